Background: an optimization exercise with open tools, aiming at small area. Do not read the settings as production practice. RTL that was checked went through simulation tests only; none was proved equivalent to the original. Runs are listed by start time; runs that overlapped did not see each other's results, and the first one shown may already differ from the original design. The series may have gaps, and a smaller design here may also do less where the tests do not look. Only the layout flow was run in run 2; the RTL was not checked for function there. No activity file was given, so power comes from the tool's default toggle rates.

==> flow/design.v <==
module pipelined_alu_3stage(
input clk,
input reset,
input [15:0] A,
input [15:0] B,
input [3:0] opcode,
output reg [15:0] result,
output reg zero,
output reg carry,
output reg sign,
output reg overflow
);
reg [15:0] A_reg,B_reg;
reg [3:0] opcode_reg;
reg [16:0] temp_reg;
reg [15:0] result_stage2;
reg carry_stage2;
reg overflow_stage2;
always @(posedge clk or posedge reset) begin
if(reset) begin
A_reg<=0;
B_reg<=0;
opcode_reg<=0;
end else begin
A_reg<=A;
B_reg<=B;
opcode_reg<=opcode;
end
end
always @(posedge clk or posedge reset) begin
if(reset) begin
result_stage2<=0;
carry_stage2<=0;
overflow_stage2<=0;
temp_reg<=0;
end else begin
case(opcode_reg)
4'b0000: begin
temp_reg=A_reg+B_reg;
result_stage2<=temp_reg[15:0];
carry_stage2<=temp_reg[16];
overflow_stage2<=temp_reg[15]^temp_reg[16];
end
4'b0001: begin
temp_reg=A_reg-B_reg;
result_stage2<=temp_reg[15:0];
carry_stage2<=temp_reg[16];
overflow_stage2<=temp_reg[15]^temp_reg[16];
end
4'b0010: result_stage2<=A_reg&B_reg;
4'b0011: result_stage2<=A_reg|B_reg;
4'b0100: result_stage2<=A_reg^B_reg;
default: result_stage2<=0;
endcase
end
end
always @(posedge clk or posedge reset) begin
if(reset) begin
result<=0;
zero<=0;
carry<=0;
sign<=0;
overflow<=0;
end else begin
result<=result_stage2;
carry<=carry_stage2;
overflow<=overflow_stage2;
zero<=(result_stage2==0);
sign<=result_stage2[15];
end
end
endmodule
==> flow/run.sh <==
#!/bin/bash
# synth_recipe.tcl (not shown) runs the flow's synth.tcl, then flattens the netlist and writes it again
# the make line also repeats each setting of config.mk as NAME=value (left out here)
make -C /OpenROAD-flow-scripts/flow DESIGN_CONFIG=/design/flow/config.mk WORK_HOME=/design/flow/orfs CLKGATE_MAP_FILE= SYNTH_SCRIPT=/design/flow/synth_recipe.tcl finish
==> flow/config.mk <==
export PLATFORM = sky130hd
export DESIGN_NAME = pipelined_alu_3stage
export DESIGN_NICKNAME = pipelined_alu_3stage
export VERILOG_FILES = /design/flow/design.v
export SDC_FILE = /design/flow/constraint.sdc
export NUM_CORES = 4
export LEC_CHECK = 0
export CAP_MARGIN = 20
export CORE_MARGIN = 2
export CORE_UTILIZATION = 40
export SLEW_MARGIN = 20
==> flow/constraint.sdc <==
create_clock -name core_clock -period 4.0 [get_ports {clk}]
set_input_delay 0.8000 -clock core_clock [delete_from_list [all_inputs] [get_ports {clk}]]
set_output_delay 0.8000 -clock core_clock [all_outputs]
set_load 0.01 [all_outputs]
==> reports/metrics.yaml, run 1 <==
status:
  status: "finished clean"
worst_setup_path:
  path_buf_inv: 1
  crit_end: "overflow_stage2$_DFFE_PP0P_"
  reg2reg_to: "overflow_stage2$_DFFE_PP0P_"
  startpoint_type: "register"
  ff2ff_path_depth: 11
  regToRegStartpoint: "A_reg[1]$_DFF_PP0_"
  cp.required_ps: 4230
  cp-startpoint: "A_reg[1]$_DFF_PP0_"
  worst_setup_path_end_kind: "register"
  reg2reg_slack_ps: 870
  cp_slowest_stage_delay_ps: 470
  critPathKind: "reg -> reg"
  crit_arrival_ps: 3360
  critical_path.top_delay_family: "compound AO/OA/AOI/OAI gates"
  path_cells: "inv_1 -> ha_1 -> a211oi_1 -> o21ai_0 -> a21o_1 -> o31ai_1 -> o21ai_1 -> a31oi_1 -> o32ai_1 -> or4b_1 -> o311ai_0"
  path_max_fanout: 4
  critical-path-slowest-cell: "or4b_1"
  cp.depth: 11
synthesis:
  synth_seq_area_share: 0.4399
  synth_top_area_frac: 0.4399
  synth_area_um2: 4153
  synthTopCellsByArea: "dfrtp_1 (44%), ha_1 (15%), inv_1 (4.5%), a21oi_1 (4.0%), o21ai_0 (3.1%)"
  netlist_instances: 422
  synth_warnings: 1
  yosysUniqueCellTypes: 57
  synth_edf_count: 0
  netlist_top_cells_count: "dfrtp_1 (73), ha_1 (51), inv_1 (50)"
  synth_largest_area_cell: "dfrtp_1"
  synth_most_common_cell: "dfrtp_1"
  ys_ff_latch: 73
  synth_ff_type: "dfrtp_1"
  synthArstFlopShare: 1.000
  synth_area_per_cell_um2: 9.841
  synth_fp_nets: 513
final_layout:
  layout-drive-gt1-share: 0.05405
  fin_area_um2: 5045
  area_delta_synth_final_pct: 21.48
  fin_util: 0.4953
  antenna_cells: 0
  nNetsFinal: 568
grt:
  grt_max_degree: 48
  antenna_found_initial: 0
  grt_pass1_vias: 3177
  grt_pass1_wl_um: 15610
  grt-ovfl-total: 0
  grt_usage: 0.1776
timing:
  maxSlewViolCount: 0
  max_freq_ghz: 0.3194
  clock_skew_ps: 13.55
  finalSetupViolCount: 0
  tns_ps: 0
  tightest_slew_ps: 1048
  post-route-period-util: 0.7827
  hold_viol_final: 0
  rsz0062_at_grt: "false"
  slew_headroom: 0.2983
  layout_min_cycle_time_ps: 3131
clock_tree:
  post_cts_buffers: 0
  cts_max_level: 3
  cts_root_buffer: "clkbuf_8"
  clkTransAtPathRegs_ps: 80
  clock_path_buffers: 2
  ctsHoldBuffers: 0
  numCtsBuffers: 9
  cts_resized: 0
  cts_tree: "done"
  clock-sinks: 73
  insertion_delay_ps: 350
power:
  power_density_nw_per_um2: 347.4
  switching_share: 0.2966
  power_frac_seq: 0.470
  clkPwrFrac: 0.306
  p_int_mw: 1.233
  power_leakage_nw: 2.391
  comb_power_share: 0.224
  ir_drop_uv: 143.9
  p_switching_mw: 0.5198
floorplan:
  ios: 58
  start_util: 0.4077
  die_height_um: 105.9
  num_rows: 37
  core_um2: 10180
  die_area_um2: 11210
  die_w_um: 105.9
detailed_routing:
  drt_first_pass_iters: 6
  drc_errors: 0
  vias: 3268
  ant_nets: 0
  vias_per_cell: 5.297
  finalWirelength_um: 9204
  post_drt_wl_per_cell_um: 14.92
  drtIter0Drc: 261
placed_design:
  gp_congestion: 0.9575
  hpwl_um: 6669
  port_buffers: 57
  placed_cell_area_um2: 4866
hold_path:
  hp-class: "reg -> reg"
  hp-start: "overflow_stage2$_DFFE_PP0P_"
flow_run:
  max-cap-violations: 0
-- metrics by stage --
step | hold slack (ps) | setup WS, ps | power (mW) | instances
final | 365.9 | 869.0 | 1.753 | 617
after global routing | 381.1 | 556.8 | 1.858 | 617
after CTS | 371.7 | 913.9 | 1.769 | 617
after detailed placement | 362.3 | 960.2 | 1.227 | 602
after global placement | 360.5 | 1041 | 1.222 | 602
after floorplan | 353.5 | 1244 | 1.078 | 422
-- worst min path at each step --
stage	end	slack, ps	cells after the start
6_report	overflow$_DFF_PP0_	370	0
5_1_grt	overflow$_DFF_PP0_	380	0
4_1_cts	overflow$_DFF_PP0_	370	0
3_5_place_dp	result[10]$_DFF_PP0_	360	0
3_3_place_gp	result[10]$_DFF_PP0_	360	0
2_1_floorplan	overflow$_DFF_PP0_	350	0
-- area by class of cell --
| class | instances | area (um^2) |
|---|---|---|
| fill | 932 | 5140 |
| multi-input combinational | 282 | 2081 |
| tap | 136 | 170.2 |
| clock inverter | 4 | 27.53 |
| inverter | 50 | 187.7 |
| clock buffer | 11 | 151.4 |
| sequential | 73 | 1827 |
| timing repair buffer | 61 | 600.6 |
-- layer usage --
| layer | vias to the layer above | GRT usage | routed length (um) |
|---|---|---|---|
| met2 | 113 | 0.2765 | 4231 |
| li1 | 1579 | - | - |
| met4 | 0 | 0.06109 | 123 |
| met5 | - | 0 | 0 |
| met3 | 14 | 0.04231 | 533 |
| met1 | 1562 | 0.2437 | 4317 |
-- power groups by stage --
stage | sequential [mW] | combinational, mW | clock [mW]
global route | 0.833 | 0.434 | 0.590
detailed placement | 0.839 | 0.388 | 0
finish | 0.823 | 0.393 | 0.536
global placement | 0.837 | 0.385 | 0
floorplan | 0.844 | 0.234 | 0
CTS | 0.824 | 0.390 | 0.554
-- logic make-up (layout without fill, tap and decap cells) --
logic type / after synthesis / count (layout) / share of synthesized area
DFF: 73 / 73 / 0.4399
muxes: 4 / 4 / 0.009642
AOI/OAI and AO/OA: 118 / 118 / 0.1913
and+or+nand+nor: 99 / 99 / 0.1163
xor gates and xnor gates: 8 / 8 / 0.01687
adders and majority gates: 53 / 53 / 0.1633
buffers and inverters: 67 / 126 / 0.06267
-- placed cells by master (no fill, tap or decap), types with 3 or more instances in the layout --
cell	count
a31oi_1	5
o311ai_0	5
o31ai_1	4
buf_4	4
and3_1	3
nand2b_1	7
o211ai_1	5
o2111ai_1	3
a21oi_1	33
inv_1	49
a211oi_1	4
nor4_1	6
nand2_1	23
clkdlybuf4s50_1	57
mux2i_1	4
xnor2_1	7
or3_1	5
nand3_1	4
ha_1	51
nor2_1	30
a21o_1	4
nor3_1	11
o21ai_0	26
dfrtp_1	73
a221oi_1	5
clkbuf_8	11
==> inputs of run 2 (changes only) <==
==> flow/design.v (replaced) <==
module pipelined_alu_3stage(
input clk,
input reset,
input [15:0] A,
input [15:0] B,
input [3:0] opcode,
output reg [15:0] result,
output reg zero,
output reg carry,
output sign,
output reg overflow
);
wire arith = (opcode[3:1] == 3'b000);
wire [16:0] T = opcode[0] ? ({1'b0, A} - {1'b0, B}) : ({1'b0, A} + {1'b0, B});
reg [15:0] res_c;
always @(*) begin
  case (opcode)
    4'd0, 4'd1: res_c = T[15:0];
    4'd2: res_c = A & B;
    4'd3: res_c = A | B;
    4'd4: res_c = A ^ B;
    default: res_c = 16'd0;
  endcase
end
reg [15:0] res1, res2;
reg c1, v1, c2, v2;
always @(posedge clk or posedge reset) begin
  if (reset) begin
    res1 <= 0; c1 <= 0; v1 <= 0;
    res2 <= 0; c2 <= 0; v2 <= 0;
    result <= 0; zero <= 0; carry <= 0; overflow <= 0;
  end else begin
    res1 <= res_c;
    if (arith) begin
      c1 <= T[16];
      v1 <= T[15] ^ T[16];
    end
    res2 <= res1; c2 <= c1; v2 <= v1;
    result <= res2;
    zero <= (res2 == 16'd0);
    carry <= c2;
    overflow <= v2;
  end
end
assign sign = result[15];
endmodule
==> run 2 against run 1 <==
Net effect: still clean; synthesized cell count decreased by 18%; register-to-register slack improved by 2100 ps; clock skew decreased by 4.2 ps; total power decreased by 20%; first-iteration DRC count decreased by 68%; routed wire length decreased by 18%; global-route usage decreased by 1.4 points; area after synthesis decreased by 17%; non-clock buffer count increased by 17; design area decreased by 13%; via count decreased by 17%; combinational power increased by 19%; largest power group unchanged.
==> reports/metrics.yaml, run 2 <==
timing:
  hold_viol_final: 0
  post-route-period-util: 0.9244
  max_freq_ghz: 0.2705
  finalWorstSetupSlack_ps: 302.5
  layout_min_cycle_time_ps: 3697
  maxSlewViolCount: 0
  slew_headroom: 0.4188
  tns_ps: 0
  tightest_slew_ps: 870.8
  rsz0062_at_grt: "false"
  hold_slack_ps: 340.9
  finalSetupViolCount: 0
  clock_skew_ps: 9.309
detailed_routing:
  drtIter0Drc: 83
  ant_nets: 0
  vias_per_cell: 5.140
  vias: 2719
  finalWirelength_um: 7590
  post_drt_wl_per_cell_um: 14.35
  drt_first_pass_iters: 4
  drc_errors: 0
placed_design:
  hpwl_um: 5936
  gp_congestion: 0.8573
  post-place-ws_ps: -62.22
  port_buffers: 57
  placed_cell_area_um2: 4274
  dp.cells: 521
power:
  comb_power_share: 0.336
  power_leakage_nw: 2.087
  power_frac_seq: 0.463
  switching_share: 0.2982
  fin_total_pwr_mw: 1.394
  power_density_nw_per_um2: 319.2
  p_int_mw: 0.9780
  ir_drop_uv: 127.4
  p_switching_mw: 0.4155
  clkPwrFrac: 0.201
synthesis:
  synth_area_um2: 3445
  ys_ff_latch: 55
  synthTopCellsByArea: "dfrtp_1 (40%), ha_1 (18%), xnor2_1 (5.8%), inv_1 (4.1%), nor2_1 (3.3%)"
  netlist_top_cells_count: "dfrtp_1 (55), ha_1 (49), inv_1 (38)"
  synthArstFlopShare: 1.000
  synth_ff_type: "dfrtp_1"
  synth_edf_count: 0
  synth_top_area_frac: 0.3996
  synth_most_common_cell: "dfrtp_1"
  synth_warnings: 1
  synth_area_per_cell_um2: 9.984
  yosysUniqueCellTypes: 50
  netlist_instances: 345
  synth_fp_nets: 433
  synth_seq_area_share: 0.3996
  synth_largest_area_cell: "dfrtp_1"
floorplan:
  core_um2: 8299
  num_rows: 33
  ios: 58
  die_w_um: 96.80
  die_height_um: 96.80
  start_util: 0.4150
  die_area_um2: 9369
grt:
  grt_usage: 0.1632
  grt_pass1_vias: 2603
  grt-ovfl-total: 0
  grt_max_degree: 56
  antenna_found_initial: 0
  grt_pass1_wl_um: 12440
final_layout:
  layout-drive-gt1-share: 0.09670
  fin_util: 0.5260
  area_delta_synth_final_pct: 26.73
  top_regs: "res1 (16), res2 (16), result (16)"
  fin_cells: 529
  layout_common_cells: "clkdlybuf4s50_1 (57), dfrtp_1 (55), ha_1 (49)"
  antenna_cells: 0
  nNetsFinal: 511
  fin_area_um2: 4365
  final_common_cell: "clkdlybuf4s50_1"
clock_tree:
  cts_max_level: 2
  clock-sinks: 55
  numCtsBuffers: 5
  cts_root_buffer: "clkbuf_8"
  clock_path_buffers: 2
  clkTransAtPathRegs_ps: 90
  insertion_delay_ps: 300
  post_cts_buffers: 0
  cts_tree: "done"
worst_setup_path:
  regToRegStartpoint: "res2[10]$_DFF_PP0_"
  reg2reg_to: "zero$_DFF_PP0_"
  startpoint_type: "input pin"
  worst_setup_path_end_kind: "register"
  crit_arrival_ps: 3890
  reg2reg_slack_ps: 2960
  path_max_fanout: 10
  cp.required_ps: 4200
  ff2ff_path_depth: 2
  critPathKind: "in -> reg"
flow_run:
  max-cap-violations: 0
hold_path:
  holdPathStages: 0
  holdPathEnd: "res2[9]$_DFF_PP0_"
  hp-start: "res1[9]$_DFF_PP0_"
  hp-class: "reg -> reg"
status:
  status: "finished clean"
[run 2: cell count changes in the layout (fill, tap and decap cells not counted), moves of 11 or more]
cell / before / now
dfrtp_1: 73 / 55
buf_4: 4 / 21
a21oi_1: 33 / 17
xnor2_1: 7 / 23
o21ai_0: 26 / 13
inv_1: 49 / 37
o21ai_1: 2 / 13
[run 2: metal layers]
metal,up-vias,track usage,share of wire
met5,-,0,0
met2,68,0.2623,0.45
met3,10,0.01373,0.039
met4,0,0.06284,0.020
li1,1370,-,-
met1,1271,0.2298,0.49
[run 2: kinds of logic (layout without fill, tap and decap cells)]
logic type | after synthesis | after routing | share of synthesized area
xor gates and xnor gates | 27 | 27 | 0.06865
muxes | 2 | 2 | 0.009807
AOI/OAI and AO/OA | 89 | 89 | 0.1711
DFF | 55 | 55 | 0.3996
buffers and inverters | 45 | 124 | 0.05195
adders and majority gates | 50 | 50 | 0.1838
and+or+nand+nor | 77 | 77 | 0.1151
[run 2: final cells by class]
class,count,area (um^2)
tap,105,131.4
fill,755,3934
clock buffer,6,72.57
timing repair buffer,78,728.2
clock inverter,2,12.51
sequential,55,1376
inverter,38,143.9
multi-input combinational,245,1901
[run 2: how the worst max path moves through the flow]
stage	startpoint	cells after the start	end
after floorplan	opcode[0]	13	res1[13]$_DFF_PP0_
after global placement	B[1]	14	v1$_DFFE_PP0N_
after detailed placement	B[1]	14	v1$_DFFE_PP0N_
after CTS	B[1]	14	v1$_DFFE_PP0N_
after global routing	B[0]	15	v1$_DFFE_PP0N_
final	opcode[0]	14	v1$_DFFE_PP0N_
[run 2: critical path, stage by stage]
cell             delay, ps
clkdlybuf4s50_1        670
buf_4                  240
nor2_1                  60
nor2_1                 170
o21ai_0                140
xnor2_1                140
ha_1                   300
a21o_1                 200
a221oi_1               340
o21ai_1                130
a21oi_1                160
xnor2_1                160
nand2_1                 90
o311ai_1               300
[run 2: timing repair]
action	4_1_cts	5_1_grt
gates resized for setup	0	1
hold endpoints to repair	0	0
endpoints found under the setup margin	0	1
hold buffers	0	0
[run 2: power by group through the flow]
stage,clock [mW],combinational [mW],sequential [mW]
4_1_cts,0.291,0.468,0.646
2_1_floorplan,0,0.266,0.665
3_5_place_dp,0,0.466,0.658
3_3_place_gp,0,0.460,0.655
5_1_grt,0.316,0.519,0.653
6_report,0.280,0.468,0.645
==> inputs of run 3 (changes only) <==
--- a/flow/design.v
+++ b/flow/design.v
@@ -12,14 +12,24 @@
 );
-wire arith = (opcode[3:1] == 3'b000);
-wire [16:0] T = opcode[0] ? ({1'b0, A} - {1'b0, B}) : ({1'b0, A} + {1'b0, B});
-reg [15:0] res_c;
-always @(*) begin
-  case (opcode)
-    4'd0, 4'd1: res_c = T[15:0];
-    4'd2: res_c = A & B;
-    4'd3: res_c = A | B;
-    4'd4: res_c = A ^ B;
-    default: res_c = 16'd0;
-  endcase
-end
+wire hi0   = (opcode[3:1] == 3'b000);
+wire arith = hi0;
+wire sub   = hi0 & opcode[0];
+wire op_and = (opcode == 4'd2);
+wire op_or  = (opcode == 4'd3);
+wire op_xor = (opcode == 4'd4);
+wire sel_p = arith | op_or | op_xor;
+wire sel_g = op_and | op_or;
+wire [15:0] bx = B ^ {16{sub}};
+wire [15:0] p = A ^ bx;
+wire [15:0] g = A & bx;
+wire [16:0] c;
+assign c[0] = sub;
+genvar i;
+generate
+  for (i = 0; i < 16; i = i + 1) begin : rc
+    assign c[i+1] = g[i] | (p[i] & c[i]);
+  end
+endgenerate
+wire [15:0] s = p ^ (c[15:0] & {16{arith}});
+wire [15:0] res_c = ({16{sel_p}} & s) | ({16{sel_g}} & g);
+wire t16 = c[16] ^ sub;
 reg [15:0] res1, res2;
@@ -34,4 +44,4 @@
     if (arith) begin
-      c1 <= T[16];
-      v1 <= T[15] ^ T[16];
+      c1 <= t16;
+      v1 <= s[15] ^ t16;
     end
==> run 3 against run 2 <==
Net effect: sequential power decreased by 1%; sequential cell count stayed put; fmax up 1.3%; still clean on timing, DRC and antenna; worst setup slack improved by 47 ps.
==> reports/metrics.yaml, run 3 <==
hold_path:
  hp-class: "reg -> reg"
detailed_routing:
  drc_errors: 0
  post_drt_wl_per_cell_um: 12.16
  vias: 1754
  drt_first_pass_iters: 4
  ant_nets: 0
  finalWirelength_um: 4402
  drtIter0Drc: 67
  vias_per_cell: 4.845
synthesis:
  synth_fp_nets: 272
  synthTopCellsByArea: "dfrtp_1 (55%), xor2_1 (8.8%), ha_1 (7.5%), o21ai_0 (4.4%), nand2_1 (3.9%)"
  ys_ff_latch: 55
  synth_seq_area_share: 0.5506
  netlist_instances: 219
  synth_top_area_frac: 0.5506
  synthArstFlopShare: 1.000
  synth_area_um2: 2500
  synth_warnings: 1
  synth_ff_type: "dfrtp_1"
  synth_edf_count: 0
  netlist_top_cells_count: "dfrtp_1 (55), nand2_1 (26), xor2_1 (25)"
  synth_area_per_cell_um2: 11.42
  synth_most_common_cell: "dfrtp_1"
  synth_largest_area_cell: "dfrtp_1"
  yosysUniqueCellTypes: 37
worst_setup_path:
  crit_arrival_ps: 3800
  cp.required_ps: 4150
  path_max_fanout: 4
  worst_setup_path_end_kind: "register"
  startpoint_type: "input pin"
  path_cells: "clkdlybuf4s50_1 -> nor4b_4 -> buf_4 -> xor2_1 -> ha_1 -> a31o_2 -> a221oi_2 -> a211o_1 -> a21boi_0 -> o21a_1 -> o21ai_0 -> xor2_1 -> o21ai_0"
  critical-path-slowest-cell: "clkdlybuf4s50_1"
  reg2reg_slack_ps: 3010
  critPathKind: "in -> reg"
  cp_slowest_stage_delay_ps: 460
floorplan:
  die_w_um: 83.06
  num_rows: 28
  die_height_um: 83.06
  core_um2: 5991
  die_area_um2: 6898
  start_util: 0.4173
  ios: 58
clock_tree:
  cts_resized: 0
  ctsHoldBuffers: 0
  clkTransAtPathRegs_ps: 90
  cts_max_level: 2
  insertion_delay_ps: 300
  cts_tree: "done"
  post_cts_buffers: 0
  cts_root_buffer: "clkbuf_8"
  numCtsBuffers: 5
  clock_path_buffers: 2
  clock-sinks: 55
placed_design:
  dp.cells: 354
  port_buffers: 57
  gp_congestion: 0.7829
  hpwl_um: 3433
final_layout:
  fin_cells: 362
  nNetsFinal: 339
  top_regs: "res1 (16), res2 (16), result (16)"
  antenna_cells: 0
  area_delta_synth_final_pct: 33.58
  fin_util: 0.5574
  layout-drive-gt1-share: 0.08711
  layout_common_cells: "clkdlybuf4s50_1 (57), dfrtp_1 (55), nand2_1 (26)"
  final_common_cell: "clkdlybuf4s50_1"
timing:
  rsz0062_at_grt: "false"
  finalSetupViolCount: 0
  max_freq_ghz: 0.2739
  maxSlewViolCount: 0
  clock_skew_ps: 5.667
  post-route-period-util: 0.9126
  hold_viol_final: 0
  slew_headroom: 0.4102
  tightest_slew_ps: 883.6
  layout_min_cycle_time_ps: 3650
  tns_ps: 0
power:
  fin_total_pwr_mw: 1.266
  ir_drop_uv: 230.8
  power_leakage_nw: 1.500
  power_density_nw_per_um2: 379.2
grt:
  grt_usage: 0.1361
  antenna_found_initial: 0
  grt_pass1_wl_um: 7714
  grt_max_degree: 56
  grt-ovfl-total: 0
  grt_pass1_vias: 1723
status:
  status: "finished clean"
flow_run:
  max-cap-violations: 0
==> run 3: changes by cell type after synthesis, moves of 11 or more <==
| cell | previous run | this run |
|---|---|---|
| xnor2_1 | 23 | 7 |
| nand2_1 | 14 | 26 |
| inv_1 | 38 | 3 |
| nor2_1 | 30 | 7 |
| xor2_1 | 4 | 25 |
| a221oi_1 | 12 | 0 |
| a21oi_1 | 17 | 6 |
| ha_1 | 49 | 15 |
==> run 3: final timing paths <==
check,start,endpoint,cells after the start
min reg2reg,res1[4]$_DFF_PP0_,res2[4]$_DFF_PP0_,0
min,res1[4]$_DFF_PP0_,res2[4]$_DFF_PP0_,0
max,opcode[3],res1[10]$_DFF_PP0_,13
min in group asynchronous,reset,overflow$_DFF_PP0_,2
max reg2reg,res2[9]$_DFF_PP0_,zero$_DFF_PP0_,2
max in group asynchronous,reset,res2[9]$_DFF_PP0_,2
==> run 3: cell families after synthesis <==
| kind of cell | share of synthesized area |
|---|---|
| adder cells (fa/ha/maj) | 0.07508 |
| AND/OR/NAND/NOR | 0.1161 |
| buffers and inverters | 0.01701 |
| XOR/XNOR | 0.1121 |
| AO/OA/AOI/OAI | 0.1246 |
| flip-flops | 0.5506 |
| multiplexers | 0.004504 |
==> run 3: per-stage QoR <==
step,area [um^2],setup WS (ps),hold WS [ps]
after floorplan,2500,102.2,331.2
after global placement,3221,59.30,333.8
after detailed placement,3221,27.42,334.7
after CTS,3338,355.2,354.7
after global routing,3339,100.2,362.2
final,3339,349.6,351.7
==> run 3: metal layers <==
layer,vias up,track usage,part of all wire
li1,890,-,-
met1,798,0.1866,0.49
met2,59,0.2141,0.44
met3,7,0.02087,0.046
met4,0,0.06110,0.019
met5,-,0,0
==> run 3: final cells by class <==
| cell class | instances | area (um^2) |
|---|---|---|
| fillers | 545 | 2651 |
| flip-flops and latches | 55 | 1376 |
| multi-input cells | 154 | 1081 |
| repair buffers | 67 | 658.1 |
| well taps | 75 | 93.84 |
| clock buffers | 6 | 82.58 |
| clock inverters | 2 | 35.03 |
| inverters | 3 | 12.51 |
==> run 3: power breakdown <==
part	internal, mW	switching (mW)	total (mW)	leakage [nW]
Clock	0.202	0.158	0.360	0.0612
Combinational	0.146	0.124	0.270	0.714
Sequential	0.615	0.0208	0.636	0.726
==> run 3: critical path, delay by kind of cell <==
| family | cells | cell delay (ps) |
|---|---|---|
| AO/OA/AOI/OAI | 7 | 1480 |
| AND/OR/NAND/NOR | 1 | 280 |
| buffers and inverters | 2 | 650 |
| XOR/XNOR | 2 | 320 |
| adder cells (fa/ha/maj) | 1 | 290 |
==> inputs of run 4 (changes only) <==
--- a/flow/config.mk
+++ b/flow/config.mk
@@ -7,2 +7,3 @@
 export LEC_CHECK = 0
+export ABC_AREA = 1
 export CAP_MARGIN = 20
==> run 4 against run 3 <==
Net effect: total power grew 1.5%; worst setup slack gained 43 ps; routed wire length decreased by 2.2%; sequential cell count stayed put; die area grew 2.2%; clock-buffer cell count stayed put; synthesized cell count up 1.8%; area after synthesis is 2.3% higher; first-iteration DRC count shrank 34%; critical path depth grew 24.
==> reports/metrics.yaml, run 4 <==
floorplan:
  num_rows: 29
  start_util: 0.4074
  core_um2: 6277
  die_w_um: 83.96
  ios: 58
  die_area_um2: 7049
  die_height_um: 83.96
power:
  power_leakage_nw: 1.640
  fin_total_pwr_mw: 1.285
  ir_drop_uv: 275.1
  power_density_nw_per_um2: 377.1
grt:
  grt_pass1_vias: 1684
  grt_usage: 0.1328
  grt_max_degree: 56
  antenna_found_initial: 0
  grt_pass1_wl_um: 7521
  grt-ovfl-total: 0
timing:
  max_freq_ghz: 0.2772
  layout_min_cycle_time_ps: 3607
  post-route-period-util: 0.9018
  hold_viol_final: 0
  rsz0062_at_grt: "false"
  hold_slack_ps: 347.5
  slew_headroom: 0.4184
  maxSlewViolCount: 0
  tightest_slew_ps: 871.4
  finalSetupViolCount: 0
  clock_skew_ps: 5.821
  finalWorstSetupSlack_ps: 393.0
synthesis:
  netlist_top_cells_count: "dfrtp_1 (55), nand2_4 (24), inv_1 (21)"
  synth_ff_type: "dfrtp_1"
  netlist_instances: 223
  synth_most_common_cell: "dfrtp_1"
  synth_largest_area_cell: "dfrtp_1"
  synth_area_per_cell_um2: 11.47
  synth_edf_count: 0
  synth_top_area_frac: 0.5382
  synth_seq_area_share: 0.5382
  synthTopCellsByArea: "dfrtp_1 (54%), nand2_4 (11%), ha_1 (7.3%), xnor2_1 (5.1%), o32ai_1 (4.5%)"
  synth_warnings: 1
  synthArstFlopShare: 1.000
  yosysUniqueCellTypes: 23
  ys_ff_latch: 55
  synth_area_um2: 2557
  synth_fp_nets: 276
worst_setup_path:
  cp.required_ps: 4190
  critPathKind: "in -> reg"
  cpMostUsedCell: "nand2_4"
  cp-startpoint: "B[1]"
  critical-path-slowest-cell: "clkdlybuf4s50_1"
  reg2reg_to: "zero$_DFF_PP0_"
  cp_slowest_stage_delay_ps: 420
  regToRegStartpoint: "res2[1]$_DFF_PP0_"
  reg2reg_slack_ps: 3030
  ff2ff_path_depth: 3
  worst_setup_path_end_kind: "register"
  path_max_fanout: 3
  startpoint_type: "input pin"
  crit_arrival_ps: 3800
clock_tree:
  clock_path_buffers: 2
  cts_max_level: 2
  numCtsBuffers: 5
  clkTransAtPathRegs_ps: 90
  cts_tree: "done"
  clock-sinks: 55
  post_cts_buffers: 0
  cts_root_buffer: "clkbuf_8"
  insertion_delay_ps: 300
  ctsHoldBuffers: 0
detailed_routing:
  finalWirelength_um: 4303
  drt_first_pass_iters: 4
  drc_errors: 0
  ant_nets: 0
  drtIter0Drc: 44
  post_drt_wl_per_cell_um: 11.63
  vias_per_cell: 4.708
  vias: 1742
final_layout:
  top_regs: "res1 (16), res2 (16), result (16)"
  area_delta_synth_final_pct: 33.27
  nNetsFinal: 345
  layout-drive-gt1-share: 0.1843
  antenna_cells: 0
  layout_common_cells: "dfrtp_1 (55), clkdlybuf4s50_1 (53), nand2_4 (24)"
  multiInputGateArea_um2: 1071
  fill_cells: 543
  final_common_cell: "dfrtp_1"
  fin_area_um2: 3408
  final-seq-area_um2: 1376
hold_path:
  hp-start: "v2$_DFF_PP0_"
  holdPathStages: 0
  hp-class: "reg -> reg"
  holdPathEnd: "overflow$_DFF_PP0_"
placed_design:
  port_buffers: 57
  placed_cell_area_um2: 3279
  gp_congestion: 0.7739
  post-place-ws_ps: -205.4
  hpwl_um: 3387
status:
  status: "finished clean"
flow_run:
  max-cap-violations: 0
[run 4: cell count changes in the layout (fill, tap and decap cells not counted), sizes merged, moves of 8 or more]
cell,delta
o21ai,-25
xor2,-24
nand2,+21
inv,+18
o32ai,+13
nor2,+12
a21oi,+9
xnor2,+8
[run 4: cell type report]
class | instances | share of cell area
clock buffers | 6 | 0.02423
flip-flops and latches | 55 | 0.4038
clock inverters | 2 | 0.01028
multi-input cells | 140 | 0.3142
inverters | 22 | 0.02460
well taps | 77 | 0.02827
repair buffers | 68 | 0.1946
[run 4: worst max-delay path: cells and delay by family]
family | cells | cell delay [ps]
buffers and inverters | 1 | 420
AND/OR/NAND/NOR | 34 | 2070
adder cells (fa/ha/maj) | 1 | 320
XOR/XNOR | 1 | 140
[run 4: how the worst max path moves through the flow]
stage                          end  slack [ps]  cells after the start
floorplan           v1$_DFFE_PP0P_         430                     38
global placement    v1$_DFFE_PP0P_        -120                     39
detailed placement  v1$_DFFE_PP0P_        -210                     39
CTS                 v1$_DFFE_PP0P_         120                     39
global route        v1$_DFFE_PP0P_          80                     37
finish              v1$_DFFE_PP0P_         390                     37
[run 4: kinds of logic after synthesis]
logic type	after synthesis	share of synthesized area
XOR/XNOR	16	0.05480
AND/OR/NAND/NOR	77	0.2074
AO/OA/AOI/OAI	32	0.08317
adder cells (fa/ha/maj)	15	0.07339
flip-flops	55	0.5382
buffers and inverters	28	0.04305
[run 4: through the flow]
step / cells / util / setup TNS, ps
6_report: 370 / 0.5430 / 0
4_1_cts: 370 / 0.5412 / 0
2_1_floorplan: 223 / - / 0
3_3_place_gp: 362 / 0.5224 / -186.8
5_1_grt: 370 / 0.5430 / 0
3_5_place_dp: 362 / 0.5224 / -578.6
[run 4: layer usage]
layer	share of wire	global-route usage	up-vias	wire length, um
met5	0	0	-	0
met4	0.017	0.04839	0	71
met3	0.036	0.02077	9	155
met2	0.49	0.2305	43	2119
met1	0.45	0.1673	818	1957
li1	-	-	872	-
[run 4: report_power, final]
group / internal, mW / total [mW] / switching [mW]
logic: 0.145 / 0.292 / 0.147
registers: 0.612 / 0.632 / 0.0197
clock network: 0.202 / 0.362 / 0.160
[run 4: what timing repair did]
item                                    in CTS  in global routing
resized for setup                            0                  5
endpoints found under the setup margin       0                  4
endpoints found under the hold margin        0                  0
==> inputs of run 5 (changes only) <==
==> flow/flow/run.sh (new file) <==
#!/bin/bash
# Standard ORFS layout with small port buffers and no dummy clock loads.
bash standard.sh \
  "BUFFER_PORTS_ARGS=-buffer_cell sky130_fd_sc_hd__buf_1" \
  "CTS_ARGS=-sink_clustering_enable -repair_clock_nets -dont_use_dummy_load" \
  finish > standard.log 2>&1
==> flow/standard.sh (new file) <==
#!/bin/bash
# synth_recipe.tcl (not shown) runs the flow's synth.tcl, then flattens the netlist and writes it again
# the make line also repeats each setting of config.mk as NAME=value (left out here)
make -C /OpenROAD-flow-scripts/flow DESIGN_CONFIG=/design/flow/config.mk WORK_HOME=/design/flow/orfs CLKGATE_MAP_FILE= SYNTH_SCRIPT=/design/flow/synth_recipe.tcl "${@:-finish}"
--- a/flow/config.mk
+++ b/flow/config.mk
@@ -7,3 +7,2 @@
 export LEC_CHECK = 0
-export ABC_AREA = 1
 export CAP_MARGIN = 20
removed: flow/run.sh
==> run 5 against run 4 <==
Net effect: synthesized cell count is 1.8% lower; fmax is 4.0% higher; design area is 15% lower; critical path depth is 24 lower; area after synthesis is 2.3% lower; combinational power is 27% lower; non-clock buffer count is 6 lower; cell count is 4.3% lower; sequential cell count stayed put; register-to-register slack worse by 20 ps; critical path type unchanged; critical endpoint is now res1[14]$_DFF_PP0_.
==> reports/metrics.yaml, run 5 <==
timing:
  tightest_slew_ps: 865.4
  rsz0062_at_grt: "false"
  max_freq_ghz: 0.2883
  hold_slack_ps: 346.8
  slew_headroom: 0.4224
  finalSetupViolCount: 0
  layout_min_cycle_time_ps: 3469
  hold_viol_final: 0
  clock_skew_ps: 6.139
  post-route-period-util: 0.8672
  tns_ps: 0
  maxSlewViolCount: 0
worst_setup_path:
  critical-path-slowest-cell: "nor4b_4"
  path_buf_inv: 2
  worst_setup_path_end_kind: "register"
  cp-startpoint: "opcode[3]"
  path_cells: "buf_1 -> nor4b_4 -> buf_4 -> xor2_1 -> ha_1 -> a21o_1 -> a21oi_1 -> nor3b_1 -> a211oi_2 -> o31a_1 -> o21ai_1 -> xor2_1 -> o21ai_1"
  path_max_fanout: 14
  cp_slowest_stage_delay_ps: 390
  startpoint_type: "input pin"
  critPathKind: "in -> reg"
  crit_arrival_ps: 3630
  critical_path.top_delay_family: "compound AO/OA/AOI/OAI gates"
  cp.required_ps: 4160
  regToRegStartpoint: "res2[1]$_DFF_PP0_"
power:
  ir_drop_uv: 266.4
  fin_total_pwr_mw: 1.106
  power_leakage_nw: 1.299
  power_density_nw_per_um2: 383.5
final_layout:
  antenna_cells: 0
  nNetsFinal: 334
  layout_common_cells: "buf_1 (57), dfrtp_1 (55), nand2_1 (26)"
  fin_cells: 354
  area_delta_synth_final_pct: 15.37
  layout-drive-gt1-share: 0.06093
  final_common_cell: "buf_1"
  top_regs: "res1 (16), res2 (16), result (16)"
  fin_area_um2: 2884
placed_design:
  dp.cells: 349
  hpwl_um: 3290
  port_buffers: 57
  placed_cell_area_um2: 2814
  gp_congestion: 0.8128
clock_tree:
  clock_path_buffers: 2
  cts_root_buffer: "clkbuf_8"
  clock-sinks: 55
  ctsHoldBuffers: 0
  clkTransAtPathRegs_ps: 80
  post_cts_buffers: 0
  cts_max_level: 2
  numCtsBuffers: 5
  insertion_delay_ps: 290
  cts_resized: 0
  cts_tree: "done"
synthesis:
  synth_most_common_cell: "dfrtp_1"
  netlist_top_cells_count: "dfrtp_1 (55), nand2_1 (26), xor2_1 (25)"
  netlist_instances: 219
  synthArstFlopShare: 1.000
  synth_seq_area_share: 0.5506
  synthTopCellsByArea: "dfrtp_1 (55%), xor2_1 (8.8%), ha_1 (7.5%), o21ai_0 (4.4%), nand2_1 (3.9%)"
  synth_largest_area_cell: "dfrtp_1"
  synth_top_area_frac: 0.5506
  synth_fp_nets: 272
  synth_ff_type: "dfrtp_1"
  synth_area_um2: 2500
  synth_warnings: 1
  synth_area_per_cell_um2: 11.42
  yosysUniqueCellTypes: 37
  ys_ff_latch: 55
  synth_edf_count: 0
flow_run:
  max-cap-violations: 0
detailed_routing:
  ant_nets: 0
  vias: 1699
  drc_errors: 0
  drtIter0Drc: 67
  vias_per_cell: 4.799
  finalWirelength_um: 4331
  post_drt_wl_per_cell_um: 12.23
  drt_first_pass_iters: 4
grt:
  use_met2: 0.2009
  grt_pass1_wl_um: 7389
  grt_usage: 0.1331
  grtUsageMet3: 0.02286
  grt_max_degree: 56
  grt-ovfl-total: 0
  grt_pass1_vias: 1601
  busiest_layer: "met2"
  grt_use_met1: 0.1872
  antenna_found_initial: 0
floorplan:
  die_height_um: 83.06
  num_rows: 28
  core_um2: 5991
  ios: 58
  die_w_um: 83.06
  start_util: 0.4173
  die_area_um2: 6898
hold_path:
  hp-class: "reg -> reg"
  hp-start: "res1[10]$_DFF_PP0_"
status:
  status: "finished clean"
-- run 5: cell count changes after synthesis, moves of 8 or more --
cell and delta:
a21oi_1 -9, inv_1 -18, xnor2_1 -8, nand2_1 +8, nor2_1 -11, o32ai_1 -13
o21ai_0 +22, xor2_1 +24, nand2_4 -24
-- run 5: final timing paths --
| kind | end | slack (ps) | cells after the start |
|---|---|---|---|
| max in group asynchronous | res2[11]$_DFF_PP0_ | 2860 | 2 |
| worst max-delay path | res1[14]$_DFF_PP0_ | 530 | 13 |
| worst min register to register | res2[10]$_DFF_PP0_ | 350 | 0 |
| worst max register to register | zero$_DFF_PP0_ | 3010 | 2 |
| min in group asynchronous | result[3]$_DFF_PP0_ | 640 | 2 |
| worst min-delay path | res2[10]$_DFF_PP0_ | 350 | 0 |
-- run 5: metrics by stage --
stage / utilization / setup WS, ps
after floorplan: - / 102.2
after global placement: 0.4697 / 290.6
after detailed placement: 0.4697 / 260.1
after CTS: 0.4812 / 547.4
after global routing: 0.4814 / 311.6
final: 0.4814 / 531.1
-- run 5: final cells by class --
| class | count | area [um^2] |
|---|---|---|
| tap | 75 | 93.84 |
| multi-input combinational | 154 | 1081 |
| clock buffer | 5 | 68.82 |
| sequential | 55 | 1376 |
| timing repair buffer | 62 | 251.5 |
| fill | 565 | 3107 |
| inverter | 3 | 12.51 |
-- run 5: report_power, final --
group / leakage (nW) / total, mW / switching (mW) / internal (mW)
sequential: 0.726 / 0.636 / 0.0203 / 0.615
clock: 0.0359 / 0.257 / 0.144 / 0.113
combinational: 0.537 / 0.213 / 0.124 / 0.0899
total: 1.30 / 1.11 / 0.288 / 0.818
-- run 5: routing by layer --
layer / wire length (um) / vias up
li1: - / 878
met1: 2096 / 758
met2: 1907 / 58
met3: 237 / 5
met4: 89 / 0
met5: 0 / -
-- run 5: cell families (layout without fill, tap and decap cells) --
kind of cell / after synthesis / count (layout) / synth area share
buf+inv: 10 / 70 / 0.01701
flops: 55 / 55 / 0.5506
mux: 1 / 1 / 0.004504
compound gates: 49 / 49 / 0.1246
simple gates: 57 / 57 / 0.1161
xor+xnor: 32 / 32 / 0.1121
fa+ha+maj: 15 / 15 / 0.07508
==> inputs of run 6 (changes only) <==
--- a/flow/config.mk
+++ b/flow/config.mk
@@ -10,2 +10,4 @@
 export CORE_UTILIZATION = 40
+export CTS_BUF_LIST = sky130_fd_sc_hd__clkbuf_4
+export GPL_TIMING_DRIVEN = 0
 export SLEW_MARGIN = 20
==> run 6 against run 5 <==
Net effect: still clean; non-clock buffer count increased by 6; fmax decreased by 3.6%; core utilization increased by 0.75 points; clock-buffer cell count unchanged; sequential share of layout area decreased by 0.73 points; combinational power about the same; clock power increased by 2%; synthesized cell count unchanged; hold slack improved by 0.96 ps; first-iteration DRC count decreased by 3.0%; global-route usage increased by 0.088 points; critical endpoint is now c1$_DFFE_PP0P_.
==> reports/metrics.yaml, run 6 <==
clock_tree:
  clock-sinks: 55
  clock_path_buffers: 2
  numCtsBuffers: 5
  cts_root_buffer: "clkbuf_8"
  cts_max_level: 2
  cts_tree: "done"
  insertion_delay_ps: 300
  ctsHoldBuffers: 0
  clkTransAtPathRegs_ps: 90
floorplan:
  die_area_um2: 6898
  num_rows: 28
  core_um2: 5991
  start_util: 0.4173
  die_height_um: 83.06
  ios: 58
  die_w_um: 83.06
synthesis:
  synth_most_common_cell: "dfrtp_1"
  synth_edf_count: 0
  synth_area_um2: 2500
  synth_seq_area_share: 0.5506
  synth_fp_nets: 272
  synthTopCellsByArea: "dfrtp_1 (55%), xor2_1 (8.8%), ha_1 (7.5%), o21ai_0 (4.4%), nand2_1 (3.9%)"
  synth_warnings: 1
  synth_ff_type: "dfrtp_1"
  synthArstFlopShare: 1.000
  synth_largest_area_cell: "dfrtp_1"
  yosysUniqueCellTypes: 37
  ys_ff_latch: 55
  synth_top_area_frac: 0.5506
  netlist_top_cells_count: "dfrtp_1 (55), nand2_1 (26), xor2_1 (25)"
  netlist_instances: 219
  synth_area_per_cell_um2: 11.42
hold_path:
  holdPathStages: 0
  holdPathEnd: "res2[3]$_DFF_PP0_"
  hp-class: "reg -> reg"
  hp-start: "res1[3]$_DFF_PP0_"
grt:
  grt_pass1_wl_um: 7576
  grt_pass1_vias: 1677
  grt_usage: 0.1340
  grt_max_degree: 39
  grt-ovfl-total: 0
  antenna_found_initial: 0
final_layout:
  layout-drive-gt1-share: 0.07368
  multiInputGateArea_um2: 1086
  fin_cells: 360
  nNetsFinal: 340
  layout_common_cells: "buf_1 (56), dfrtp_1 (55), nand2_1 (26)"
  final-seq-area_um2: 1376
  area_delta_synth_final_pct: 17.17
  final_common_cell: "buf_1"
  fill_cells: 574
  antenna_cells: 0
  top_regs: "res1 (16), res2 (16), result (16)"
status:
  status: "finished clean"
detailed_routing:
  drt_first_pass_iters: 4
  ant_nets: 0
  drtIter0Drc: 65
  vias: 1732
  vias_per_cell: 4.811
  post_drt_wl_per_cell_um: 12.08
  drc_errors: 0
  finalWirelength_um: 4347
timing:
  maxSlewViolCount: 0
  rsz0062_at_grt: "false"
  tns_ps: 0
  hold_viol_final: 0
  slew_headroom: 0.4008
  post-route-period-util: 0.9000
  finalSetupViolCount: 0
  max_freq_ghz: 0.2778
  tightest_slew_ps: 896.8
  layout_min_cycle_time_ps: 3600
  clock_skew_ps: 10.19
  hold_slack_ps: 347.8
power:
  fin_total_pwr_mw: 1.112
  power_density_nw_per_um2: 379.8
  power_leakage_nw: 1.325
  ir_drop_uv: 262.4
placed_design:
  hpwl_um: 3377
  gp_congestion: 0.7708
  dp.cells: 351
  port_buffers: 56
flow_run:
  max-cap-violations: 0
worst_setup_path:
  crit_arrival_ps: 3770
  critPathKind: "in -> reg"
  cp.required_ps: 4170
  ff2ff_path_depth: 2
  reg2reg_to: "zero$_DFF_PP0_"
  path_max_fanout: 10
  regToRegStartpoint: "res2[1]$_DFF_PP0_"
  reg2reg_slack_ps: 2950
  startpoint_type: "input pin"
  worst_setup_path_end_kind: "register"
[run 6: cell counts after synthesis]
Identical to the previous run, type by type.
[run 6: metal layers]
layer,vias to the layer above,GRT usage,share of wire
li1,885,-,-
met1,782,0.1821,0.47
met2,56,0.2023,0.45
met3,9,0.02584,0.055
met4,0,0.07303,0.028
met5,-,0,0
[run 6: worst max-delay path by stage]
stage	end	slack, ps	from
2_1_floorplan	c1$_DFFE_PP0P_	100	opcode[0]
5_1_grt	c1$_DFFE_PP0P_	170	opcode[1]
6_report	c1$_DFFE_PP0P_	400	opcode[1]
4_1_cts	c1$_DFFE_PP0P_	140	opcode[3]
3_3_place_gp	c1$_DFFE_PP0P_	-450	opcode[3]
3_5_place_dp	c1$_DFFE_PP0P_	-560	opcode[3]
[run 6: stage by stage]
| step | utilization | instance area, um^2 | worst slack (ps) |
|---|---|---|---|
| after global placement | 0.4680 | 2804 | -451.2 |
| after floorplan | - | 2500 | 102.2 |
| final | 0.4889 | 2929 | 400.0 |
| after detailed placement | 0.4714 | 2824 | -561.1 |
| after CTS | 0.4839 | 2899 | 140.6 |
| after global routing | 0.4889 | 2929 | 166.9 |
[run 6: critical path: stages]
cell and delay, ps:
buf_1 140, nor4b_4 290, buf_4 180, buf_2 280
xor2_1 180, ha_1 290, a21o_1 180, a21oi_1 210
nor3b_1 370, a211oi_2 160, nor3_2 360, o31ai_2 120
xnor2_1 150, o21ai_1 70
[run 6: cells by family (layout without fill, tap and decap cells)]
family / after synthesis / in the layout / synth area share
AND/OR/NAND/NOR: 57 / 57 / 0.1161
flip-flops: 55 / 55 / 0.5506
AO/OA/AOI/OAI: 49 / 49 / 0.1246
XOR/XNOR: 32 / 32 / 0.1121
adder cells (fa/ha/maj): 15 / 15 / 0.07508
buffers and inverters: 10 / 76 / 0.01701
multiplexers: 1 / 1 / 0.004504
[run 6: layout make-up]
class	instances	area share
Inverter	3	0.003845
Buffer	7	0.01111
Timing Repair Buffer	61	0.08885
Multi-Input combinational cell	154	0.3708
Sequential cell	55	0.4699
Tap cell	75	0.03204
Clock buffer	5	0.02349
[run 6: what timing repair did]
action,CTS,global route
pin swaps,0,1
buffers inserted,0,4
gates resized for setup,2,0
gates cloned,0,0
endpoints found under the setup margin,4,5
[run 6: where the power goes]
part / internal [mW] / switching (mW) / leakage [nW]
combinational: 0.0917 / 0.124 / 0.564
sequential: 0.615 / 0.0201 / 0.726
clock: 0.113 / 0.148 / 0.0359
==> inputs of run 7 (changes only) <==
--- a/flow/config.mk
+++ b/flow/config.mk
@@ -10,3 +10,3 @@
 export CORE_UTILIZATION = 40
-export CTS_BUF_LIST = sky130_fd_sc_hd__clkbuf_4
+export CTS_BUF_LIST = sky130_fd_sc_hd__clkbuf_2
 export GPL_TIMING_DRIVEN = 0
==> run 7 against run 6 <==
Net effect: total power unchanged; fmax unchanged; area after synthesis unchanged; combinational power about the same; cell count unchanged; core utilization unchanged; global-route usage unchanged; critical path depth unchanged; synthesized cell count unchanged; clock-buffer cell count unchanged; first-iteration DRC count unchanged; still clean; critical path type unchanged.
==> reports/metrics.yaml, run 7 <==
worst_setup_path:
  path_cells: "buf_1 -> nor4b_4 -> buf_4 -> buf_2 -> xor2_1 -> ha_1 -> a21o_1 -> a21oi_1 -> nor3b_1 -> a211oi_2 -> nor3_2 -> o31ai_2 -> xnor2_1 -> o21ai_1"
  cp-startpoint: "opcode[1]"
  worst_setup_path_end_kind: "register"
  cp_slowest_stage_delay_ps: 370
  critical_path.top_delay_family: "simple AND/OR/NAND/NOR gates"
  path_buf_inv: 3
  path_max_fanout: 10
  cp.required_ps: 4170
  startpoint_type: "input pin"
  critical-path-slowest-cell: "nor3b_1"
  crit_arrival_ps: 3770
  regToRegStartpoint: "res2[1]$_DFF_PP0_"
  critPathKind: "in -> reg"
floorplan:
  die_w_um: 83.06
  core_um2: 5991
  num_rows: 28
  ios: 58
  start_util: 0.4173
  die_area_um2: 6898
  die_height_um: 83.06
timing:
  hold_viol_final: 0
  rsz0062_at_grt: "false"
  clock_skew_ps: 10.19
  slew_headroom: 0.4008
  post-route-period-util: 0.9000
  maxSlewViolCount: 0
  tns_ps: 0
  layout_min_cycle_time_ps: 3600
  tightest_slew_ps: 896.8
  finalSetupViolCount: 0
  max_freq_ghz: 0.2778
hold_path:
  hp-start: "res1[3]$_DFF_PP0_"
  hp-class: "reg -> reg"
final_layout:
  antenna_cells: 0
  layout_common_cells: "buf_1 (56), dfrtp_1 (55), nand2_1 (26)"
  final_common_cell: "buf_1"
  fin_cells: 360
  layout-drive-gt1-share: 0.07368
  nNetsFinal: 340
  area_delta_synth_final_pct: 17.17
  top_regs: "res1 (16), res2 (16), result (16)"
grt:
  grt_usage: 0.1340
  grt_max_degree: 39
  grt_pass1_vias: 1677
  grt-ovfl-total: 0
  grt_pass1_wl_um: 7576
  antenna_found_initial: 0
detailed_routing:
  ant_nets: 0
  drc_errors: 0
  finalWirelength_um: 4347
  drtIter0Drc: 65
  vias: 1732
  drt_first_pass_iters: 4
  post_drt_wl_per_cell_um: 12.08
  vias_per_cell: 4.811
clock_tree:
  clock_path_buffers: 2
  numCtsBuffers: 5
  cts_tree: "done"
  cts_max_level: 2
  insertion_delay_ps: 300
  clkTransAtPathRegs_ps: 90
  cts_root_buffer: "clkbuf_8"
  ctsHoldBuffers: 0
  clock-sinks: 55
synthesis:
  synth_most_common_cell: "dfrtp_1"
  netlist_top_cells_count: "dfrtp_1 (55), nand2_1 (26), xor2_1 (25)"
  synth_ff_type: "dfrtp_1"
  synth_edf_count: 0
  netlist_instances: 219
  synthTopCellsByArea: "dfrtp_1 (55%), xor2_1 (8.8%), ha_1 (7.5%), o21ai_0 (4.4%), nand2_1 (3.9%)"
  synth_area_um2: 2500
  ys_ff_latch: 55
  synth_area_per_cell_um2: 11.42
  synthArstFlopShare: 1.000
  yosysUniqueCellTypes: 37
  synth_largest_area_cell: "dfrtp_1"
  synth_warnings: 1
  synth_top_area_frac: 0.5506
  synth_seq_area_share: 0.5506
  synth_fp_nets: 272
placed_design:
  hpwl_um: 3377
  gp_congestion: 0.7708
  port_buffers: 56
  dp.cells: 351
flow_run:
  max-cap-violations: 0
power:
  power_leakage_nw: 1.325
  power_density_nw_per_um2: 379.8
  ir_drop_uv: 262.4
status:
  status: "finished clean"
run 7: metal layers:
layer	GRT usage	share of wire	up-vias
met1	0.1821	0.47	782
met3	0.02584	0.055	9
met5	0	0	-
met2	0.2023	0.45	56
li1	-	-	885
met4	0.07303	0.028	0
run 7: layout make-up:
cell class	count	area [um^2]
plain buffers	7	32.53
flip-flops and latches	55	1376
repair buffers	61	260.3
fillers	574	3062
multi-input cells	154	1086
inverters	3	11.26
well taps	75	93.84
clock buffers	5	68.82
run 7: repair_timing:
| action | CTS | global route |
|---|---|---|
| resized for setup | 2 | 0 |
| buffers inserted | 0 | 4 |
| setup endpoints to repair | 4 | 5 |
| pin swaps | 0 | 1 |
run 7: worst paths after layout:
path                       cells after the start                   to  slack [ps]
min                                            0    res2[3]$_DFF_PP0_         350
min reg2reg                                    0    res2[3]$_DFF_PP0_         350
max                                           14       c1$_DFFE_PP0P_         400
max reg2reg                                    2       zero$_DFF_PP0_        2950
max in group asynchronous                      3   res2[10]$_DFF_PP0_        3060
min in group asynchronous                      2  result[2]$_DFF_PP0_         440
run 7: cells by family after synthesis:
kind of cell / synth area share
mux: 0.004504
buf+inv: 0.01701
flops: 0.5506
compound gates: 0.1246
fa+ha+maj: 0.07508
xor+xnor: 0.1121
simple gates: 0.1161
run 7: through the flow:
step	util	hold WS (ps)	power, mW	instance area [um^2]	setup slack [ps]
final	0.4889	347.8	1.112	2929	400.0
after floorplan	-	331.2	0.7922	2500	102.2
after CTS	0.4839	350.1	1.126	2899	140.6
after detailed placement	0.4714	334.7	0.8631	2824	-561.1
after global routing	0.4889	358.6	1.183	2929	166.9
after global placement	0.4680	334.1	0.8545	2804	-451.2
run 7: power by group:
group	internal, mW	total [mW]	switching, mW
clock	0.113	0.261	0.148
combinational	0.0917	0.216	0.124
sequential	0.615	0.635	0.0201
==> inputs of run 8 (changes only) <==
==> flow/flow/run.sh (replaced) <==
#!/bin/bash
# Standard ORFS layout with: area-oriented abc mapping under a delay target,
# no full-adder extraction, small port buffers, small clock buffers and no
# dummy clock loads.
here=$(pwd)
export FLOW_SYNTH_TCL=$here/synth_recipe.tcl
bash standard.sh \
  "SYNTH_SCRIPT=$here/flow/my_abc_synth.tcl" \
  "ABC_SCRIPT_FILE=$here/flow/map.abc" \
  "ADDER_MAP_FILE=" \
  "BUFFER_PORTS_ARGS=-buffer_cell sky130_fd_sc_hd__buf_1" \
  "CTS_ARGS=-sink_clustering_enable -repair_clock_nets -dont_use_dummy_load -sink_clustering_size 30 -buf_list sky130_fd_sc_hd__clkbuf_8" \
  finish > standard.log 2>&1
==> flow/flow/my_abc_synth.tcl (new file) <==
# The standard flow's synthesis script, with abc given the mapping script in ABC_SCRIPT_FILE
proc abc {args} {
  set i [lsearch $args -script]
  if {$i >= 0 && [info exists ::env(ABC_SCRIPT_FILE)] && $::env(ABC_SCRIPT_FILE) ne ""} {
    lset args [expr {$i + 1}] $::env(ABC_SCRIPT_FILE)
  }
  yosys abc {*}$args
}
source $::env(FLOW_SYNTH_TCL)
==> flow/flow/map.abc (new file) <==
strash
dch -f
map -D 2500
topo
upsize -D 2500
dnsize -D 2500
stime -c
--- a/flow/config.mk
+++ b/flow/config.mk
@@ -10,4 +10,2 @@
 export CORE_UTILIZATION = 40
-export CTS_BUF_LIST = sky130_fd_sc_hd__clkbuf_2
-export GPL_TIMING_DRIVEN = 0
 export SLEW_MARGIN = 20
==> run 8 against run 7 <==
Net effect: still clean; clock skew is 4.1 ps higher; clock power fell by 3%; sequential cell count is the same; critical path type unchanged; largest power group unchanged.
==> reports/metrics.yaml, run 8 <==
worst_setup_path:
  cp.required_ps: 4170
  cp-startpoint: "opcode[3]"
  path_max_fanout: 8
  cp_slowest_stage_delay_ps: 240
  worst_setup_path_end_kind: "register"
  critical_path.top_delay_family: "simple AND/OR/NAND/NOR gates"
  critical-path-slowest-cell: "nor3_4"
  crit_arrival_ps: 3460
  cpMostUsedCell: "nand3_2"
  regToRegStartpoint: "res2[8]$_DFF_PP0_"
  critPathKind: "in -> reg"
  path_buf_inv: 2
  startpoint_type: "input pin"
  reg2reg_slack_ps: 3060
synthesis:
  synth_warnings: 1
  synth_top_area_frac: 0.5650
  synth_edf_count: 0
  synth_largest_area_cell: "dfrtp_1"
  netlist_top_cells_count: "dfrtp_1 (55), nand2_1 (52), nor2_1 (38)"
  synthArstFlopShare: 1.000
  synthTopCellsByArea: "dfrtp_1 (56%), nand2_1 (8.0%), nor2_1 (5.9%), xnor2_1 (5.0%), clkinv_1 (4.6%)"
  synth_seq_area_share: 0.5650
  synth_area_per_cell_um2: 9.479
  netlist_instances: 257
  synth_fp_nets: 295
  synth_ff_type: "dfrtp_1"
  synth_area_um2: 2436
  ys_ff_latch: 55
  yosysUniqueCellTypes: 30
  synth_most_common_cell: "dfrtp_1"
grt:
  grt_pass1_vias: 1581
  grt_max_degree: 56
  grt_pass1_wl_um: 6865
  grt_usage: 0.1333
  grt-ovfl-total: 0
  antenna_found_initial: 0
detailed_routing:
  drc_errors: 0
  drt_first_pass_iters: 4
  vias: 1811
  finalWirelength_um: 4046
  drtIter0Drc: 89
  vias_per_cell: 4.573
  post_drt_wl_per_cell_um: 10.22
  ant_nets: 0
clock_tree:
  cts_root_buffer: "clkbuf_8"
  cts_resized: 0
  post_cts_buffers: 0
  clock_path_buffers: 2
  cts_max_level: 2
  cts_tree: "done"
  numCtsBuffers: 5
  ctsHoldBuffers: 0
  clock-sinks: 55
  insertion_delay_ps: 290
  clkTransAtPathRegs_ps: 70
status:
  status: "finished clean"
hold_path:
  hp-class: "reg -> reg"
  hp-start: "res1[12]$_DFF_PP0_"
placed_design:
  hpwl_um: 3173
  port_buffers: 57
  gp_congestion: 0.8308
timing:
  finalSetupViolCount: 0
  hold_viol_final: 0
  tightest_slew_ps: 856.7
  clock_skew_ps: 14.28
  hold_slack_ps: 342.6
  maxSlewViolCount: 0
  post-route-period-util: 0.8226
  rsz0062_at_grt: "false"
  slew_headroom: 0.4282
  max_freq_ghz: 0.3039
  tns_ps: 0
  layout_min_cycle_time_ps: 3290
floorplan:
  ios: 58
  start_util: 0.4115
  num_rows: 28
  die_area_um2: 6731
  core_um2: 5921
  die_w_um: 82.04
  die_height_um: 82.04
final_layout:
  final_common_cell: "buf_1"
  area_delta_synth_final_pct: 16.13
  antenna_cells: 0
  layout_common_cells: "buf_1 (57), dfrtp_1 (55), nand2_1 (52)"
  nNetsFinal: 361
  top_regs: "res1 (16), res2 (16), result (16)"
  layout-drive-gt1-share: 0.08723
flow_run:
  max-cap-violations: 0
power:
  power_leakage_nw: 1.314
  power_density_nw_per_um2: 378.9
  ir_drop_uv: 195.4
-- run 8: changes by cell type after synthesis, sizes merged, moves of 15 or more --
cell and change:
nand2 +31, o21ai -25, ha -15, nor2 +32, clkinv +31, xor2 -19
-- run 8: worst register-to-register path: cells and delay by family, from the launching register on --
| family | cells | cell delay, ps |
|---|---|---|
| AND/OR/NAND/NOR | 3 | 510 |
| flip-flops | 1 | 380 |
-- run 8: per-stage QoR --
stage          setup WS, ps  std cells  utilization  total power [mW]  area, um^2
6_report              709.8        396       0.4778             1.072        2829
5_1_grt               348.3        396       0.4778             1.143        2829
4_1_cts               689.5        396       0.4776             1.090        2828
3_5_place_dp          383.4        391       0.4660            0.8326        2759
3_3_place_gp          493.7        391       0.4660            0.8281        2759
2_1_floorplan         541.3        257            -            0.7714        2436
-- run 8: routing by layer --
layer  track usage  vias to the layer above  share of wire
li1              -                      962              -
met1        0.1772                      797           0.46
met2        0.2154                       48           0.47
met3       0.02637                        4          0.051
met4       0.05000                        0          0.011
met5             0                        -              0
-- run 8: worst paths after layout --
check | to | cells past startpoint
worst min register to register | res2[12]$_DFF_PP0_ | 0
min in group asynchronous | res2[15]$_DFF_PP0_ | 2
worst min-delay path | res2[12]$_DFF_PP0_ | 0
worst max register to register | zero$_DFF_PP0_ | 3
worst max-delay path | v1$_DFFE_PP0P_ | 28
max in group asynchronous | res1[10]$_DFF_PP0_ | 2
-- run 8: report_power, final --
| group | switching [mW] | internal (mW) | total, mW |
|---|---|---|---|
| registers | 0.0181 | 0.609 | 0.627 |
| logic | 0.119 | 0.0711 | 0.190 |
| clock network | 0.141 | 0.113 | 0.254 |
| total | 0.278 | 0.793 | 1.07 |
-- run 8: cells by family (layout without fill, tap and decap cells) --
group / Yosys count / after routing / share of synthesized area
AND/OR/NAND/NOR: 121 / 121 / 0.2358
flip-flops: 55 / 55 / 0.5650
buffers and inverters: 32 / 96 / 0.05136
AO/OA/AOI/OAI: 29 / 29 / 0.07602
XOR/XNOR: 20 / 20 / 0.07191
-- run 8: cell type report --
class | instances | area, um^2
tap | 75 | 93.84
fill | 579 | 3092
clock buffer | 5 | 68.82
sequential | 55 | 1376
multi-input combinational | 170 | 934.6
inverter | 31 | 118.9
timing repair buffer | 60 | 236.5
==> inputs of run 9 (changes only) <==
--- a/flow/flow/run.sh
+++ b/flow/flow/run.sh
@@ -11,3 +11,3 @@
   "BUFFER_PORTS_ARGS=-buffer_cell sky130_fd_sc_hd__buf_1" \
-  "CTS_ARGS=-sink_clustering_enable -repair_clock_nets -dont_use_dummy_load -sink_clustering_size 30 -buf_list sky130_fd_sc_hd__clkbuf_8" \
+  "CTS_ARGS=-sink_clustering_enable -repair_clock_nets -dont_use_dummy_load -buf_list sky130_fd_sc_hd__clkbuf_8" \
   finish > standard.log 2>&1
==> run 9 against run 8 <==
Net effect: via count unchanged; core utilization unchanged; sequential cell count unchanged; area after synthesis unchanged; clock power about the same; synthesized cell count unchanged; critical path type unchanged; largest cell class unchanged; highest routed layer unchanged.
==> reports/metrics.yaml, run 9 <==
status:
  status: "finished clean"
timing:
  hold_viol_final: 0
  max_freq_ghz: 0.3039
  tns_ps: 0
  slew_headroom: 0.4282
  post-route-period-util: 0.8226
  layout_min_cycle_time_ps: 3290
  finalSetupViolCount: 0
  maxSlewViolCount: 0
  rsz0062_at_grt: "false"
  tightest_slew_ps: 856.7
  clock_skew_ps: 14.28
worst_setup_path:
  regToRegStartpoint: "res2[8]$_DFF_PP0_"
  reg2reg_slack_ps: 3060
  ff2ff_path_depth: 3
  worst_setup_path_end_kind: "register"
  startpoint_type: "input pin"
  cp.required_ps: 4170
  critPathKind: "in -> reg"
  path_max_fanout: 8
  crit_arrival_ps: 3460
  reg2reg_to: "zero$_DFF_PP0_"
clock_tree:
  post_cts_buffers: 0
  cts_root_buffer: "clkbuf_8"
  cts_resized: 0
  clock-sinks: 55
  numCtsBuffers: 5
  cts_max_level: 2
  ctsHoldBuffers: 0
  cts_tree: "done"
  insertion_delay_ps: 290
  clkTransAtPathRegs_ps: 70
  clock_path_buffers: 2
floorplan:
  die_area_um2: 6731
  num_rows: 28
  ios: 58
  die_height_um: 82.04
  die_w_um: 82.04
  core_um2: 5921
  start_util: 0.4115
detailed_routing:
  vias_per_cell: 4.573
  drc_errors: 0
  vias: 1811
  post_drt_wl_per_cell_um: 10.22
  drtIter0Drc: 89
  finalWirelength_um: 4046
  ant_nets: 0
  drt_first_pass_iters: 4
synthesis:
  synth_largest_area_cell: "dfrtp_1"
  synth_fp_nets: 295
  synth_edf_count: 0
  synth_ff_type: "dfrtp_1"
  synth_area_um2: 2436
  ys_ff_latch: 55
  netlist_top_cells_count: "dfrtp_1 (55), nand2_1 (52), nor2_1 (38)"
  synth_area_per_cell_um2: 9.479
  synth_most_common_cell: "dfrtp_1"
  yosysUniqueCellTypes: 30
  netlist_instances: 257
  synthTopCellsByArea: "dfrtp_1 (56%), nand2_1 (8.0%), nor2_1 (5.9%), xnor2_1 (5.0%), clkinv_1 (4.6%)"
  synth_seq_area_share: 0.5650
  synth_top_area_frac: 0.5650
  synthArstFlopShare: 1.000
  synth_warnings: 1
placed_design:
  gp_congestion: 0.8308
  port_buffers: 57
  dp.cells: 391
  hpwl_um: 3173
hold_path:
  holdPathEnd: "res2[12]$_DFF_PP0_"
  hp-start: "res1[12]$_DFF_PP0_"
  hp-class: "reg -> reg"
  holdPathStages: 0
grt:
  grt_pass1_vias: 1581
  grt_usage: 0.1333
  grt_pass1_wl_um: 6865
  grt_max_degree: 56
  antenna_found_initial: 0
  grt-ovfl-total: 0
power:
  ir_drop_uv: 195.4
  power_leakage_nw: 1.314
  power_density_nw_per_um2: 378.9
final_layout:
  final_common_cell: "buf_1"
  top_regs: "res1 (16), res2 (16), result (16)"
  layout_common_cells: "buf_1 (57), dfrtp_1 (55), nand2_1 (52)"
  antenna_cells: 0
  nNetsFinal: 361
  fin_cells: 396
  layout-drive-gt1-share: 0.08723
  area_delta_synth_final_pct: 16.13
flow_run:
  max-cap-violations: 0
[run 9: cell counts after synthesis]
No cell type changed its count.
[run 9: area by class of cell]
cell class                      count  area (um^2)
Inverter                           31        118.9
Timing Repair Buffer               60        236.5
Clock buffer                        5        68.82
Fill cell                         579         3092
Sequential cell                    55         1376
Multi-Input combinational cell    170        934.6
Tap cell                           75        93.84
[run 9: kinds of logic (layout without fill, tap and decap cells)]
logic type | Yosys count | after routing | synth area share
flops | 55 | 55 | 0.5650
buf+inv | 32 | 96 | 0.05136
simple gates | 121 | 121 | 0.2358
compound gates | 29 | 29 | 0.07602
xor+xnor | 20 | 20 | 0.07191
[run 9: where the power goes]
part           internal [mW]  switching, mW  total, mW
Sequential             0.609         0.0181      0.627
Combinational         0.0711          0.119      0.190
Clock                  0.113          0.141      0.254
[run 9: worst max-delay path, cell delays in order]
cell and delay, ps:
buf_1 130, nor3_4 240, nand2_4 140, clkinv_2 80, nand2_2 50, nand3_1 110
nand2_1 80, nand2_2 70, nand2_1 50, nand2_1 60, nand2_1 70, a31oi_1 190
nor2_1 70, nor2_2 110, nand2_2 70, nand3_2 70, nand3_2 80, nand3_2 80
nand3_2 80, nand3_2 80, nand3_2 80, nand3_2 80, nand3_2 80, nand3_1 100
nand3_1 110, a21oi_1 150, nand3b_1 110, nand2_1 50
[run 9: how the worst max path moves through the flow]
stage | end | startpoint
CTS | v1$_DFFE_PP0P_ | opcode[3]
finish | v1$_DFFE_PP0P_ | opcode[3]
global placement | v1$_DFFE_PP0P_ | opcode[3]
global route | v1$_DFFE_PP0P_ | opcode[3]
detailed placement | v1$_DFFE_PP0P_ | opcode[3]
floorplan | v1$_DFFE_PP0P_ | opcode[3]
[run 9: metal layers]
| metal | routed length (um) | GRT usage | vias up |
|---|---|---|---|
| met5 | 0 | 0 | - |
| met4 | 46 | 0.05000 | 0 |
| met3 | 205 | 0.02637 | 4 |
| met2 | 1915 | 0.2154 | 48 |
| met1 | 1877 | 0.1772 | 797 |
| li1 | - | - | 962 |
[run 9: per-stage QoR]
stage,area [um^2],power (mW),hold WS (ps),worst slack [ps],util
after global routing,2829,1.143,356.3,348.3,0.4778
final,2829,1.072,342.6,709.8,0.4778
after floorplan,2436,0.7714,331.2,541.3,-
after detailed placement,2759,0.8326,334.7,383.4,0.4660
after CTS,2828,1.090,345.8,689.5,0.4776
after global placement,2759,0.8281,335.1,493.7,0.4660
==> inputs of run 10 (changes only) <==
--- a/flow/flow/run.sh
+++ b/flow/flow/run.sh
@@ -11,3 +11,3 @@
   "BUFFER_PORTS_ARGS=-buffer_cell sky130_fd_sc_hd__buf_1" \
-  "CTS_ARGS=-sink_clustering_enable -repair_clock_nets -dont_use_dummy_load -buf_list sky130_fd_sc_hd__clkbuf_8" \
+  "CTS_ARGS=-sink_clustering_enable -repair_clock_nets -dont_use_dummy_load -sink_clustering_size 64 -sink_clustering_max_diameter 300 -buf_list sky130_fd_sc_hd__clkbuf_8 sky130_fd_sc_hd__clkbuf_16" \
   finish > standard.log 2>&1
==> run 10 against run 9 <==
Net effect: the run now fails in clock tree synthesis (4_1_cts); synthesized cell count unchanged; area after synthesis unchanged.
==> reports/metrics.yaml, run 10 <==
floorplan:
  ios: 58
  num_rows: 28
  die_w_um: 82.04
  die_height_um: 82.04
  start_util: 0.4115
synthesis:
  synth_fp_nets: 295
  synth_area_um2: 2436
  netlist_instances: 257
  netlist_top_cells_count: "dfrtp_1 (55), nand2_1 (52), nor2_1 (38)"
  synth_most_common_cell: "dfrtp_1"
  synthArstFlopShare: 1.000
  synth_top_area_frac: 0.5650
  ys_ff_latch: 55
  synthTopCellsByArea: "dfrtp_1 (56%), nand2_1 (8.0%), nor2_1 (5.9%), xnor2_1 (5.0%), clkinv_1 (4.6%)"
  synth_seq_area_share: 0.5650
  synth_edf_count: 0
  synth_area_per_cell_um2: 9.479
  synth_warnings: 1
  synth_largest_area_cell: "dfrtp_1"
  yosysUniqueCellTypes: 30
  synth_ff_type: "dfrtp_1"
placed_design:
  hpwl_um: 3173
  gp_congestion: 0.8308
  post-place-ws_ps: 383.4
  port_buffers: 57
status:
  toolErrorMsg: "[ERROR STA-0564] clock_tree_synthesis positional arguments not supported."
  status: "aborted with a tool error"
  lastStage: "clock tree synthesis (4_1_cts)"
## run 10: worst max path at each step
stage / end / start / slack [ps] / cells after the start
after detailed placement: v1$_DFFE_PP0P_ / opcode[3] / 380 / 28
after global placement: v1$_DFFE_PP0P_ / opcode[3] / 490 / 25
after floorplan: v1$_DFFE_PP0P_ / opcode[3] / 540 / 25
## run 10: kinds of logic after synthesis
family	count (synthesis)	share of synthesized area
AOI/OAI and AO/OA	29	0.07602
xor gates and xnor gates	20	0.07191
buffers and inverters	32	0.05136
DFF	55	0.5650
and+or+nand+nor	121	0.2358
## run 10: metrics by stage
stage | cell area, um^2 | power (mW) | cells
3_5_place_dp | 2759 | 0.8326 | 391
3_3_place_gp | 2759 | 0.8281 | 391
2_1_floorplan | 2436 | 0.7714 | 257
## run 10: power groups by stage
stage          sequential, mW  combinational [mW]  clock (mW)
3_5_place_dp            0.640               0.193           0
2_1_floorplan           0.645               0.126           0
3_3_place_gp            0.638               0.190           0
==> inputs of run 11 (changes only) <==
--- a/flow/flow/run.sh
+++ b/flow/flow/run.sh
@@ -11,3 +11,3 @@
   "BUFFER_PORTS_ARGS=-buffer_cell sky130_fd_sc_hd__buf_1" \
-  "CTS_ARGS=-sink_clustering_enable -repair_clock_nets -dont_use_dummy_load -sink_clustering_size 64 -sink_clustering_max_diameter 300 -buf_list sky130_fd_sc_hd__clkbuf_8 sky130_fd_sc_hd__clkbuf_16" \
+  "CTS_ARGS=-repair_clock_nets -dont_use_dummy_load -buf_list sky130_fd_sc_hd__clkbuf_16" \
   finish > standard.log 2>&1
==> run 11 against run 10 <==
Net effect: synthesized cell count did not move; area after synthesis did not move; the run now finishes clean.
==> reports/metrics.yaml, run 11 <==
power:
  ir_drop_uv: 282.6
  power_leakage_nw: 1.339
  power_density_nw_per_um2: 415.5
worst_setup_path:
  cp.required_ps: 4170
  critPathKind: "in -> reg"
  critical-path-slowest-cell: "nor3_4"
  path_max_fanout: 8
  crit_arrival_ps: 3460
  worst_setup_path_end_kind: "register"
  cpMostUsedCell: "nand3_2"
  cp_slowest_stage_delay_ps: 240
  startpoint_type: "input pin"
synthesis:
  synth_top_area_frac: 0.5650
  synth_most_common_cell: "dfrtp_1"
  synth_warnings: 1
  synth_ff_type: "dfrtp_1"
  netlist_instances: 257
  synth_largest_area_cell: "dfrtp_1"
  synth_edf_count: 0
  synth_seq_area_share: 0.5650
  synthArstFlopShare: 1.000
  synth_area_per_cell_um2: 9.479
  synth_fp_nets: 295
  yosysUniqueCellTypes: 30
  netlist_top_cells_count: "dfrtp_1 (55), nand2_1 (52), nor2_1 (38)"
  synthTopCellsByArea: "dfrtp_1 (56%), nand2_1 (8.0%), nor2_1 (5.9%), xnor2_1 (5.0%), clkinv_1 (4.6%)"
  ys_ff_latch: 55
  synth_area_um2: 2436
final_layout:
  fill_cells: 573
  top_regs: "res1 (16), res2 (16), result (16)"
  layout_common_cells: "buf_1 (57), dfrtp_1 (55), nand2_1 (52)"
  fin_cells: 396
  antenna_cells: 0
  final_common_cell: "buf_1"
  layout-drive-gt1-share: 0.08723
  nNetsFinal: 361
  area_delta_synth_final_pct: 18.44
  fin_util: 0.4873
timing:
  maxSlewViolCount: 0
  tns_ps: 0
  clock_skew_ps: 9.143
  finalSetupViolCount: 0
  rsz0062_at_grt: "false"
  layout_min_cycle_time_ps: 3297
  post-route-period-util: 0.8242
  tightest_slew_ps: 861.8
  hold_viol_final: 0
  hold_slack_ps: 339.8
  max_freq_ghz: 0.3033
  slew_headroom: 0.4248
floorplan:
  die_area_um2: 6731
  start_util: 0.4115
  ios: 58
  die_w_um: 82.04
  die_height_um: 82.04
  core_um2: 5921
  num_rows: 28
clock_tree:
  clock_path_buffers: 2
  cts_root_buffer: "clkbuf_16"
  clock-sinks: 55
  cts_tree: "done"
  clkTransAtPathRegs_ps: 60
  insertion_delay_ps: 280
  numCtsBuffers: 5
  cts_max_level: 2
  cts_resized: 0
  ctsHoldBuffers: 0
  post_cts_buffers: 0
grt:
  antenna_found_initial: 0
  grt_pass1_wl_um: 6886
  grt_pass1_vias: 1582
  grt-ovfl-total: 0
  grt_max_degree: 56
  grt_usage: 0.1348
hold_path:
  hp-class: "reg -> reg"
placed_design:
  hpwl_um: 3173
  gp_congestion: 0.8308
  dp.cells: 391
  port_buffers: 57
detailed_routing:
  post_drt_wl_per_cell_um: 10.30
  ant_nets: 0
  finalWirelength_um: 4080
  drc_errors: 0
  drt_first_pass_iters: 4
  vias: 1811
  vias_per_cell: 4.573
  drtIter0Drc: 118
status:
  status: "finished clean"
flow_run:
  max-cap-violations: 0
## run 11: cell counts after synthesis
Identical to the previous run, type by type.
## run 11: area by class of cell
class	count	area, um^2	share of cell area
inverter	31	118.9	0.04120
timing repair buffer	60	236.5	0.08196
tap	75	93.84	0.03252
clock buffer	5	125.1	0.04337
sequential	55	1376	0.4770
multi-input combinational	170	934.6	0.3239
## run 11: kinds of logic after synthesis
| kind of cell | after synthesis | share of synthesized area |
|---|---|---|
| XOR/XNOR | 20 | 0.07191 |
| AND/OR/NAND/NOR | 121 | 0.2358 |
| AO/OA/AOI/OAI | 29 | 0.07602 |
| buffers and inverters | 32 | 0.05136 |
| flip-flops | 55 | 0.5650 |
## run 11: critical path, delay by kind of cell
family	cells	cell delay, ps
and+or+nand+nor	24	2110
AOI/OAI and AO/OA	2	340
buffers and inverters	2	210
## run 11: stage by stage
stage / setup WS (ps) / power [mW] / cell area [um^2]
6_report: 703.1 / 1.199 / 2885
5_1_grt: 330.3 / 1.266 / 2885
4_1_cts: 677.6 / 1.215 / 2884
3_5_place_dp: 383.4 / 0.8326 / 2759
3_3_place_gp: 493.7 / 0.8281 / 2759
2_1_floorplan: 541.3 / 0.7714 / 2436
## run 11: layer usage
metal	wire length, um	vias up	GRT usage
met3	195	8	0.02308
met4	89	0	0.06500
met5	0	-	0
met1	1897	796	0.1772
li1	-	959	-
met2	1897	48	0.2154
## run 11: power by group
part / switching (mW) / internal [mW]
sequential: 0.0182 / 0.610
clock: 0.159 / 0.221
combinational: 0.119 / 0.0711
total: 0.296 / 0.902
## run 11: final timing paths
path,start,end,slack (ps),cells past startpoint
min,res1[12]$_DFF_PP0_,res2[12]$_DFF_PP0_,340,0
min in group asynchronous,reset,carry$_DFF_PP0_,650,2
min reg2reg,res1[12]$_DFF_PP0_,res2[12]$_DFF_PP0_,340,0
max in group asynchronous,reset,res1[10]$_DFF_PP0_,2840,2
max reg2reg,res2[8]$_DFF_PP0_,zero$_DFF_PP0_,3060,3
max,opcode[3],v1$_DFFE_PP0P_,700,28

==> static timing again, ports no longer ideal <==
How much do the figures lean on ideal ports? The routed layouts below were timed once more, with nothing changed but the port constraints.
Step 1, drivers: a clkbuf_16 drives clk and a buf_2 each remaining input, both assumed.
Step 2 times the ports against the registers' clock, not the clock port: input delays grow and output delays shrink by t, the midpoint of the rising clock arrivals with the driver on.
Slacks: ideal ports / drivers / drivers and shift; pairs: ideal ports / drivers.
run | shift t [ns] | setup slack, ns | slew at the worst register clock pin (ns)
run 1 | 0.375 | 0.869 / 0.869 / 0.869 | 0.08 / 0.08
run 2 | 0.320 | 0.303 / 0.301 / -0.018 | 0.09 / 0.09
run 3 | 0.321 | 0.350 / 0.349 / 0.028 | 0.09 / 0.09
run 4 | 0.320 | 0.393 / 0.393 / 0.073 | 0.09 / 0.09
run 5 | 0.317 | 0.531 / 0.536 / 0.219 | 0.08 / 0.08
run 6 | 0.321 | 0.400 / 0.402 / 0.081 | 0.09 / 0.09
run 7 | 0.321 | 0.400 / 0.402 / 0.081 | 0.09 / 0.09
run 8 | 0.309 | 0.710 / 0.714 / 0.405 | 0.09 / 0.09
run 9 | 0.309 | 0.710 / 0.714 / 0.405 | 0.09 / 0.09
run 11 | 0.305 | 0.703 / 0.709 / 0.404 | 0.06 / 0.06
With both steps, setup timing fails in run 2, where it was met with ideal ports. The setup slack of run 3, which loses most, moves by -0.001 ns with the drivers and by -0.322 ns with both steps.
